What follows belongs to an exercise in optimizing a design on an open flow for small area; a production flow would make more cautious choices. Where RTL was checked, it was by simulation tests only, not by an equivalence proof against the original. Runs are listed by start time; runs that overlapped did not see each other's results, and the first one shown may already differ from the original design. The series may have gaps, and a smaller design here may also do less where the tests do not look. No functional check of the RTL was part of runs 2, 3, 5 and 7.

==> flow/design.v <==
`timescale 1ns/1ps
package alu_pkg;
    typedef enum logic [3:0] {
        ALU_ADD = 4'b0000,
        ALU_SUB = 4'b0001,
        ALU_AND = 4'b0010,  
        ALU_ORR = 4'b0011,  
        ALU_EOR = 4'b0100,  
        ALU_LSL = 4'b0101,  
        ALU_LSR = 4'b0110,  
        ALU_ASR = 4'b0111   
    } alu_op_t;
    typedef struct packed {
        logic n;   
        logic z;   
        logic c;   
        logic v;   
    } alu_flags_t;
endpackage
`timescale 1ns/1ps
module Alu #()
(
    input  alu_pkg::alu_op_t     alu_opcode ,
    input  logic [31:0] data_in1   ,
    input  logic [31:0] data_in2   ,
    output logic[31:0]  data_out   ,
    output alu_pkg::alu_flags_t flags_out
);
    logic [32:0] result;
    always_comb begin : ALU_Execution
        unique case (alu_opcode)
            alu_pkg::ALU_ADD: begin
                result = {1'b0, data_in1} + {1'b0, data_in2};   
            end
            alu_pkg::ALU_SUB: begin
                result =  {1'b0, data_in1} - {1'b0, data_in2};  
            end
            alu_pkg::ALU_AND: begin
                result = {1'b0, data_in1} & {1'b0, data_in2};
            end
            alu_pkg::ALU_ORR: begin
                result = {1'b0, data_in1} | {1'b0, data_in2};
            end
            alu_pkg::ALU_EOR: begin
                result = {1'b0, data_in1} ^ {1'b0, data_in2};
            end
            alu_pkg::ALU_LSR: begin
                result = {1'b0, data_in1 >> data_in2[4:0]};
            end
            alu_pkg::ALU_LSL: begin
                result = {1'b0, data_in1} << data_in2[4:0];
            end
            alu_pkg::ALU_ASR: begin
                result = {1'b0, $signed(data_in1) >>> data_in2[4:0]};  
            end
            default: begin
                result = 33'b0;
            end
        endcase
    end
    always_comb begin : ALU_Flag_Assignment
        flags_out.n = result[31];  
        flags_out.z = (result[31:0] == 32'h0);  
        unique case (alu_opcode)
            alu_pkg::ALU_ADD: begin
                flags_out.c = result[32];   
                flags_out.v = (data_in1[31] == data_in2[31]) && (result[31] != data_in1[31]);
            end
            alu_pkg::ALU_SUB: begin
                flags_out.c = ~result[32];   
                flags_out.v = (data_in1[31] != data_in2[31]) && (result[31] != data_in1[31]);
            end
            alu_pkg::ALU_LSL: begin
                flags_out.c = result[32];
                flags_out.v = 1'b0;
            end
            alu_pkg::ALU_LSR, alu_pkg::ALU_ASR: begin  
                flags_out.c = (data_in2[4:0] != 0) ? data_in1[data_in2[4:0] - 1] : 1'b0;  
                flags_out.v = 1'b0;
            end
            default: begin
                flags_out.c = 1'b0;
                flags_out.v = 1'b0;
            end
        endcase
    end
    assign data_out = result[31:0];  
endmodule
`timescale 1ns/1ps
module register_file #()
(
    input  logic        clk,
    input  logic        rst_n,
    input  logic [3:0]  read_addr1,
    input  logic [3:0]  read_addr2,
    output logic [31:0] read_data1,
    output logic [31:0] read_data2,
    input  logic [3:0]  write_addr,
    input  logic [31:0] write_data,
    input  logic        write_en
);
logic [31:0] registers [16];  
integer  i;
    always_ff @( posedge clk ) begin : register_file_rst
        if (!rst_n) begin
            for ( i =  0;  i < 12; i++ ) begin
                registers[i] <= 32'b0;
            end
        end
        if(write_en) begin
            registers[write_addr] <= write_data;
        end
    end
    always_comb begin : read_registers
        read_data1 = registers[read_addr1];
        read_data2 = registers[read_addr2];
    end
endmodule
`timescale 1ns/1ps
module xPSR #()
(
    input  logic              clk,
    input  alu_pkg::alu_flags_t    flags_in,
    input  logic          write_en,
    input  logic [1:0]   read_addr,
    output logic [31:0]  read_data
);
logic [31:0] apsr;  
logic [31:0] ipsr;  
logic [31:0] epsr;  
assign ipsr = 32'b0;
assign epsr = 32'b0;
    always_ff @( posedge clk ) begin : APSR_write
        if (write_en) begin
            apsr <= {flags_in, apsr[27:0]};  
        end
    end
    always_comb begin : read_port
        case (read_addr)
            2'd0:    read_data = {apsr[31:28], 28'b0};  
            2'd1:    read_data = ipsr;
            2'd2:    read_data = epsr;
            default: read_data = 32'b0;
        endcase
    end
endmodule
`timescale 1ns/1ps
module exec_core
(
    input  logic        clk,
    input  logic        rst_n,
    input  logic [3:0]  rs1,
    input  logic [3:0]  rs2,
    input  logic [3:0]  rd,
    input  logic [3:0]  alu_op,
    input  logic        use_imm,
    input  logic [31:0] imm,
    input  logic        reg_we,
    input  logic        flags_we,
    input  logic [1:0]  psr_addr,
    output logic [31:0] result,
    output logic [31:0] psr_rdata
);
    logic [31:0] rdata1, rdata2, op2, alu_out;
    alu_pkg::alu_flags_t  alu_flags;
    register_file u_regs (
        .clk        (clk),
        .rst_n      (rst_n),
        .read_addr1 (rs1),
        .read_addr2 (rs2),
        .read_data1 (rdata1),
        .read_data2 (rdata2),
        .write_addr (rd),
        .write_data (alu_out),
        .write_en   (reg_we)
    );
    assign op2 = use_imm ? imm : rdata2;
    Alu u_alu (
        .alu_opcode (alu_pkg::alu_op_t'(alu_op)),
        .data_in1   (rdata1),
        .data_in2   (op2),
        .data_out   (alu_out),
        .flags_out  (alu_flags)
    );
    xPSR u_psr (
        .clk       (clk),
        .flags_in  (alu_flags),
        .write_en  (flags_we),
        .read_addr (psr_addr),
        .read_data (psr_rdata)
    );
    always_ff @(posedge clk) begin : result_reg
        if (!rst_n) result <= 32'b0;
        else        result <= alu_out;
    end
endmodule
==> flow/run.sh <==
#!/bin/bash
# synth_recipe.tcl (not shown) runs the flow's synth.tcl, then flattens the netlist and writes it again
# the make line also repeats each setting of config.mk as NAME=value (left out here)
make -C /OpenROAD-flow-scripts/flow DESIGN_CONFIG=/design/flow/config.mk WORK_HOME=/design/flow/orfs CLKGATE_MAP_FILE= SYNTH_SCRIPT=/design/flow/synth_recipe.tcl finish
==> flow/config.mk <==
export PLATFORM = sky130hd
export DESIGN_NAME = exec_core
export DESIGN_NICKNAME = exec_core
export VERILOG_FILES = /design/flow/design.v
export SDC_FILE = /design/flow/constraint.sdc
export NUM_CORES = 4
export LEC_CHECK = 0
export CAP_MARGIN = 20
export CORE_MARGIN = 2
export CORE_UTILIZATION = 40
export PLACE_DENSITY = 0.6
export SLEW_MARGIN = 20
==> flow/constraint.sdc <==
create_clock -name core_clock -period 7.0 [get_ports {clk}]
set_input_delay 1.4000 -clock core_clock [delete_from_list [all_inputs] [get_ports {clk}]]
set_output_delay 1.4000 -clock core_clock [all_outputs]
set_load 0.01 [all_outputs]
==> results.sh, run 1 <==
export IMPL_outcome="complete, no violations"
export IMPL_synth_most_common_cell="edfxtp_1"
export IMPL_slew_violations=0
export IMPL_dp_hpwl_um=94800
export IMPL_tightest_slew_ps=1040
export IMPL_r2r_cells=25
export IMPL_clock_path_buffers=3
export IMPL_grt_usage=0.299
export IMPL_syn_to_final_growth_pct=19.7
export IMPL_drive_gt1_frac=0.298
export IMPL_setup_ws_ps=159
export IMPL_path_class="in2reg"
export IMPL_synth_top_area_frac=0.442
export IMPL_worstReg2RegStart="u_regs.registers[15][7]"
export IMPL_yosysTopAreaCell="edfxtp_1"
export IMPL_h_tree_depth=2
export IMPL_ys_ff_latch=548
export IMPL_antenna_found_initial=7
export IMPL_synth_edf_count=516
export IMPL_postRouteAntennaNets=0
export IMPL_synth_area_leaders="edfxtp_1, mux4_2, mux2i_1"
export IMPL_finalHoldViolCount=0
export IMPL_ys_top_cells_by_count="edfxtp_1, nor2_1, mux4_2, mux2i_1, nand2_1"
export IMPL_wirelength_um=136000
export IMPL_fin_util=0.484
export IMPL_relSlewSlack=0.284
export IMPL_syn_area_per_cell_um2=12.4
export IMPL_synthXorXnorAreaFrac=0.0142
export IMPL_r2r_end="u_psr.apsr[30]"
export IMPL_core_area_um2=86800
export IMPL_dp_cells=4273
export IMPL_skew_ps=29.4
export IMPL_cts_made_buffers=52
export IMPL_nNetsFinal=3346
export IMPL_num_vias=27500
export IMPL_clk_pin_slew_ps=70
export IMPL_drv_cap=0
export IMPL_critPathLaunchType="primary input"
export IMPL_grt_pass1_vias=28100
export IMPL_startpoint="rs2[0]"
export IMPL_synthFlopType="edfxtp_1"
export IMPL_drc=0
export IMPL_worstPathArrival_ps=7300
export IMPL_first_pass_iters=6
export IMPL_largest_reg_flops=512
export IMPL_gp_congestion=1.03
export IMPL_hold_buffers=0
export IMPL_place_ws_ps=-1130
export IMPL_cp_max_fo=15
export IMPL_synth_simple_gate_area_frac=0.100
export IMPL_synthCells=2828
export IMPL_ios=119
export IMPL_endpoint="u_psr.apsr[30]"
export IMPL_die_y_um=300
export IMPL_fillers=7676
export IMPL_dpl_cell_area_um2=40000
export IMPL_cts_tree="yes"
export IMPL_period_share=0.977
export IMPL_avgRoutedWirePerCell_um=31.0
export IMPL_drtIter0Drc=3642
export IMPL_row_count=108
export IMPL_rsz0062_at_grt="yes"
export IMPL_synth_compound_area_frac=0.0732
export IMPL_critPathRequiredTime_ps=7460
export IMPL_synth_async_reset_ratio=0
export IMPL_final_cell_area_um2=41900
export IMPL_grt_max_degree=65
export IMPL_synth_mux_area_frac=0.265
export IMPL_regToRegSetupSlack_ps=860
export IMPL_grt_pass1_wl_um=195000
export IMPL_cts_root_buf="clkbuf_16"
export IMPL_io_buffers=90
export IMPL_yosys_warnings=4
export IMPL_post_route_min_period_ps=6840
export IMPL_synthesis_area_um2=35100
export IMPL_vias_per_cell=6.28
export IMPL_synth_fa_ha_area_frac=0.0384
export IMPL_holdCritPathClass="reg2reg"
export IMPL_initial_utilization=0.404
export IMPL_synth_top_family_by_area="multiplexers"
export IMPL_grt_ovfl_total=0
export IMPL_clock_sink_count=548
export IMPL_max_freq_mhz=146
export IMPL_crit_path_end_kind="flop"
export IMPL_ys_types=88
export IMPL_setup_viol=0
export IMPL_clkLatencyLatePin_ps=610
export IMPL_die_area_um2=90000
export IMPL_fp_dieW_um=300
export IMPL_fin_cells=4384
export IMPL_seq_area_frac_synth=0.460
==> layer usage <==
metal  vias to the layer above  share of wire  global-route usage
met5                         -        0.00021                   0
met4                         4          0.049               0.136
met3                       301          0.091              0.0434
met2                      1670           0.48               0.490
met1                     14100           0.38               0.394
li1                      11400              -                   -
==> critical path: stages <==
cell and delay, ps:
buf_8 150, buf_12 160, mux4_2 500, mux4_2 570, mux2i_2 200, and2_4 170
nand2_1 100, nor2_4 130, nand2_2 100, o21ai_2 150, xnor2_1 80, ha_1 360
a21o_1 200, a21oi_1 130, o22ai_1 170, or4_4 460, o21ai_4 200, a211oi_2 120
a41o_1 260, o41ai_4 410, buf_4 200, o21a_1 170, mux2i_1 200, and3_1 210
buf_12 160, nand2_1 120, nor3_2 170
==> logic make-up after synthesis <==
logic type / Yosys count
adder cells (fa/ha/maj): 107
AND/OR/NAND/NOR: 829
multiplexers: 533
AO/OA/AOI/OAI: 385
XOR/XNOR: 57
buffers and inverters: 368
flip-flops: 548
other: 1
==> through the flow <==
stage	TNS (ps)	hold slack [ps]
floorplan	-7930	1290
global placement	-125520	1500
finish	0	1540
detailed placement	-127390	1490
global route	-66.7	1590
CTS	0	1520
==> worst min path at each step <==
| stage | endpoint | startpoint | cells after the start |
|---|---|---|---|
| detailed placement | u_psr.apsr[29] | u_regs.registers[11][31] | 7 |
| CTS | u_psr.apsr[29] | u_regs.registers[11][31] | 7 |
| finish | u_psr.apsr[29] | u_regs.registers[11][31] | 7 |
| global placement | u_psr.apsr[29] | u_regs.registers[14][31] | 7 |
| floorplan | u_psr.apsr[29] | u_regs.registers[2][31] | 7 |
| global route | u_psr.apsr[28] | flags_we | 1 |
==> placed cells by master (no fill, tap or decap), types with 14 or more instances in the layout <==
master / synthesis / final
a31oi_1: 28 / 24
dfxtp_1: 32 / 32
edfxtp_1: 516 / 516
clkdlybuf4s50_1: 0 / 82
o22ai_1: 15 / 14
nand3_1: 39 / 36
xnor2_1: 49 / 47
buf_12: 0 / 20
buf_4: 41 / 422
mux4_2: 312 / 312
mux2i_1: 206 / 200
nand2_1: 153 / 130
nand2_2: 0 / 23
conb_1: 1 / 28
a22oi_1: 19 / 19
o21ai_0: 74 / 70
inv_1: 105 / 101
a221oi_1: 25 / 25
ha_1: 106 / 105
a21oi_1: 93 / 91
clkbuf_16: 0 / 53
nor2_1: 513 / 509
==> layout make-up <==
class	instances	area [um^2]	share of cell area
Multi-Input combinational cell	1939	17700	0.423
Sequential cell	548	16100	0.385
Timing Repair Buffer	534	4490	0.107
Tap cell	1155	1450	0.0345
Clock buffer	61	1370	0.0326
Inverter	109	414	0.00987
Clock inverter	36	357	0.00850
Antenna cell	2	5.00	0.000119
==> repair_timing <==
action,4_1_cts,5_1_grt
gates cloned,0,0
setup buffers,1,11
pin swaps,1,10
resized for setup,6,30
endpoints found under the setup margin,123,104
Power of run 1 is not shown: the default activity estimate is doubtful for this run.
==> inputs of run 2 (changes only) <==
==> flow/design.v (replaced) <==
`timescale 1ns/1ps
package alu_pkg;
    typedef enum logic [3:0] {
        ALU_ADD = 4'b0000,
        ALU_SUB = 4'b0001,
        ALU_AND = 4'b0010,  
        ALU_ORR = 4'b0011,  
        ALU_EOR = 4'b0100,  
        ALU_LSL = 4'b0101,  
        ALU_LSR = 4'b0110,  
        ALU_ASR = 4'b0111   
    } alu_op_t;
    typedef struct packed {
        logic n;   
        logic z;   
        logic c;   
        logic v;   
    } alu_flags_t;
endpackage
`timescale 1ns/1ps
module lf_muxi (input logic s, d0, d1, output logic y);
    assign y = ~(s ? d1 : d0);
endmodule
module alu_add32
(
    input  logic [31:0] a,
    input  logic [31:0] b,
    input  logic        cin,
    output logic [31:0] p,
    output logic [31:0] g,
    output logic [32:0] c
);
    assign p = a ^ b;
    assign g = a & b;
    logic [31:0] G [0:5];
    logic [31:0] P [0:5];
    logic [31:0] GG, PP;
    always_comb begin
        G[0] = g;
        P[0] = p;
        G[0][0] = g[0] | (p[0] & cin);
        for (int l = 1; l <= 5; l++) begin
            G[l] = G[l-1];
            P[l] = P[l-1];
            for (int i = 0; i < 32; i++) begin
                if (((i + 1) % (1 << l)) == 0) begin
                    G[l][i] = G[l-1][i] | (P[l-1][i] & G[l-1][i - (1 << (l-1))]);
                    P[l][i] = P[l-1][i] & P[l-1][i - (1 << (l-1))];
                end
            end
        end
        GG = G[5];
        PP = P[5];
        for (int l = 4; l >= 1; l--) begin
            for (int i = 0; i < 32; i++) begin
                if (((i + 1) % (1 << l)) == (1 << (l-1)) && i >= (1 << l)) begin
                    GG[i] = GG[i] | (PP[i] & GG[i - (1 << (l-1))]);
                    PP[i] = PP[i] & PP[i - (1 << (l-1))];
                end
            end
        end
        for (int i = 2; i < 32; i += 2) begin
            GG[i] = GG[i] | (PP[i] & GG[i-1]);
        end
    end
    assign c[0] = cin;
    assign c[32:1] = GG;
endmodule
module alu_rot32n
(
    input  logic [31:0] x,
    input  logic [4:0]  k,
    output logic [31:0] yn
);
    logic [31:0] s0, s1, s2, s3;    
    genvar i;
    generate
        for (i = 0; i < 32; i++) begin : g_rot
            lf_muxi m0 (.s(k[0]), .d0(x[i]),            .d1(x[(i + 1) % 32]),   .y(s0[i]));
            lf_muxi m1 (.s(k[1]), .d0(s0[i]),           .d1(s0[(i + 2) % 32]),  .y(s1[i]));
            lf_muxi m2 (.s(k[2]), .d0(s1[i]),           .d1(s1[(i + 4) % 32]),  .y(s2[i]));
            lf_muxi m3 (.s(k[3]), .d0(s2[i]),           .d1(s2[(i + 8) % 32]),  .y(s3[i]));
            lf_muxi m4 (.s(k[4]), .d0(s3[i]),           .d1(s3[(i + 16) % 32]), .y(yn[i]));
        end
    endgenerate
endmodule
module alu_res_bit
(
    input  logic p, g, c, rotn, keep_r, keep_l,
    input  logic arith, en_g, en_p, lsl, rsh, fill,
    output logic r
);
    logic sh_keep;
    assign sh_keep = (lsl & keep_l) | (rsh & keep_r);
    assign r = (arith & (p ^ c)) | (en_g & g) | (en_p & p)
             | (sh_keep & ~rotn) | (~keep_r & fill);
endmodule
module alu_zero32 (input logic [31:0] x, output logic z);
    assign z = (x == 32'h0);
endmodule
module Alu
(
    input  logic [3:0]          alu_opcode,
    input  logic [31:0]         data_in1,
    input  logic [31:0]         data_in2,
    output logic [31:0]         data_out,
    output alu_pkg::alu_flags_t flags_out
);
    logic op_sub, op_and, op_orr, op_eor, op_lsl, op_lsr, op_asr, arith, rsh, en_g, en_p;
    assign arith  = (alu_opcode[3:1] == 3'b000);
    assign op_sub = (alu_opcode == 4'd1);
    assign op_and = (alu_opcode == 4'd2);
    assign op_orr = (alu_opcode == 4'd3);
    assign op_eor = (alu_opcode == 4'd4);
    assign op_lsl = (alu_opcode == 4'd5);
    assign op_lsr = (alu_opcode == 4'd6);
    assign op_asr = (alu_opcode == 4'd7);
    assign rsh    = op_lsr | op_asr;
    assign en_g   = op_and | op_orr;
    assign en_p   = op_orr | op_eor;
    logic [31:0] bx, p, g;
    logic [32:0] c;
    assign bx = data_in2 ^ {32{op_sub}};
    alu_add32 u_add (.a(data_in1), .b(bx), .cin(op_sub), .p(p), .g(g), .c(c));
    logic [4:0]  sh, k;
    logic [31:0] rotn, keep_t;
    logic        fill;
    assign sh = data_in2[4:0];
    assign k  = op_lsl ? (5'd0 - sh) : sh;
    alu_rot32n u_rot (.x(data_in1), .k(k), .yn(rotn));
    genvar i;
    generate
        for (i = 0; i < 32; i++) begin : g_keep
            assign keep_t[i] = ({1'b0, sh} <= 6'(i));
        end
    endgenerate
    assign fill = op_asr & data_in1[31];
    generate
        for (i = 0; i < 32; i++) begin : g_res
            alu_res_bit u_rb (
                .p(p[i]), .g(g[i]), .c(c[i]), .rotn(rotn[i]),
                .keep_r(keep_t[31 - i]), .keep_l(keep_t[i]),
                .arith(arith), .en_g(en_g), .en_p(en_p), .lsl(op_lsl), .rsh(rsh), .fill(fill),
                .r(data_out[i]));
        end
    endgenerate
    logic z;
    alu_zero32 u_z (.x(data_out), .z(z));
    assign flags_out.n = data_out[31];
    assign flags_out.z = z;
    assign flags_out.c = (arith & c[32]) | ((op_lsl | rsh) & (sh != 5'd0) & ~(op_lsl ? rotn[0] : rotn[31]));
    assign flags_out.v = arith & (c[32] ^ c[31]);
endmodule
`timescale 1ns/1ps
module lf_ao22 (input logic a1, a2, b1, b2, output logic y);
    assign y = (a1 & a2) | (b1 & b2);
endmodule
module lf_aoi222 (input logic a1, a2, b1, b2, c1, c2, output logic y);
    assign y = ~((a1 & a2) | (b1 & b2) | (c1 & c2));
endmodule
module lf_aoi22 (input logic a1, a2, b1, b2, output logic y);
    assign y = ~((a1 & a2) | (b1 & b2));
endmodule
module lf_nand2 (input logic a, b, output logic y);
    assign y = ~(a & b);
endmodule
module lf_and3 (input logic a, b, c, output logic y);
    assign y = a & b & c;
endmodule
module lf_nand4 (input logic a, b, c, d, output logic y);
    assign y = ~(a & b & c & d);
endmodule
module rf_rd16
(
    input  logic [15:0] s,
    input  logic [15:0] d,
    output logic        y
);
    logic t0, t1, t2, t3, t4, t5, u;
    lf_aoi222 m0 (.a1(s[0]),  .a2(d[0]),  .b1(s[1]),  .b2(d[1]),  .c1(s[2]),  .c2(d[2]),  .y(t0));
    lf_aoi222 m1 (.a1(s[3]),  .a2(d[3]),  .b1(s[4]),  .b2(d[4]),  .c1(s[5]),  .c2(d[5]),  .y(t1));
    lf_aoi222 m2 (.a1(s[6]),  .a2(d[6]),  .b1(s[7]),  .b2(d[7]),  .c1(s[8]),  .c2(d[8]),  .y(t2));
    lf_aoi222 m3 (.a1(s[9]),  .a2(d[9]),  .b1(s[10]), .b2(d[10]), .c1(s[11]), .c2(d[11]), .y(t3));
    lf_aoi222 m4 (.a1(s[12]), .a2(d[12]), .b1(s[13]), .b2(d[13]), .c1(s[14]), .c2(d[14]), .y(t4));
    lf_nand2  m5 (.a(s[15]), .b(d[15]), .y(t5));
    lf_and3   m6 (.a(t0), .b(t1), .c(t2), .y(u));
    lf_nand4  m7 (.a(u), .b(t3), .c(t4), .d(t5), .y(y));
endmodule
module rf_rd17
(
    input  logic [15:0] s,
    input  logic [15:0] d,
    input  logic        si,
    input  logic        imm,
    output logic        y
);
    logic t0, t1, t2, t3, t4, t5, u;
    lf_aoi222 m0 (.a1(s[0]),  .a2(d[0]),  .b1(s[1]),  .b2(d[1]),  .c1(s[2]),  .c2(d[2]),  .y(t0));
    lf_aoi222 m1 (.a1(s[3]),  .a2(d[3]),  .b1(s[4]),  .b2(d[4]),  .c1(s[5]),  .c2(d[5]),  .y(t1));
    lf_aoi222 m2 (.a1(s[6]),  .a2(d[6]),  .b1(s[7]),  .b2(d[7]),  .c1(s[8]),  .c2(d[8]),  .y(t2));
    lf_aoi222 m3 (.a1(s[9]),  .a2(d[9]),  .b1(s[10]), .b2(d[10]), .c1(s[11]), .c2(d[11]), .y(t3));
    lf_aoi222 m4 (.a1(s[12]), .a2(d[12]), .b1(s[13]), .b2(d[13]), .c1(s[14]), .c2(d[14]), .y(t4));
    lf_aoi22  m5 (.a1(s[15]), .a2(d[15]), .b1(si), .b2(imm), .y(t5));
    lf_and3   m6 (.a(t0), .b(t1), .c(t2), .y(u));
    lf_nand4  m7 (.a(u), .b(t3), .c(t4), .d(t5), .y(y));
endmodule
`timescale 1ns/1ps
module xPSR
(
    input  logic [3:0]  nzcv,
    input  logic [1:0]  read_addr,
    output logic [31:0] read_data
);
    assign read_data = {nzcv & {4{read_addr == 2'd0}}, 28'b0};
endmodule
`timescale 1ns/1ps
module exec_core
(
    input  logic        clk,
    input  logic        rst_n,
    input  logic [3:0]  rs1,
    input  logic [3:0]  rs2,
    input  logic [3:0]  rd,
    input  logic [3:0]  alu_op,
    input  logic        use_imm,
    input  logic [31:0] imm,
    input  logic        reg_we,
    input  logic        flags_we,
    input  logic [1:0]  psr_addr,
    output logic [31:0] result,
    output logic [31:0] psr_rdata
);
    logic [15:0][31:0] regs;        
    logic [15:0][31:0] regs_d;
    logic [15:0]       sel1, sel2, we, keep;
    logic [31:0]       rdata1, op2, alu_out;
    logic [3:0]        apsr_nzcv, apsr_d;
    alu_pkg::alu_flags_t alu_flags;
    genvar i, j;
    generate
        for (i = 0; i < 16; i++) begin : g_dec
            assign sel1[i] = (rs1 == i);
            assign sel2[i] = !use_imm && (rs2 == i);
            assign we[i]   = reg_we && (rd == i);
            if (i < 12) begin : g_rst
                assign keep[i] = !we[i] && rst_n;
            end else begin : g_norst
                assign keep[i] = !we[i];
            end
        end
        for (i = 0; i < 16; i++) begin : g_wr
            for (j = 0; j < 32; j++) begin : g_bit
                lf_ao22 u_w (.a1(we[i]), .a2(alu_out[j]), .b1(keep[i]), .b2(regs[i][j]), .y(regs_d[i][j]));
            end
        end
        for (j = 0; j < 32; j++) begin : g_rd
            logic [15:0] col;
            for (i = 0; i < 16; i++) begin : g_col
                assign col[i] = regs[i][j];
            end
            rf_rd16 u_r1 (.s(sel1), .d(col), .y(rdata1[j]));
            rf_rd17 u_r2 (.s(sel2), .d(col), .si(use_imm), .imm(imm[j]), .y(op2[j]));
        end
        for (i = 0; i < 4; i++) begin : g_psr
            lf_ao22 u_f (.a1(flags_we), .a2(alu_flags[i]), .b1(!flags_we), .b2(apsr_nzcv[i]), .y(apsr_d[i]));
        end
    endgenerate
    always_ff @(posedge clk) begin : reg_write
        regs      <= regs_d;
        apsr_nzcv <= apsr_d;
    end
    Alu u_alu (
        .alu_opcode (alu_op),
        .data_in1   (rdata1),
        .data_in2   (op2),
        .data_out   (alu_out),
        .flags_out  (alu_flags)
    );
    xPSR u_psr (
        .nzcv      (apsr_nzcv),
        .read_addr (psr_addr),
        .read_data (psr_rdata)
    );
    always_ff @(posedge clk) begin : result_reg
        if (!rst_n) result <= 32'b0;
        else        result <= alu_out;
    end
endmodule
--- a/flow/config.mk
+++ b/flow/config.mk
@@ -10,3 +10,5 @@
 export CORE_UTILIZATION = 40
 export PLACE_DENSITY = 0.6
 export SLEW_MARGIN = 20
+export SYNTH_HIERARCHICAL = 1
+export SYNTH_MINIMUM_KEEP_SIZE = 0
==> results.sh, run 2 <==
export IMPL_place_ws_ps=-382
export IMPL_grt_ovfl_total=0
export IMPL_holdCritPathClass="reg2reg"
export IMPL_seq_area_frac_synth=0.423
export IMPL_ys_ff_latch=548
export IMPL_yosysTopAreaCell="dfxtp_1"
export IMPL_grt_pass1_wl_um=169000
export IMPL_drt_met1_wl_um=47400
export IMPL_clock_path_buffers=3
export IMPL_grt_usage=0.332
export IMPL_post_route_min_period_ps=6660
export IMPL_syn_to_final_growth_pct=24.0
export IMPL_cts_tree="yes"
export IMPL_num_vias=26200
export IMPL_synth_top_area_frac=0.423
export IMPL_wl_met3_um=14100
export IMPL_die_y_um=259
export IMPL_antenna_found_initial=2
export IMPL_worstReg2RegStart="regs[104]"
export IMPL_cp_max_fo=11
export IMPL_cts_root_buf="clkbuf_16"
export IMPL_clk_pin_slew_ps=60
export IMPL_fillers=5849
export IMPL_max_freq_mhz=150
export IMPL_slew_violations=0
export IMPL_setup_viol=0
export IMPL_synth_async_reset_ratio=0
export IMPL_dp_cells=3526
export IMPL_synth_edf_count=0
export IMPL_fp_dieW_um=259
export IMPL_die_area_um2=66900
export IMPL_final_common_cell="dfxtp_1"
export IMPL_drc=0
export IMPL_tightest_slew_ps=1130
export IMPL_synthCells=2349
export IMPL_yosys_warnings=10
export IMPL_synth_most_common_cell="dfxtp_1"
export IMPL_ios=119
export IMPL_clkLatencyLatePin_ps=650
export IMPL_clock_sink_count=548
export IMPL_regToRegSetupSlack_ps=2110
export IMPL_relSlewSlack=0.244
export IMPL_final_cell_mix="dfxtp_1, a22o_1, a222oi_1, buf_4, mux2i_1"
export IMPL_syn_area_per_cell_um2=11.0
export IMPL_setup_ws_ps=340
export IMPL_finalHoldViolCount=0
export IMPL_critPathLaunchType="primary input"
export IMPL_highest_layer="met5"
export IMPL_postRouteAntennaNets=0
export IMPL_fin_cells=3639
export IMPL_synth_area_leaders="dfxtp_1, a22o_1, a222oi_1"
export IMPL_vias_per_cell=7.21
export IMPL_path_class="in2reg"
export IMPL_drive_gt1_frac=0.170
export IMPL_nNetsFinal=2825
export IMPL_synthesis_area_um2=25900
export IMPL_wirelength_um=116000
export IMPL_ys_top_cells_by_count="dfxtp_1, a22o_1, a222oi_1, mux2i_1, nand2_1"
export IMPL_skew_ps=32.0
export IMPL_dp_hpwl_um=77300
export IMPL_avgRoutedWirePerCell_um=32.0
export IMPL_startpoint="rs2[0]"
export IMPL_period_share=0.951
export IMPL_ys_types=59
export IMPL_rsz0062_at_grt="no"
export IMPL_multiInputGateArea_um2=14900
export IMPL_finalSetupTns_ps=0
export IMPL_gp_congestion=0.968
export IMPL_row_count=93
export IMPL_whs_path_depth=1
export IMPL_worstPathArrival_ps=7230
export IMPL_initial_utilization=0.404
export IMPL_io_buffers=90
export IMPL_synthFlopType="dfxtp_1"
export IMPL_first_pass_iters=11
export IMPL_core_area_um2=64200
export IMPL_seq_area_um2=11000
export IMPL_h_tree_depth=2
export IMPL_wl_met2_um=50100
export IMPL_r2r_cells=20
export IMPL_cts_made_buffers=59
export IMPL_outcome="complete, no violations"
export IMPL_crit_path_end_kind="flop"
export IMPL_critPathRequiredTime_ps=7570
export IMPL_drv_cap=0
export IMPL_grt_max_degree=45
export IMPL_drtIter0Drc=5107
export IMPL_min_from="apsr_nzcv[1]"
export IMPL_grt_pass1_vias=25100
export IMPL_largest_reg_flops=512
[run 2: cell count changes in the layout (fill, tap and decap cells not counted), sizes merged, moves of 68 or more]
cell,before,now
ha,106,37
dfxtp,32,548
a21oi,94,19
a22o,4,516
edfxtp,516,0
buf,451,260
a222oi,0,352
inv,111,43
mux4,312,0
nor2,513,39
[run 2: cells by family (layout without fill, tap and decap cells)]
family | count (synthesis) | in the layout | share of synthesized area
other cells | 1 | 29 | 0.000145
compound gates | 1055 | 1055 | 0.367
fa+ha+maj | 37 | 37 | 0.0179
flops | 548 | 548 | 0.423
xor+xnor | 67 | 67 | 0.0273
buf+inv | 96 | 502 | 0.0210
simple gates | 385 | 386 | 0.0816
mux | 160 | 160 | 0.0618
[run 2: final timing paths]
kind / to
setup / recovery: apsr_nzcv[2]
hold / removal: apsr_nzcv[1]
setup reg to reg: apsr_nzcv[2]
hold reg to reg: apsr_nzcv[1]
[run 2: metrics by stage]
| step | area, um^2 | utilization | hold WS (ps) |
|---|---|---|---|
| after CTS | 32100 | 0.500 | 481 |
| after global placement | 30100 | 0.469 | 454 |
| final | 32200 | 0.501 | 473 |
| after floorplan | 26300 | - | 431 |
| after global routing | 32200 | 0.501 | 503 |
| after detailed placement | 30200 | 0.469 | 464 |
[run 2: worst max-delay path, cell delays in order]
cell and delay, ps:
clkdlybuf4s50_1 450, buf_4 160, nor2_1 50, and3b_1 440
buf_4 330, a222oi_1 480, and3_1 320, nand4_1 230
xor2_2 240, ha_1 320, a21oi_1 130, o21a_1 180
o22ai_1 150, a2111o_1 440, a311o_1 350, a31o_1 210
nand2_1 80, nand2b_1 90, xor2_1 170, nand2_1 70
o211ai_1 110, nor4_1 380, nand4_1 120, nor2_1 140
a22o_1 160
[run 2: layout make-up]
class / count / share of cell area
tap: 855 / 0.0333
clock buffer: 82 / 0.0511
multi-input combinational: 1733 / 0.464
timing repair buffer: 348 / 0.0946
clock inverter: 29 / 0.0109
antenna: 1 / 0.0000778
sequential: 548 / 0.341
inverter: 43 / 0.00502
[run 2: metal layers]
metal / vias up / global-route usage
met5: - / 0
met4: 4 / 0.131
met3: 342 / 0.0833
met2: 1922 / 0.497
met1: 12900 / 0.457
li1: 11000 / -
[run 2: timing repair]
item                       4_1_cts  5_1_grt
setup endpoints to repair        0        1
hold buffers                     0        0
resized for setup                0        0
buffers inserted                 0        0
[run 2: modules after synthesis (local to each module, per instance), a selection]
module       flops+latches  cells inside  area [um^2]  copies in the design
lf_ao22                  0             1         8.76                   516
lf_nand4                 0             1         6.26                    64
alu_zero32               0            11         72.6                     1
lf_aoi222                0             1         10.0                   320
xPSR                     0            33          244                     1
lf_and3                  0             1         6.26                    64
exec_core              548           679        11700                     1
lf_aoi22                 0             1         12.5                    32
Alu                      0           128         1020                     1
lf_nand2                 0             1         3.75                    32
lf_muxi                  0             1         10.0                   160
alu_res_bit              0             6         41.3                    32
alu_add32                0           118          926                     1
Power of run 2 is not shown: the default activity estimate is doubtful for this run.
==> inputs of run 3 (changes only) <==
--- a/flow/design.v
+++ b/flow/design.v
@@ -18,8 +18,17 @@
     } alu_flags_t;
 endpackage
 `timescale 1ns/1ps
-module lf_muxi (input logic s, d0, d1, output logic y);
-    assign y = ~(s ? d1 : d0);
+module lf_xor2 (input logic a, b, output logic y);
+    assign y = a ^ b;
+endmodule
+module lf_ao21 (input logic a1, a2, b1, output logic y);
+    assign y = (a1 & a2) | b1;
+endmodule
+module lf_ao221 (input logic a1, a2, b1, b2, c1, output logic y);
+    assign y = (a1 & a2) | (b1 & b2) | c1;
+endmodule
+module lf_res (input logic p, c, en_t, rot, mk, lg, output logic y);
+    assign y = ((p ^ c) & en_t) | (rot & mk) | lg;
 endmodule
 module alu_add32
 (
@@ -66,37 +75,27 @@
     assign c[0] = cin;
     assign c[32:1] = GG;
 endmodule
-module alu_rot32n
+module alu_rot32
 (
     input  logic [31:0] x,
     input  logic [4:0]  k,
-    output logic [31:0] yn
+    input  logic [4:0]  kn,
+    output logic [31:0] y
 );
-    logic [31:0] s0, s1, s2, s3;    
-    genvar i;
+    logic [31:0] s [0:5];
+    assign s[0] = x;
+    genvar i, l;
     generate
-        for (i = 0; i < 32; i++) begin : g_rot
-            lf_muxi m0 (.s(k[0]), .d0(x[i]),            .d1(x[(i + 1) % 32]),   .y(s0[i]));
-            lf_muxi m1 (.s(k[1]), .d0(s0[i]),           .d1(s0[(i + 2) % 32]),  .y(s1[i]));
-            lf_muxi m2 (.s(k[2]), .d0(s1[i]),           .d1(s1[(i + 4) % 32]),  .y(s2[i]));
-            lf_muxi m3 (.s(k[3]), .d0(s2[i]),           .d1(s2[(i + 8) % 32]),  .y(s3[i]));
-            lf_muxi m4 (.s(k[4]), .d0(s3[i]),           .d1(s3[(i + 16) % 32]), .y(yn[i]));
+        for (l = 0; l < 5; l++) begin : g_stage
+            for (i = 0; i < 32; i++) begin : g_bit
+                lf_ao22 m (.a1(kn[l]), .a2(s[l][i]), .b1(k[l]), .b2(s[l][(i + (1 << l)) % 32]), .y(s[l+1][i]));
+            end
         end
     endgenerate
-endmodule
-module alu_res_bit
-(
-    input  logic p, g, c, rotn, keep_r, keep_l,
-    input  logic arith, en_g, en_p, lsl, rsh, fill,
-    output logic r
-);
-    logic sh_keep;
-    assign sh_keep = (lsl & keep_l) | (rsh & keep_r);
-    assign r = (arith & (p ^ c)) | (en_g & g) | (en_p & p)
-             | (sh_keep & ~rotn) | (~keep_r & fill);
+    assign y = s[5];
 endmodule
 module alu_zero32 (input logic [31:0] x, output logic z);
-    assign z = (x == 32'h0);
+    assign z = ~|x;
 endmodule
 module Alu
 (
@@ -118,37 +117,62 @@
     assign rsh    = op_lsr | op_asr;
     assign en_g   = op_and | op_orr;
     assign en_p   = op_orr | op_eor;
+    genvar i;
     logic [31:0] bx, p, g;
     logic [32:0] c;
-    assign bx = data_in2 ^ {32{op_sub}};
+    generate
+        for (i = 0; i < 32; i++) begin : g_bx
+            lf_xor2 u_x (.a(data_in2[i]), .b(op_sub), .y(bx[i]));
+        end
+    endgenerate
     alu_add32 u_add (.a(data_in1), .b(bx), .cin(op_sub), .p(p), .g(g), .c(c));
     logic [4:0]  sh, k;
-    logic [31:0] rotn, keep_t;
-    logic        fill;
+    logic [31:0] rot;
     assign sh = data_in2[4:0];
     assign k  = op_lsl ? (5'd0 - sh) : sh;
-    alu_rot32n u_rot (.x(data_in1), .k(k), .yn(rotn));
-    genvar i;
+    alu_rot32 u_rot (.x(data_in1), .k(k), .kn(~k), .y(rot));
+    logic [1:0] qs;
+    logic [2:0] rs;
+    logic [3:0] lt, eq, gt, eq_l, eq_r, lt_c, gt_f, eq_f;
+    logic [7:0] le, gtr;
+    logic       fill;
+    assign qs   = sh[4:3];
+    assign rs   = sh[2:0];
+    assign fill = op_asr & data_in1[31];
     generate
-        for (i = 0; i < 32; i++) begin : g_keep
-            assign keep_t[i] = ({1'b0, sh} <= 6'(i));
+        for (i = 0; i < 4; i++) begin : g_q
+            assign lt[i]   = (qs < i);
+            assign eq[i]   = (qs == i);
+            assign gt[i]   = (qs > i);
+            assign eq_l[i] = op_lsl & eq[i];
+            assign eq_r[i] = rsh & eq[3 - i];
+            assign gt_f[i] = fill & gt[3 - i];
+            assign eq_f[i] = fill & eq[3 - i];
+        end
+        for (i = 0; i < 4; i++) begin : g_qc
+            assign lt_c[i] = (op_lsl & lt[i]) | (rsh & lt[3 - i]);
+        end
+        for (i = 0; i < 8; i++) begin : g_r
+            assign le[i]  = (rs <= i);
+            assign gtr[i] = (rs > (7 - i));
         end
     endgenerate
-    assign fill = op_asr & data_in1[31];
+    logic [31:0] mk, fk, lg;
     generate
         for (i = 0; i < 32; i++) begin : g_res
-            alu_res_bit u_rb (
-                .p(p[i]), .g(g[i]), .c(c[i]), .rotn(rotn[i]),
-                .keep_r(keep_t[31 - i]), .keep_l(keep_t[i]),
-                .arith(arith), .en_g(en_g), .en_p(en_p), .lsl(op_lsl), .rsh(rsh), .fill(fill),
-                .r(data_out[i]));
+            lf_ao221 u_mk (.a1(eq_l[i / 8]), .a2(le[i % 8]), .b1(eq_r[i / 8]), .b2(le[7 - (i % 8)]),
+                           .c1(lt_c[i / 8]), .y(mk[i]));
+            lf_ao21  u_fk (.a1(eq_f[i / 8]), .a2(gtr[i % 8]), .b1(gt_f[i / 8]), .y(fk[i]));
+            lf_ao221 u_lg (.a1(g[i]), .a2(en_g), .b1(p[i]), .b2(en_p), .c1(fk[i]), .y(lg[i]));
+            lf_res   u_r  (.p(p[i]), .c(c[i]), .en_t(arith), .rot(rot[i]), .mk(mk[i]), .lg(lg[i]),
+                           .y(data_out[i]));
         end
     endgenerate
     logic z;
     alu_zero32 u_z (.x(data_out), .z(z));
     assign flags_out.n = data_out[31];
     assign flags_out.z = z;
-    assign flags_out.c = (arith & c[32]) | ((op_lsl | rsh) & (sh != 5'd0) & ~(op_lsl ? rotn[0] : rotn[31]));
+    assign flags_out.c = (arith & c[32]) | ((op_lsl | rsh) & (sh != 5'd0) & (op_lsl ? rot[0] : rot[31]));
     assign flags_out.v = arith & (c[32] ^ c[31]);
 endmodule
 `timescale 1ns/1ps
@@ -158,9 +182,6 @@
 module lf_aoi222 (input logic a1, a2, b1, b2, c1, c2, output logic y);
     assign y = ~((a1 & a2) | (b1 & b2) | (c1 & c2));
 endmodule
-module lf_aoi22 (input logic a1, a2, b1, b2, output logic y);
-    assign y = ~((a1 & a2) | (b1 & b2));
-endmodule
 module lf_nand2 (input logic a, b, output logic y);
     assign y = ~(a & b);
 endmodule
@@ -170,6 +191,9 @@
 module lf_nand4 (input logic a, b, c, d, output logic y);
     assign y = ~(a & b & c & d);
 endmodule
+module lf_rd_tail (input logic a, b, c, d1, d2, e1, e2, output logic y);
+    assign y = ~(a & b & c & ~((d1 & d2) | (e1 & e2)));
+endmodule
 module rf_rd16
 (
     input  logic [15:0] s,
@@ -194,24 +218,23 @@
     input  logic        imm,
     output logic        y
 );
-    logic t0, t1, t2, t3, t4, t5, u;
-    lf_aoi222 m0 (.a1(s[0]),  .a2(d[0]),  .b1(s[1]),  .b2(d[1]),  .c1(s[2]),  .c2(d[2]),  .y(t0));
-    lf_aoi222 m1 (.a1(s[3]),  .a2(d[3]),  .b1(s[4]),  .b2(d[4]),  .c1(s[5]),  .c2(d[5]),  .y(t1));
-    lf_aoi222 m2 (.a1(s[6]),  .a2(d[6]),  .b1(s[7]),  .b2(d[7]),  .c1(s[8]),  .c2(d[8]),  .y(t2));
-    lf_aoi222 m3 (.a1(s[9]),  .a2(d[9]),  .b1(s[10]), .b2(d[10]), .c1(s[11]), .c2(d[11]), .y(t3));
-    lf_aoi222 m4 (.a1(s[12]), .a2(d[12]), .b1(s[13]), .b2(d[13]), .c1(s[14]), .c2(d[14]), .y(t4));
-    lf_aoi22  m5 (.a1(s[15]), .a2(d[15]), .b1(si), .b2(imm), .y(t5));
-    lf_and3   m6 (.a(t0), .b(t1), .c(t2), .y(u));
-    lf_nand4  m7 (.a(u), .b(t3), .c(t4), .d(t5), .y(y));
+    logic t0, t1, t2, t3, t4, u;
+    lf_aoi222  m0 (.a1(s[0]),  .a2(d[0]),  .b1(s[1]),  .b2(d[1]),  .c1(s[2]),  .c2(d[2]),  .y(t0));
+    lf_aoi222  m1 (.a1(s[3]),  .a2(d[3]),  .b1(s[4]),  .b2(d[4]),  .c1(s[5]),  .c2(d[5]),  .y(t1));
+    lf_aoi222  m2 (.a1(s[6]),  .a2(d[6]),  .b1(s[7]),  .b2(d[7]),  .c1(s[8]),  .c2(d[8]),  .y(t2));
+    lf_aoi222  m3 (.a1(s[9]),  .a2(d[9]),  .b1(s[10]), .b2(d[10]), .c1(s[11]), .c2(d[11]), .y(t3));
+    lf_aoi222  m4 (.a1(s[12]), .a2(d[12]), .b1(s[13]), .b2(d[13]), .c1(s[14]), .c2(d[14]), .y(t4));
+    lf_and3    m6 (.a(t0), .b(t1), .c(t2), .y(u));
+    lf_rd_tail m7 (.a(u), .b(t3), .c(t4), .d1(s[15]), .d2(d[15]), .e1(si), .e2(imm), .y(y));
 endmodule
 `timescale 1ns/1ps
 module xPSR
 (
     input  logic [3:0]  nzcv,
     input  logic [1:0]  read_addr,
-    output logic [31:0] read_data
+    output logic [3:0]  read_nzcv
 );
-    assign read_data = {nzcv & {4{read_addr == 2'd0}}, 28'b0};
+    assign read_nzcv = nzcv & {4{read_addr == 2'd0}};
 endmodule
 `timescale 1ns/1ps
 module exec_core
@@ -279,8 +302,9 @@
     xPSR u_psr (
         .nzcv      (apsr_nzcv),
         .read_addr (psr_addr),
-        .read_data (psr_rdata)
+        .read_nzcv (psr_rdata[31:28])
     );
+    assign psr_rdata[27:0] = 28'b0;
     always_ff @(posedge clk) begin : result_reg
         if (!rst_n) result <= 32'b0;
         else        result <= alu_out;
==> results.sh, run 3 <==
export IMPL_ys_top_cells_by_count="a22o_1, dfxtp_1, a222oi_1, a221o_1, nand4_1"
export IMPL_row_count=92
export IMPL_multiInputGateArea_um2=14800
export IMPL_skew_ps=34.6
export IMPL_critical_path_buf_inv_count=5
export IMPL_dp_cells=3436
export IMPL_drive_gt1_frac=0.150
export IMPL_dp_hpwl_um=76400
export IMPL_clk_pin_slew_ps=70
export IMPL_syn_area_per_cell_um2=11.0
export IMPL_syn_to_final_growth_pct=23.3
export IMPL_worstPathArrival_ps=7290
export IMPL_wirelength_um=118000
export IMPL_cts_tree="yes"
export IMPL_drv_cap=0
export IMPL_setup_viol=0
export IMPL_finalHoldViolCount=0
export IMPL_slowest_delay_ps=780
export IMPL_grt_max_degree=45
export IMPL_max_freq_mhz=149
export IMPL_synth_async_reset_ratio=0
export IMPL_crit_path_end_kind="flop"
export IMPL_postRouteAntennaNets=0
export IMPL_path_class="in2reg"
export IMPL_post_route_min_period_ps=6700
export IMPL_endpoint="apsr_nzcv[2]"
export IMPL_final_cell_mix="a22o_1, dfxtp_1, a222oi_1, buf_4, clkdlybuf4s50_1"
export IMPL_avgRoutedWirePerCell_um=33.2
export IMPL_grt_pass1_vias=25100
export IMPL_hold_ws_ps=471
export IMPL_seq_area_um2=11000
export IMPL_antenna_found_initial=6
export IMPL_cpMostUsedCell="a22o_1"
export IMPL_grt_busiest_layer="met2"
export IMPL_die_area_um2=66000
export IMPL_setup_ws_ps=296
export IMPL_relSlewSlack=0.391
export IMPL_cts_made_buffers=58
export IMPL_num_vias=26500
export IMPL_rsz0062_at_grt="no"
export IMPL_die_y_um=257
export IMPL_cts_root_buf="clkbuf_16"
export IMPL_synth_edf_count=0
export IMPL_ios=119
export IMPL_grt_ovfl_total=0
export IMPL_cts_resized=0
export IMPL_slew_violations=0
export IMPL_worstReg2RegStart="regs[6]"
export IMPL_grt_pass1_wl_um=171000
export IMPL_hold_buffers=0
export IMPL_r2r_cells=20
export IMPL_synth_area_leaders="dfxtp_1, a22o_1, a222oi_1"
export IMPL_holdCritPathClass="reg2reg"
export IMPL_cp_slowest_cell="nor4b_4"
export IMPL_fillers=5744
export IMPL_grt_usage=0.339
export IMPL_ys_ff_latch=548
export IMPL_fp_dieW_um=257
export IMPL_r2r_end="apsr_nzcv[2]"
export IMPL_regToRegSetupSlack_ps=1890
export IMPL_drtIter0Drc=5188
export IMPL_path_cells="clkdlybuf4s50_1 > nand2b_1 > nor4b_4 > a222oi_1 > nand4_1 > buf_4 > clkinvlp_4 > buf_4 > a22o_1 > a22o_1 > a22o_1 > a22o_1 > a22o_1 > a221o_2 > nor4_1 > buf_4 > nand4_1 > nor2_1 > a22o_1"
export IMPL_period_share=0.958
export IMPL_fin_cells=3547
export IMPL_core_area_um2=63100
export IMPL_post_cts_buffers=0
export IMPL_finalSetupTns_ps=0
export IMPL_tightest_slew_ps=909
export IMPL_final_common_cell="a22o_1"
export IMPL_synth_top_area_frac=0.429
export IMPL_io_buffers=90
export IMPL_startpoint="rs2[1]"
export IMPL_gp_congestion=0.980
export IMPL_clock_path_buffers=3
export IMPL_path_delay_family="compound AO/OA/AOI/OAI gates"
export IMPL_synthesis_area_um2=25600
export IMPL_synthCells=2315
export IMPL_yosysTopAreaCell="dfxtp_1"
export IMPL_initial_utilization=0.405
export IMPL_largest_reg_flops=512
export IMPL_grt_use_met3=0.0914
export IMPL_h_tree_depth=2
export IMPL_clock_sink_count=548
export IMPL_yosys_warnings=12
export IMPL_place_ws_ps=-182
export IMPL_min_from="apsr_nzcv[0]"
export IMPL_ys_types=53
export IMPL_grt_use_met2=0.519
export IMPL_worstSetupPathDepth=19
export IMPL_synth_most_common_cell="a22o_1"
export IMPL_cp_max_fo=39
export IMPL_nNetsFinal=2744
export IMPL_synthFlopType="dfxtp_1"
export IMPL_use_met1=0.453
export IMPL_first_pass_iters=15
export IMPL_critPathLaunchType="primary input"
export IMPL_critPathRequiredTime_ps=7580
export IMPL_seq_area_frac_synth=0.429
export IMPL_clkLatencyLatePin_ps=630
export IMPL_drc=0
export IMPL_outcome="complete, no violations"
export IMPL_vias_per_cell=7.48
-- run 3: cell count changes after synthesis, sizes merged, moves of 24 or more --
cell / previous run / this run
a21o: 24 / 57
a221o: 0 / 96
a222oi: 352 / 320
a22o: 516 / 676
a22oi: 64 / 32
inv: 41 / 17
mux2i: 160 / 0
nand2: 91 / 54
o211ai: 32 / 0
-- run 3: logic make-up after synthesis --
logic type | after synthesis | synth area share
AOI/OAI and AO/OA | 1236 | 0.435
xor gates and xnor gates | 67 | 0.0230
adders and majority gates | 38 | 0.0186
buffers and inverters | 68 | 0.0157
DFF | 548 | 0.429
other | 2 | 0.000294
and+or+nand+nor | 356 | 0.0787
-- run 3: layout make-up --
| cell class | instances | share of cell area |
|---|---|---|
| Multi-Input combinational cell | 1733 | 0.469 |
| Tap cell | 846 | 0.0336 |
| Timing Repair Buffer | 293 | 0.0816 |
| Clock buffer | 80 | 0.0535 |
| Antenna cell | 3 | 0.000238 |
| Clock inverter | 27 | 0.0114 |
| Inverter | 17 | 0.00214 |
| Sequential cell | 548 | 0.348 |
-- run 3: Yosys stat by module (local to each module, per instance), excerpt --
module | cells inside | copies in the design | cell area [um^2] | flops+latches
Alu | 94 | 1 | 576 | 0
alu_zero32 | 11 | 1 | 72.6 | 0
xPSR | 4 | 1 | 30.0 | 0
lf_aoi222 | 1 | 320 | 10.0 | 0
lf_ao221 | 1 | 64 | 10.0 | 0
lf_xor2 | 1 | 32 | 8.76 | 0
lf_ao22 | 1 | 676 | 8.76 | 0
lf_and3 | 1 | 64 | 6.26 | 0
lf_nand4 | 1 | 32 | 6.26 | 0
-- run 3: routing by layer --
| layer | share of wire | routed length (um) |
|---|---|---|
| met5 | 0.0015 | 172 |
| met4 | 0.039 | 4610 |
| met3 | 0.13 | 14800 |
| met2 | 0.44 | 51700 |
| met1 | 0.39 | 46600 |
-- run 3: worst min path at each step --
| stage | endpoint | slack (ps) | cells after the start |
|---|---|---|---|
| 6_report | apsr_nzcv[0] | 470 | 1 |
| 5_1_grt | apsr_nzcv[0] | 490 | 1 |
| 4_1_cts | apsr_nzcv[0] | 470 | 1 |
| 3_5_place_dp | apsr_nzcv[0] | 450 | 1 |
| 3_3_place_gp | apsr_nzcv[1] | 450 | 1 |
| 2_1_floorplan | apsr_nzcv[0] | 430 | 1 |
-- run 3: metrics by stage --
stage                util  instance area, um^2
floorplan               -                26000
global placement    0.466                29400
detailed placement  0.466                29400
CTS                 0.499                31500
global route        0.500                31500
finish              0.500                31500
Power of run 3 is not shown: the default activity estimate is doubtful for this run.
==> inputs of run 4 (changes only) <==
--- a/flow/design.v
+++ b/flow/design.v
@@ -21,14 +21,8 @@
 module lf_xor2 (input logic a, b, output logic y);
     assign y = a ^ b;
 endmodule
-module lf_ao21 (input logic a1, a2, b1, output logic y);
-    assign y = (a1 & a2) | b1;
-endmodule
-module lf_ao221 (input logic a1, a2, b1, b2, c1, output logic y);
-    assign y = (a1 & a2) | (b1 & b2) | c1;
-endmodule
-module lf_res (input logic p, c, en_t, rot, mk, lg, output logic y);
-    assign y = ((p ^ c) & en_t) | (rot & mk) | lg;
+module lf_res (input logic t, en_t, g, en_g, p, en_p, sn, output logic y);
+    assign y = (t & en_t) | (g & en_g) | (p & en_p) | ~sn;
 endmodule
 module alu_add32
 (
@@ -75,24 +69,59 @@
     assign c[0] = cin;
     assign c[32:1] = GG;
 endmodule
-module alu_rot32
+module lf_sh (input logic n, xn, r, xr, l, xl, output logic y);
+    assign y = ~((n & xn) | (r & xr) | (l & xl));
+endmodule
+module alu_shift
 (
     input  logic [31:0] x,
-    input  logic [4:0]  k,
-    input  logic [4:0]  kn,
-    output logic [31:0] y
+    input  logic        fill,
+    input  logic [4:0]  n,
+    input  logic [4:0]  r,
+    input  logic [4:0]  l_,
+    output logic [33:0] yn         
 );
-    logic [31:0] s [0:5];
-    assign s[0] = x;
-    genvar i, l;
+    logic [33:0] col [0:5];
+    assign col[0] = {1'b0, x, 1'b0};    
+    genvar i, s;
     generate
-        for (l = 0; l < 5; l++) begin : g_stage
-            for (i = 0; i < 32; i++) begin : g_bit
-                lf_ao22 m (.a1(kn[l]), .a2(s[l][i]), .b1(k[l]), .b2(s[l][(i + (1 << l)) % 32]), .y(s[l+1][i]));
+        for (s = 0; s < 5; s++) begin : g_st
+            localparam int D = 1 << s;
+            localparam bit INV = (s % 2) == 1;    
+            logic fs;
+            assign fs = INV ? ~fill : fill;
+            for (i = -1; i <= 32; i++) begin : g_col
+                if (s == 0 && i == -1) begin : g_m1
+                    lf_nand2 m (.a(r[0]), .b(x[0]), .y(col[1][0]));
+                end else if (s == 0 && i == 32) begin : g_p32
+                    lf_nand2 m (.a(l_[0]), .b(x[31]), .y(col[1][33]));
+                end else if (i == -1) begin : g_m1s
+                    lf_sh m (.n(n[s]), .xn(col[s][0]), .r(r[s]), .xr(col[s][D]),
+                             .l(l_[s]), .xl(n[s]), .y(col[s+1][0]));
+                end else if (i == 32) begin : g_p32s
+                    lf_sh m (.n(n[s]), .xn(col[s][33]), .r(l_[s]), .xr(col[s][33 - D]),
+                             .l(r[s]), .xl(l_[s]), .y(col[s+1][33]));
+                end else begin : g_mid
+                    logic xr_, xl_, ll;
+                    if (i + D <= 31) begin : g_r
+                        assign xr_ = col[s][i + D + 1];
+                    end else begin : g_rf
+                        assign xr_ = fs;
+                    end
+                    if (i - D >= 0) begin : g_l
+                        assign xl_ = col[s][i - D + 1];
+                    end else if (INV) begin : g_l1
+                        assign xl_ = l_[s];
+                    end else begin : g_l0
+                        assign xl_ = n[s];
+                    end
+                    lf_sh m (.n(n[s]), .xn(col[s][i + 1]), .r(r[s]), .xr(xr_),
+                             .l(l_[s]), .xl(xl_), .y(col[s+1][i + 1]));
+                end
             end
         end
     endgenerate
-    assign y = s[5];
+    assign yn = col[5];
 endmodule
 module alu_zero32 (input logic [31:0] x, output logic z);
     assign z = ~|x;
@@ -105,7 +134,7 @@
     output logic [31:0]         data_out,
     output alu_pkg::alu_flags_t flags_out
 );
-    logic op_sub, op_and, op_orr, op_eor, op_lsl, op_lsr, op_asr, arith, rsh, en_g, en_p;
+    logic op_sub, op_and, op_orr, op_eor, op_lsl, op_lsr, op_asr, arith, rsh, shift, en_g, en_p;
     assign arith  = (alu_opcode[3:1] == 3'b000);
     assign op_sub = (alu_opcode == 4'd1);
     assign op_and = (alu_opcode == 4'd2);
@@ -115,10 +144,11 @@
     assign op_lsr = (alu_opcode == 4'd6);
     assign op_asr = (alu_opcode == 4'd7);
     assign rsh    = op_lsr | op_asr;
+    assign shift  = op_lsl | rsh;
     assign en_g   = op_and | op_orr;
     assign en_p   = op_orr | op_eor;
     genvar i;
-    logic [31:0] bx, p, g;
+    logic [31:0] bx, p, g, t;
     logic [32:0] c;
     generate
         for (i = 0; i < 32; i++) begin : g_bx
@@ -126,53 +156,25 @@
         end
     endgenerate
     alu_add32 u_add (.a(data_in1), .b(bx), .cin(op_sub), .p(p), .g(g), .c(c));
-    logic [4:0]  sh, k;
-    logic [31:0] rot;
-    assign sh = data_in2[4:0];
-    assign k  = op_lsl ? (5'd0 - sh) : sh;
-    alu_rot32 u_rot (.x(data_in1), .k(k), .kn(~k), .y(rot));
-    logic [1:0] qs;
-    logic [2:0] rs;
-    logic [3:0] lt, eq, gt, eq_l, eq_r, lt_c, gt_f, eq_f;
-    logic [7:0] le, gtr;
-    logic       fill;
-    assign qs   = sh[4:3];
-    assign rs   = sh[2:0];
-    assign fill = op_asr & data_in1[31];
-    generate
-        for (i = 0; i < 4; i++) begin : g_q
-            assign lt[i]   = (qs < i);
-            assign eq[i]   = (qs == i);
-            assign gt[i]   = (qs > i);
-            assign eq_l[i] = op_lsl & eq[i];
-            assign eq_r[i] = rsh & eq[3 - i];
-            assign gt_f[i] = fill & gt[3 - i];
-            assign eq_f[i] = fill & eq[3 - i];
-        end
-        for (i = 0; i < 4; i++) begin : g_qc
-            assign lt_c[i] = (op_lsl & lt[i]) | (rsh & lt[3 - i]);
-        end
-        for (i = 0; i < 8; i++) begin : g_r
-            assign le[i]  = (rs <= i);
-            assign gtr[i] = (rs > (7 - i));
-        end
-    endgenerate
-    logic [31:0] mk, fk, lg;
+    logic [4:0]  sh, sn_n, sn_r, sn_l;
+    logic [33:0] shn;
+    assign sh   = data_in2[4:0];
+    assign sn_r = {5{rsh}} & sh;
+    assign sn_l = {5{op_lsl}} & sh;
+    assign sn_n = {shift, 4'b1111} & ~sh;
+    alu_shift u_sh (.x(data_in1), .fill(op_asr & data_in1[31]), .n(sn_n), .r(sn_r), .l_(sn_l), .yn(shn));
     generate
         for (i = 0; i < 32; i++) begin : g_res
-            lf_ao221 u_mk (.a1(eq_l[i / 8]), .a2(le[i % 8]), .b1(eq_r[i / 8]), .b2(le[7 - (i % 8)]),
-                           .c1(lt_c[i / 8]), .y(mk[i]));
-            lf_ao21  u_fk (.a1(eq_f[i / 8]), .a2(gtr[i % 8]), .b1(gt_f[i / 8]), .y(fk[i]));
-            lf_ao221 u_lg (.a1(g[i]), .a2(en_g), .b1(p[i]), .b2(en_p), .c1(fk[i]), .y(lg[i]));
-            lf_res   u_r  (.p(p[i]), .c(c[i]), .en_t(arith), .rot(rot[i]), .mk(mk[i]), .lg(lg[i]),
-                           .y(data_out[i]));
+            lf_xor2 u_t (.a(p[i]), .b(c[i]), .y(t[i]));
+            lf_res  u_r (.t(t[i]), .en_t(arith), .g(g[i]), .en_g(en_g), .p(p[i]), .en_p(en_p),
+                         .sn(shn[i + 1]), .y(data_out[i]));
         end
     endgenerate
     logic z;
     alu_zero32 u_z (.x(data_out), .z(z));
     assign flags_out.n = data_out[31];
     assign flags_out.z = z;
-    assign flags_out.c = (arith & c[32]) | ((op_lsl | rsh) & (sh != 5'd0) & (op_lsl ? rot[0] : rot[31]));
+    assign flags_out.c = (arith & c[32]) | (shift & (sh != 5'd0) & ~(op_lsl ? shn[33] : shn[0]));
     assign flags_out.v = arith & (c[32] ^ c[31]);
 endmodule
 `timescale 1ns/1ps
--- a/flow/config.mk
+++ b/flow/config.mk
@@ -5,10 +5,13 @@
 export SDC_FILE = /design/flow/constraint.sdc
 export NUM_CORES = 4
 export LEC_CHECK = 0
-export CAP_MARGIN = 20
+export CAP_MARGIN = 0
 export CORE_MARGIN = 2
 export CORE_UTILIZATION = 40
+export CTS_BUF_LIST = sky130_fd_sc_hd__clkbuf_16
+export CTS_CLUSTER_DIAMETER = 100
+export CTS_CLUSTER_SIZE = 30
 export PLACE_DENSITY = 0.6
-export SLEW_MARGIN = 20
+export SLEW_MARGIN = 0
 export SYNTH_HIERARCHICAL = 1
 export SYNTH_MINIMUM_KEEP_SIZE = 0
==> results.sh, run 4 <==
export IMPL_synth_async_reset_ratio=0
export IMPL_antenna_found_initial=8
export IMPL_yosysTopAreaCell="dfxtp_1"
export IMPL_h_tree_depth=1
export IMPL_setup_viol=0
export IMPL_ys_types=46
export IMPL_io_buffers=90
export IMPL_grt_ovfl_total=0
export IMPL_grt_busiest_layer="met2"
export IMPL_grt_use_met3=0.100
export IMPL_clkLatencyLatePin_ps=610
export IMPL_hold_buffers=0
export IMPL_first_pass_iters=15
export IMPL_row_count=91
export IMPL_wirelength_um=111000
export IMPL_slew_violations=0
export IMPL_cts_root_buf="clkbuf_16"
export IMPL_fp_dieW_um=253
export IMPL_die_area_um2=64100
export IMPL_seq_area_frac_synth=0.442
export IMPL_ios=119
export IMPL_postRouteAntennaNets=0
export IMPL_cp_slowest_cell="a222oi_1"
export IMPL_synthCells=2236
export IMPL_critical_path_buf_inv_count=8
export IMPL_rsz0062_at_grt="no"
export IMPL_grt_pass1_wl_um=163000
export IMPL_drc=0
export IMPL_critPathLaunchType="primary input"
export IMPL_clk_pin_slew_ps=100
export IMPL_ys_ff_latch=548
export IMPL_cts_resized=0
export IMPL_clock_sink_count=548
export IMPL_holdCritPathClass="reg2reg"
export IMPL_nNetsFinal=2766
export IMPL_path_delay_family="compound AO/OA/AOI/OAI gates"
export IMPL_ys_top_cells_by_count="dfxtp_1, a22o_1, a222oi_1, nand2_1, nand4_1"
export IMPL_cpMostUsedCell="buf_4"
export IMPL_synthFlopType="dfxtp_1"
export IMPL_vias_per_cell=7.61
export IMPL_final_cell_mix="dfxtp_1, a22o_1, a222oi_1, buf_4, clkdlybuf4s50_1"
export IMPL_avgRoutedWirePerCell_um=31.9
export IMPL_regToRegSetupSlack_ps=1800
export IMPL_grt_pass1_vias=24700
export IMPL_period_share=0.964
export IMPL_max_freq_mhz=148
export IMPL_initial_utilization=0.404
export IMPL_cts_tree="yes"
export IMPL_skew_ps=21.8
export IMPL_worstPathArrival_ps=7290
export IMPL_final_common_cell="dfxtp_1"
export IMPL_endpoint="apsr_nzcv[2]"
export IMPL_startpoint="rs1[2]"
export IMPL_grt_usage=0.330
export IMPL_cts_made_buffers=23
export IMPL_grt_max_degree=52
export IMPL_largest_reg_flops=512
export IMPL_die_y_um=253
export IMPL_post_route_min_period_ps=6750
export IMPL_drtIter0Drc=5992
export IMPL_post_cts_buffers=0
export IMPL_finalSetupTns_ps=0
export IMPL_cp_max_fo=10
export IMPL_crit_path_end_kind="flop"
export IMPL_synth_edf_count=0
export IMPL_synth_most_common_cell="dfxtp_1"
export IMPL_use_met1=0.454
export IMPL_critPathRequiredTime_ps=7540
export IMPL_clock_path_buffers=3
export IMPL_yosys_warnings=13
export IMPL_r2r_end="apsr_nzcv[2]"
export IMPL_slowest_delay_ps=630
export IMPL_grt_use_met2=0.487
export IMPL_outcome="complete, no violations"
export IMPL_dp_hpwl_um=74600
export IMPL_worstReg2RegStart="regs[288]"
export IMPL_finalHoldViolCount=0
export IMPL_r2r_cells=18
export IMPL_gp_congestion=1.02
export IMPL_synth_area_leaders="dfxtp_1, a222oi_1, a22o_1"
export IMPL_synth_top_area_frac=0.442
export IMPL_path_cells="clkdlybuf4s50_1 > buf_4 > nand2b_1 > nor3_4 > buf_4 > buf_4 > a222oi_1 > and3_1 > nand4_1 > a222oi_1 > buf_4 > buf_4 > a222oi_1 > a222oi_1 > a222oi_1 > a222oi_1 > buf_4 > nand3_1 > nor4_1 > buf_4 > nand4_1 > nor2_1 > a22o_1"
export IMPL_syn_to_final_growth_pct=22.7
export IMPL_tightest_slew_ps=1160
export IMPL_drive_gt1_frac=0.162
export IMPL_path_class="in2reg"
export IMPL_relSlewSlack=0.223
export IMPL_synthesis_area_um2=24800
export IMPL_worstSetupPathDepth=23
export IMPL_syn_area_per_cell_um2=11.1
export IMPL_core_area_um2=61500
export IMPL_num_vias=26500
export IMPL_drv_cap=0
==> run 4: area by class of cell <==
cell class | instances | area (um^2)
Fill cell | 5579 | 31000
Multi-Input combinational cell | 1661 | 14000
Sequential cell | 548 | 11000
Timing Repair Buffer | 435 | 3820
Tap cell | 790 | 988
Clock buffer | 23 | 576
Clock inverter | 8 | 71.3
Inverter | 10 | 37.5
Antenna cell | 2 | 5.00
==> run 4: logic make-up after synthesis <==
family	synth area share
buffers and inverters	0.0130
adders and majority gates	0.0161
xor gates and xnor gates	0.0229
other	0.000151
AOI/OAI and AO/OA	0.417
and+or+nand+nor	0.0891
DFF	0.442
==> run 4: how the worst min path moves through the flow <==
stage / cells past startpoint / end / from / slack (ps)
after floorplan: 1 / apsr_nzcv[0] / apsr_nzcv[0] / 430
after global placement: 1 / apsr_nzcv[0] / apsr_nzcv[0] / 460
after detailed placement: 1 / apsr_nzcv[3] / apsr_nzcv[3] / 460
after CTS: 1 / apsr_nzcv[3] / apsr_nzcv[3] / 490
after global routing: 1 / apsr_nzcv[3] / apsr_nzcv[3] / 510
final: 1 / apsr_nzcv[3] / apsr_nzcv[3] / 480
==> run 4: per-module statistics from Yosys (local to each module, per instance), a selection <==
module | area, um^2 | copies in the design | flops+latches
Alu | 226 | 1 | 0
alu_add32 | 926 | 1 | 0
alu_shift | 3.75 | 1 | 0
alu_zero32 | 72.6 | 1 | 0
lf_and3 | 6.26 | 64 | 0
lf_ao22 | 8.76 | 516 | 0
lf_aoi222 | 10.0 | 320 | 0
lf_nand4 | 6.26 | 32 | 0
lf_rd_tail | 13.8 | 32 | 0
lf_sh | 10.0 | 168 | 0
lf_xor2 | 8.76 | 64 | 0
xPSR | 30.0 | 1 | 0
==> run 4: metal layers <==
metal,up-vias,share of wire
met5,-,0.00052
met3,268,0.14
met4,10,0.037
li1,11100,-
met2,2040,0.42
met1,13000,0.40
==> run 4: through the flow <==
stage	worst slack (ps)	util	hold WS, ps	cells	area [um^2]
floorplan	53.0	-	431	2263	25100
global placement	-470	0.484	456	3439	29800
detailed placement	-399	0.484	462	3439	29800
CTS	172	0.495	488	3470	30400
global route	25.4	0.495	509	3475	30500
finish	254	0.496	481	3477	30500
Power of run 4 is not shown: the default activity estimate is doubtful for this run.
==> inputs of run 5 (changes only) <==
==> flow/design.v: back to that of run 3 <==
--- a/flow/config.mk
+++ b/flow/config.mk
@@ -7,11 +7,11 @@
 export LEC_CHECK = 0
 export CAP_MARGIN = 0
 export CORE_MARGIN = 2
-export CORE_UTILIZATION = 40
+export CORE_UTILIZATION = 50
 export CTS_BUF_LIST = sky130_fd_sc_hd__clkbuf_16
 export CTS_CLUSTER_DIAMETER = 100
-export CTS_CLUSTER_SIZE = 30
-export PLACE_DENSITY = 0.6
+export CTS_CLUSTER_SIZE = 24
+export PLACE_DENSITY = 0.75
 export SLEW_MARGIN = 0
 export SYNTH_HIERARCHICAL = 1
 export SYNTH_MINIMUM_KEEP_SIZE = 0
==> results.sh, run 5 <==
export IMPL_outcome="complete, no violations"
export IMPL_path_cells="clkdlybuf4s50_1 > nand2b_1 > nor3_2 > buf_4 > a222oi_1 > and3_1 > nand4_1 > ha_1 > and2_1 > a211o_1 > buf_4 > a31oi_1 > inv_1 > a21o_1 > a21o_1 > a21o_1 > xor2_1 > a221o_2 > nor4_1 > nand4_1 > nor2_1 > a22o_1"
export IMPL_ys_top_cells_by_count="a22o_1, dfxtp_1, a222oi_1, a221o_1, nand4_1"
export IMPL_regToRegSetupSlack_ps=1790
export IMPL_ys_ff_latch=548
export IMPL_yosys_warnings=12
export IMPL_max_freq_mhz=146
export IMPL_num_vias=26700
export IMPL_tightest_slew_ps=1100
export IMPL_critPathRequiredTime_ps=7570
export IMPL_endpoint="apsr_nzcv[2]"
export IMPL_rsz0062_at_grt="no"
export IMPL_crit_path_end_kind="flop"
export IMPL_die_y_um=230
export IMPL_relSlewSlack=0.267
export IMPL_worstReg2RegStart="regs[96]"
export IMPL_startpoint="rs1[2]"
export IMPL_dpl_cell_area_um2=29300
export IMPL_final_common_cell="a22o_1"
export IMPL_cts_made_buffers=27
export IMPL_post_route_min_period_ps=6840
export IMPL_grt_max_degree=41
export IMPL_critPathLaunchType="primary input"
export IMPL_largest_reg_flops=512
export IMPL_synth_async_reset_ratio=0
export IMPL_postRouteAntennaNets=0
export IMPL_ios=119
export IMPL_clk_pin_slew_ps=100
export IMPL_final_cell_mix="a22o_1, dfxtp_1, a222oi_1, buf_4, clkdlybuf4s50_1"
export IMPL_slew_violations=0
export IMPL_synth_most_common_cell="a22o_1"
export IMPL_synth_top_area_frac=0.429
export IMPL_synthCells=2315
export IMPL_clkLatencyLatePin_ps=640
export IMPL_drv_cap=0
export IMPL_critical_path_buf_inv_count=4
export IMPL_cts_root_buf="clkbuf_16"
export IMPL_slowest_delay_ps=690
export IMPL_grt_ovfl_total=0
export IMPL_synth_edf_count=0
export IMPL_gp_congestion=1.01
export IMPL_skew_ps=20.0
export IMPL_synthFlopType="dfxtp_1"
export IMPL_clock_sink_count=548
export IMPL_synthesis_area_um2=25600
export IMPL_cts_tree="yes"
export IMPL_drc=0
export IMPL_grt_pass1_vias=25400
export IMPL_holdCritPathClass="reg2reg"
export IMPL_drive_gt1_frac=0.137
export IMPL_cp_slowest_cell="nor3_2"
export IMPL_dp_hpwl_um=75300
export IMPL_clock_path_buffers=3
export IMPL_cp_max_fo=18
export IMPL_synth_area_leaders="dfxtp_1, a22o_1, a222oi_1"
export IMPL_setup_viol=0
export IMPL_worstSetupPathDepth=22
export IMPL_wirelength_um=111000
export IMPL_finalHoldViolCount=0
export IMPL_seq_area_frac_synth=0.429
export IMPL_antenna_found_initial=3
export IMPL_period_share=0.977
export IMPL_die_area_um2=53000
export IMPL_ys_types=53
export IMPL_nNetsFinal=2741
export IMPL_avgRoutedWirePerCell_um=33.3
export IMPL_grt_pass1_wl_um=163000
export IMPL_yosysTopAreaCell="dfxtp_1"
export IMPL_h_tree_depth=1
export IMPL_first_pass_iters=13
export IMPL_path_class="in2reg"
export IMPL_core_area_um2=50300
export IMPL_row_count=82
export IMPL_syn_area_per_cell_um2=11.0
export IMPL_worstPathArrival_ps=7410
export IMPL_final_cell_area_um2=30100
export IMPL_path_delay_family="simple AND/OR/NAND/NOR gates"
export IMPL_drtIter0Drc=5472
export IMPL_io_buffers=90
export IMPL_hold_buffers=0
export IMPL_fillers=4253
export IMPL_initial_utilization=0.509
export IMPL_r2r_end="apsr_nzcv[2]"
export IMPL_cpMostUsedCell="a21o_1"
export IMPL_syn_to_final_growth_pct=17.6
export IMPL_fp_dieW_um=230
export IMPL_grt_usage=0.399
export IMPL_r2r_cells=20
export IMPL_vias_per_cell=8.02
run 5: area by class of cell:
| type | count | area [um^2] | share of cell area |
|---|---|---|---|
| clock inverters | 4 | 53.8 | 0.00179 |
| multi-input cells | 1733 | 14800 | 0.492 |
| diodes | 3 | 7.51 | 0.000250 |
| well taps | 672 | 841 | 0.0280 |
| inverters | 17 | 67.6 | 0.00225 |
| clock buffers | 27 | 676 | 0.0225 |
| flip-flops and latches | 548 | 11000 | 0.365 |
| repair buffers | 321 | 2670 | 0.0887 |
run 5: through the flow:
step,hold WS (ps),TNS (ps),instances,utilization,setup WS (ps)
final,479,0,3325,0.598,160
after global routing,509,0,3323,0.598,34.1
after CTS,477,0,3318,0.597,241
after detailed placement,451,-2550,3287,0.583,-374
after global placement,447,-180,3287,0.583,-180
after floorplan,431,-13890,2349,-,-463
run 5: worst min path at each step:
| stage | start | slack, ps | endpoint | depth (start not counted) |
|---|---|---|---|---|
| 5_1_grt | apsr_nzcv[0] | 510 | apsr_nzcv[0] | 1 |
| 3_3_place_gp | apsr_nzcv[0] | 450 | apsr_nzcv[0] | 1 |
| 2_1_floorplan | apsr_nzcv[0] | 430 | apsr_nzcv[0] | 1 |
| 6_report | apsr_nzcv[0] | 480 | apsr_nzcv[0] | 1 |
| 3_5_place_dp | apsr_nzcv[0] | 450 | apsr_nzcv[0] | 1 |
| 4_1_cts | apsr_nzcv[0] | 480 | apsr_nzcv[0] | 1 |
run 5: routing by layer:
metal | vias up | share of wire | wire, um | track usage
li1 | 11000 | - | - | -
met1 | 12900 | 0.38 | 41600 | 0.526
met2 | 2226 | 0.42 | 46900 | 0.601
met3 | 494 | 0.15 | 16100 | 0.126
met4 | 0 | 0.054 | 5980 | 0.171
met5 | - | 0 | 0 | 0
run 5: logic make-up (layout without fill, tap and decap cells):
logic type      count (synthesis)  after routing  share of synthesized area
compound gates               1236           1236                      0.435
flops                         548            548                      0.429
simple gates                  356            356                     0.0787
buf+inv                        68            369                     0.0157
xor+xnor                       67             67                     0.0230
fa+ha+maj                      38             38                     0.0186
other cells                     2             39                   0.000294
run 5: timing repair:
action	4_1_cts	5_1_grt
endpoints found under the setup margin	0	1
resized for setup	0	0
setup buffers	0	4
run 5: Yosys stat by module (local to each module, per instance), a selection:
| module | cells | flops+latches | area [um^2] |
|---|---|---|---|
| exec_core | 708 | 548 | 11900 |
| xPSR | 4 | 0 | 30.0 |
| lf_res | 2 | 0 | 18.8 |
| lf_rd_tail | 2 | 0 | 13.8 |
| lf_ao221 | 1 | 0 | 10.0 |
| lf_ao22 | 1 | 0 | 8.76 |
| lf_xor2 | 1 | 0 | 8.76 |
| lf_ao21 | 1 | 0 | 7.51 |
| lf_and3 | 1 | 0 | 6.26 |
| lf_nand4 | 1 | 0 | 6.26 |
| lf_nand2 | 1 | 0 | 3.75 |
Power of run 5 is not shown: the default activity estimate is doubtful for this run.
==> inputs of run 6 (changes only) <==
==> flow/design.v: back to that of run 4 <==
==> flow/flow/run.sh (new file) <==
#!/bin/bash
# Layout flow: the standard ORFS flow (standard.sh) with two changes:
#  - the input and output ports are buffered with sky130_fd_sc_hd__buf_1
#    instead of the default port buffer cell;
#  - after global routing, repair_timing -recover_power downsizes cells on
#    paths that have slack to spare.
# standard.sh's full output goes to standard.log in the work folder; ORFS's
# per-step logs stay under orfs/logs/.
set -euo pipefail
export BUFFER_PORTS_ARGS="-buffer_cell sky130_fd_sc_hd__buf_1"
export RECOVER_POWER=100
bash standard.sh > standard.log 2>&1
==> flow/standard.sh (new file) <==
#!/bin/bash
# synth_recipe.tcl (not shown) runs the flow's synth.tcl, then flattens the netlist and writes it again
# the make line also repeats each setting of config.mk as NAME=value (left out here)
make -C /OpenROAD-flow-scripts/flow DESIGN_CONFIG=/design/flow/config.mk WORK_HOME=/design/flow/orfs CLKGATE_MAP_FILE= SYNTH_SCRIPT=/design/flow/synth_recipe.tcl "${@:-finish}"
--- a/flow/config.mk
+++ b/flow/config.mk
@@ -7,11 +7,11 @@
 export LEC_CHECK = 0
 export CAP_MARGIN = 0
 export CORE_MARGIN = 2
-export CORE_UTILIZATION = 50
+export CORE_UTILIZATION = 40
 export CTS_BUF_LIST = sky130_fd_sc_hd__clkbuf_16
 export CTS_CLUSTER_DIAMETER = 100
-export CTS_CLUSTER_SIZE = 24
-export PLACE_DENSITY = 0.75
+export CTS_CLUSTER_SIZE = 30
+export PLACE_DENSITY = 0.6
 export SLEW_MARGIN = 0
 export SYNTH_HIERARCHICAL = 1
 export SYNTH_MINIMUM_KEEP_SIZE = 0
removed: flow/run.sh
==> results.sh, run 6 <==
export IMPL_fp_dieW_um=253
export IMPL_dp_hpwl_um=69400
export IMPL_regToRegSetupSlack_ps=1390
export IMPL_gp_congestion=0.964
export IMPL_worstReg2RegStart="regs[192]"
export IMPL_syn_area_per_cell_um2=11.1
export IMPL_clkLatencyLatePin_ps=600
export IMPL_cp_max_fo=23
export IMPL_synthesis_area_um2=24800
export IMPL_setup_viol=0
export IMPL_relSlewSlack=0.125
export IMPL_multiInputGateArea_um2=14000
export IMPL_outcome="complete, no violations"
export IMPL_place_ws_ps=-228
export IMPL_period_share=0.967
export IMPL_clk_pin_slew_ps=110
export IMPL_critPathLaunchType="primary input"
export IMPL_synth_area_leaders="dfxtp_1, a222oi_1, a22o_1"
export IMPL_rsz0062_at_grt="no"
export IMPL_ys_top_cells_by_count="dfxtp_1, a22o_1, a222oi_1, nand2_1, nand4_1"
export IMPL_io_buffers=90
export IMPL_cpMostUsedCell="a222oi_1"
export IMPL_synth_edf_count=0
export IMPL_final_cell_mix="dfxtp_1, a22o_1, a222oi_1, buf_4, buf_1"
export IMPL_slew_violations=0
export IMPL_yosys_warnings=13
export IMPL_fillers=5737
export IMPL_slowest_delay_ps=780
export IMPL_drv_cap=0
export IMPL_seq_area_frac_synth=0.442
export IMPL_whs_path_depth=1
export IMPL_cts_tree="yes"
export IMPL_r2r_cells=15
export IMPL_min_to="apsr_nzcv[0]"
export IMPL_vias_per_cell=7.80
export IMPL_drc=0
export IMPL_die_area_um2=64100
export IMPL_r2r_end="apsr_nzcv[2]"
export IMPL_synth_top_area_frac=0.442
export IMPL_min_from="apsr_nzcv[0]"
export IMPL_post_route_min_period_ps=6770
export IMPL_path_class="in2reg"
export IMPL_dpl_cell_area_um2=27500
export IMPL_avgRoutedWirePerCell_um=32.3
export IMPL_ys_ff_latch=548
export IMPL_wirelength_um=106000
export IMPL_drtIter0Drc=5477
export IMPL_synth_async_reset_ratio=0
export IMPL_synthCells=2236
export IMPL_grt_usage=0.316
export IMPL_clock_path_buffers=3
export IMPL_num_vias=25700
export IMPL_yosysTopAreaCell="dfxtp_1"
export IMPL_synthFlopType="dfxtp_1"
export IMPL_skew_ps=18.9
export IMPL_finalHoldViolCount=0
export IMPL_cts_made_buffers=23
export IMPL_critPathRequiredTime_ps=7530
export IMPL_first_pass_iters=19
export IMPL_cp_slowest_cell="a222oi_1"
export IMPL_cts_root_buf="clkbuf_16"
export IMPL_crit_path_end_kind="flop"
export IMPL_postRouteAntennaNets=0
export IMPL_grt_ovfl_total=0
export IMPL_setup_ws_ps=233
export IMPL_synth_most_common_cell="dfxtp_1"
export IMPL_final_common_cell="dfxtp_1"
export IMPL_grt_max_degree=52
export IMPL_final_cell_area_um2=28100
export IMPL_max_freq_mhz=148
export IMPL_seq_area_um2=11000
export IMPL_h_tree_depth=1
export IMPL_hold_buffers=0
export IMPL_holdCritPathClass="reg2reg"
export IMPL_largest_reg_flops=512
export IMPL_syn_to_final_growth_pct=13.1
export IMPL_antenna_found_initial=2
export IMPL_initial_utilization=0.404
export IMPL_path_cells="clkbuf_1 > nand2b_1 > nor2_2 > buf_4 > a222oi_1 > and3_1 > nand4_1 > a222oi_1 > a222oi_1 > a222oi_1 > a222oi_1 > a222oi_1 > nand3_1 > nor4_2 > nand4_1 > nor2_1 > a22o_1"
export IMPL_fin_util=0.457
export IMPL_finalSetupTns_ps=0
export IMPL_grt_pass1_vias=24000
export IMPL_row_count=91
export IMPL_die_y_um=253
export IMPL_clock_sink_count=548
export IMPL_nNetsFinal=2582
export IMPL_core_area_um2=61500
export IMPL_drive_gt1_frac=0.0921
export IMPL_ys_types=46
export IMPL_ios=119
export IMPL_tightest_slew_ps=1310
export IMPL_worstPathArrival_ps=7300
export IMPL_grt_pass1_wl_um=156000
==> run 6: layer usage <==
metal / up-vias / track usage / routed length, um / share of wire
li1: 10800 / - / - / -
met1: 12700 / 0.430 / 42200 / 0.40
met2: 1941 / 0.476 / 45700 / 0.43
met3: 269 / 0.0791 / 14100 / 0.13
met4: 0 / 0.128 / 4170 / 0.039
met5: - / 0 / 0 / 0
==> run 6: metrics by stage <==
stage	instances	hold slack, ps
6_report	3289	482
5_1_grt	3289	490
4_1_cts	3280	483
3_5_place_dp	3252	456
3_3_place_gp	3252	456
2_1_floorplan	2263	431
==> run 6: cell type report <==
cell class	count	share of cell area
clock buffers	23	0.0205
well taps	790	0.0352
clock inverters	5	0.00232
inverters	10	0.00134
multi-input cells	1661	0.498
flip-flops and latches	548	0.391
diodes	1	0.0000891
repair buffers	251	0.0525
==> run 6: cell families (layout without fill, tap and decap cells) <==
group	after synthesis	in the layout	synth area share
buffers and inverters	54	289	0.0130
xor gates and xnor gates	65	65	0.0229
adders and majority gates	32	32	0.0161
and+or+nand+nor	401	401	0.0891
DFF	548	548	0.442
AOI/OAI and AO/OA	1135	1135	0.417
other	1	29	0.000151
==> run 6: modules after synthesis, one instance, submodules excluded, excerpt <==
module	area [um^2]	flops+latches
exec_core	11900	548
lf_and3	6.26	0
alu_add32	926	0
lf_aoi222	10.0	0
lf_nand4	6.26	0
lf_ao22	8.76	0
lf_rd_tail	13.8	0
lf_xor2	8.76	0
alu_zero32	72.6	0
lf_res	16.3	0
xPSR	30.0	0
lf_nand2	3.75	0
lf_sh	10.0	0
alu_shift	3.75	0
Alu	226	0
==> run 6: timing repair <==
| item | CTS | global route |
|---|---|---|
| endpoints found under the hold margin | 0 | 0 |
| buffers inserted | 0 | 8 |
| resized for setup | 0 | 1 |
| setup endpoints to repair | 0 | 1 |
==> run 6: worst max-delay path by stage <==
stage / start / end / cells past startpoint
2_1_floorplan: use_imm / apsr_nzcv[2] / 22
3_3_place_gp: rs1[1] / apsr_nzcv[2] / 18
3_5_place_dp: rs2[1] / apsr_nzcv[2] / 19
4_1_cts: rs2[1] / apsr_nzcv[2] / 19
5_1_grt: use_imm / apsr_nzcv[2] / 18
6_report: rs1[0] / apsr_nzcv[2] / 17
==> run 6: critical path, delay by kind of cell <==
family,cells,cell delay [ps]
simple gates,8,2200
compound gates,7,3060
buf+inv,2,570
Power of run 6 is not shown: the default activity estimate is doubtful for this run.
==> inputs of run 7 (changes only) <==
==> flow/design.v: back to that of run 3 <==
--- a/flow/config.mk
+++ b/flow/config.mk
@@ -10,7 +10,7 @@
 export CORE_UTILIZATION = 40
 export CTS_BUF_LIST = sky130_fd_sc_hd__clkbuf_16
 export CTS_CLUSTER_DIAMETER = 100
-export CTS_CLUSTER_SIZE = 30
+export CTS_CLUSTER_SIZE = 24
 export PLACE_DENSITY = 0.6
 export SLEW_MARGIN = 0
 export SYNTH_HIERARCHICAL = 1
==> results.sh, run 7 <==
export IMPL_crit_path_end_kind="flop"
export IMPL_path_class="in2reg"
export IMPL_avgRoutedWirePerCell_um=34.0
export IMPL_critPathRequiredTime_ps=7570
export IMPL_seq_area_um2=11000
export IMPL_skew_ps=47.3
export IMPL_cp_max_fo=17
export IMPL_post_cts_buffers=0
export IMPL_postRouteAntennaNets=0
export IMPL_place_ws_ps=-268
export IMPL_holdCritPathClass="reg2reg"
export IMPL_synthFlopType="dfxtp_1"
export IMPL_synthCells=2315
export IMPL_grt_max_degree=45
export IMPL_synth_most_common_cell="a22o_1"
export IMPL_finalSetupTns_ps=0
export IMPL_die_area_um2=66000
export IMPL_yosys_warnings=12
export IMPL_outcome="complete, no violations"
export IMPL_largest_reg_flops=512
export IMPL_worstPathArrival_ps=7390
export IMPL_cts_made_buffers=28
export IMPL_antenna_found_initial=1
export IMPL_seq_area_frac_synth=0.429
export IMPL_fp_dieW_um=257
export IMPL_cts_root_buf="clkbuf_16"
export IMPL_initial_utilization=0.405
export IMPL_wirelength_um=117000
export IMPL_setup_viol=0
export IMPL_final_common_cell="a22o_1"
export IMPL_yosysTopAreaCell="dfxtp_1"
export IMPL_synth_area_leaders="dfxtp_1, a22o_1, a222oi_1"
export IMPL_finalHoldViolCount=0
export IMPL_relSlewSlack=0.140
export IMPL_ys_top_cells_by_count="a22o_1, dfxtp_1, a222oi_1, a221o_1, nand4_1"
export IMPL_die_y_um=257
export IMPL_grt_pass1_wl_um=168000
export IMPL_drtIter0Drc=5693
export IMPL_core_area_um2=63100
export IMPL_critPathLaunchType="primary input"
export IMPL_syn_to_final_growth_pct=14.4
export IMPL_dp_hpwl_um=77700
export IMPL_ys_types=53
export IMPL_tightest_slew_ps=1280
export IMPL_dpl_cell_area_um2=28500
export IMPL_antenna_cells=0
export IMPL_grt_usage=0.335
export IMPL_final_cell_area_um2=29300
export IMPL_nNetsFinal=2677
export IMPL_syn_area_per_cell_um2=11.0
export IMPL_hold_ws_ps=474
export IMPL_h_tree_depth=1
export IMPL_first_pass_iters=11
export IMPL_vias_per_cell=7.63
export IMPL_clkLatencyLatePin_ps=640
export IMPL_synth_top_area_frac=0.429
export IMPL_num_vias=26200
export IMPL_fillers=5959
export IMPL_final_cell_mix="a22o_1, dfxtp_1, a222oi_1, buf_4, buf_1"
export IMPL_clk_pin_slew_ps=100
export IMPL_row_count=92
export IMPL_clock_path_buffers=3
export IMPL_post_route_min_period_ps=6820
export IMPL_io_buffers=90
export IMPL_drc=0
export IMPL_ios=119
export IMPL_hold_buffers=0
export IMPL_setup_ws_ps=182
export IMPL_drv_cap=0
export IMPL_max_freq_mhz=147
export IMPL_slew_violations=0
export IMPL_period_share=0.974
export IMPL_clock_sink_count=548
export IMPL_gp_congestion=0.975
export IMPL_cts_resized=0
export IMPL_synth_async_reset_ratio=0
export IMPL_synth_edf_count=0
export IMPL_drive_gt1_frac=0.114
export IMPL_cts_tree="yes"
export IMPL_ys_ff_latch=548
export IMPL_rsz0062_at_grt="no"
export IMPL_synthesis_area_um2=25600
export IMPL_grt_ovfl_total=0
export IMPL_multiInputGateArea_um2=14800
export IMPL_grt_pass1_vias=24500
## run 7: cell count changes after synthesis, sizes merged, moves of 7 or more
cell,delta
nand2,-31
a221o,+96
inv,+7
a21oi,+7
nor2,+20
a21o,+34
a22o,+160
a222oi,-168
and2,-10
buf,+7
nand3,-31
a22oi,-32
## run 7: layout make-up
cell class / count / share of cell area
multi-input combinational: 1734 / 0.506
inverter: 17 / 0.00231
tap: 846 / 0.0362
sequential: 548 / 0.375
clock buffer: 29 / 0.0248
timing repair buffer: 255 / 0.0533
clock inverter: 5 / 0.00227
## run 7: worst paths after layout
kind / startpoint / to / slack [ps] / cells after the start
min: apsr_nzcv[0] / apsr_nzcv[0] / 470 / 1
max reg2reg: regs[4] / apsr_nzcv[2] / 1810 / 20
min reg2reg: apsr_nzcv[0] / apsr_nzcv[0] / 470 / 1
max: use_imm / apsr_nzcv[2] / 180 / 23
## run 7: per-stage QoR
step	instances	util
3_3_place_gp	3397	0.452
2_1_floorplan	2349	-
5_1_grt	3434	0.464
4_1_cts	3431	0.465
3_5_place_dp	3397	0.452
6_report	3434	0.464
## run 7: critical path, stage by stage
cell	delay, ps
clkbuf_2	110
buf_12	160
nor4_4	1080
a222oi_1	300
and3_1	350
nand4_1	180
xor2_1	170
ha_1	300
a21o_1	170
a31o_1	220
a211o_1	370
clkbuf_1	170
a31oi_1	250
inv_1	100
a21o_1	190
a21o_1	200
a21o_1	190
xor2_1	150
a221o_2	380
nor4_1	480
nand4_1	150
nor2_1	170
a22o_1	150
## run 7: per-module statistics from Yosys (local to each module, per instance), a selection
module | copies in the design | cells | flip-flops and latches
xPSR | 1 | 4 | 0
lf_rd_tail | 32 | 2 | 0
Alu | 1 | 94 | 0
lf_res | 32 | 2 | 0
lf_ao221 | 64 | 1 | 0
alu_zero32 | 1 | 11 | 0
lf_ao22 | 676 | 1 | 0
exec_core | 1 | 708 | 548
## run 7: per-layer routing
layer,global-route usage,vias up,wire [um]
met3,0.0636,314,14400
met1,0.457,13000,45400
met5,0,-,14
met2,0.521,2003,51400
met4,0.130,2,5690
li1,-,10900,-
## run 7: cells by family (layout without fill, tap and decap cells)
logic type                 Yosys count  in the layout  share of synthesized area
other                                2             36                   0.000294
and+or+nand+nor                    356            357                     0.0787
DFF                                548            548                      0.429
AOI/OAI and AO/OA                 1236           1236                      0.435
xor gates and xnor gates            67             67                     0.0230
adders and majority gates           38             38                     0.0186
buffers and inverters               68            306                     0.0157
Power of run 7 is not shown: the default activity estimate is doubtful for this run.
==> inputs of run 8 (changes only) <==
--- a/flow/design.v
+++ b/flow/design.v
@@ -21,14 +21,8 @@
 module lf_xor2 (input logic a, b, output logic y);
     assign y = a ^ b;
 endmodule
-module lf_ao21 (input logic a1, a2, b1, output logic y);
-    assign y = (a1 & a2) | b1;
-endmodule
-module lf_ao221 (input logic a1, a2, b1, b2, c1, output logic y);
-    assign y = (a1 & a2) | (b1 & b2) | c1;
-endmodule
-module lf_res (input logic p, c, en_t, rot, mk, lg, output logic y);
-    assign y = ((p ^ c) & en_t) | (rot & mk) | lg;
+module lf_res (input logic t, en_t, g, en_g, p, en_p, sn, output logic y);
+    assign y = (t & en_t) | (g & en_g) | (p & en_p) | ~sn;
 endmodule
 module alu_add32
 (
@@ -75,24 +69,59 @@
     assign c[0] = cin;
     assign c[32:1] = GG;
 endmodule
-module alu_rot32
+module lf_sh (input logic n, xn, r, xr, l, xl, output logic y);
+    assign y = ~((n & xn) | (r & xr) | (l & xl));
+endmodule
+module alu_shift
 (
     input  logic [31:0] x,
-    input  logic [4:0]  k,
-    input  logic [4:0]  kn,
-    output logic [31:0] y
-);
-    logic [31:0] s [0:5];
-    assign s[0] = x;
-    genvar i, l;
+    input  logic        fill,
+    input  logic [4:0]  n,
+    input  logic [4:0]  r,
+    input  logic [4:0]  l_,
+    output logic [33:0] yn         
+);
+    logic [33:0] col [0:5];
+    assign col[0] = {1'b0, x, 1'b0};    
+    genvar i, s;
     generate
-        for (l = 0; l < 5; l++) begin : g_stage
-            for (i = 0; i < 32; i++) begin : g_bit
-                lf_ao22 m (.a1(kn[l]), .a2(s[l][i]), .b1(k[l]), .b2(s[l][(i + (1 << l)) % 32]), .y(s[l+1][i]));
+        for (s = 0; s < 5; s++) begin : g_st
+            localparam int D = 1 << s;
+            localparam bit INV = (s % 2) == 1;    
+            logic fs;
+            assign fs = INV ? ~fill : fill;
+            for (i = -1; i <= 32; i++) begin : g_col
+                if (s == 0 && i == -1) begin : g_m1
+                    lf_nand2 m (.a(r[0]), .b(x[0]), .y(col[1][0]));
+                end else if (s == 0 && i == 32) begin : g_p32
+                    lf_nand2 m (.a(l_[0]), .b(x[31]), .y(col[1][33]));
+                end else if (i == -1) begin : g_m1s
+                    lf_sh m (.n(n[s]), .xn(col[s][0]), .r(r[s]), .xr(col[s][D]),
+                             .l(l_[s]), .xl(n[s]), .y(col[s+1][0]));
+                end else if (i == 32) begin : g_p32s
+                    lf_sh m (.n(n[s]), .xn(col[s][33]), .r(l_[s]), .xr(col[s][33 - D]),
+                             .l(r[s]), .xl(l_[s]), .y(col[s+1][33]));
+                end else begin : g_mid
+                    logic xr_, xl_, ll;
+                    if (i + D <= 31) begin : g_r
+                        assign xr_ = col[s][i + D + 1];
+                    end else begin : g_rf
+                        assign xr_ = fs;
+                    end
+                    if (i - D >= 0) begin : g_l
+                        assign xl_ = col[s][i - D + 1];
+                    end else if (INV) begin : g_l1
+                        assign xl_ = l_[s];
+                    end else begin : g_l0
+                        assign xl_ = n[s];
+                    end
+                    lf_sh m (.n(n[s]), .xn(col[s][i + 1]), .r(r[s]), .xr(xr_),
+                             .l(l_[s]), .xl(xl_), .y(col[s+1][i + 1]));
+                end
             end
         end
     endgenerate
-    assign y = s[5];
+    assign yn = col[5];
 endmodule
 module alu_zero32 (input logic [31:0] x, output logic z);
     assign z = ~|x;
@@ -105,7 +134,7 @@
     output logic [31:0]         data_out,
     output alu_pkg::alu_flags_t flags_out
 );
-    logic op_sub, op_and, op_orr, op_eor, op_lsl, op_lsr, op_asr, arith, rsh, en_g, en_p;
+    logic op_sub, op_and, op_orr, op_eor, op_lsl, op_lsr, op_asr, arith, rsh, shift, en_g, en_p;
     assign arith  = (alu_opcode[3:1] == 3'b000);
     assign op_sub = (alu_opcode == 4'd1);
     assign op_and = (alu_opcode == 4'd2);
@@ -115,10 +144,11 @@
     assign op_lsr = (alu_opcode == 4'd6);
     assign op_asr = (alu_opcode == 4'd7);
     assign rsh    = op_lsr | op_asr;
+    assign shift  = op_lsl | rsh;
     assign en_g   = op_and | op_orr;
     assign en_p   = op_orr | op_eor;
     genvar i;
-    logic [31:0] bx, p, g;
+    logic [31:0] bx, p, g, t;
     logic [32:0] c;
     generate
         for (i = 0; i < 32; i++) begin : g_bx
@@ -126,53 +156,25 @@
         end
     endgenerate
     alu_add32 u_add (.a(data_in1), .b(bx), .cin(op_sub), .p(p), .g(g), .c(c));
-    logic [4:0]  sh, k;
-    logic [31:0] rot;
-    assign sh = data_in2[4:0];
-    assign k  = op_lsl ? (5'd0 - sh) : sh;
-    alu_rot32 u_rot (.x(data_in1), .k(k), .kn(~k), .y(rot));
-    logic [1:0] qs;
-    logic [2:0] rs;
-    logic [3:0] lt, eq, gt, eq_l, eq_r, lt_c, gt_f, eq_f;
-    logic [7:0] le, gtr;
-    logic       fill;
-    assign qs   = sh[4:3];
-    assign rs   = sh[2:0];
-    assign fill = op_asr & data_in1[31];
-    generate
-        for (i = 0; i < 4; i++) begin : g_q
-            assign lt[i]   = (qs < i);
-            assign eq[i]   = (qs == i);
-            assign gt[i]   = (qs > i);
-            assign eq_l[i] = op_lsl & eq[i];
-            assign eq_r[i] = rsh & eq[3 - i];
-            assign gt_f[i] = fill & gt[3 - i];
-            assign eq_f[i] = fill & eq[3 - i];
-        end
-        for (i = 0; i < 4; i++) begin : g_qc
-            assign lt_c[i] = (op_lsl & lt[i]) | (rsh & lt[3 - i]);
-        end
-        for (i = 0; i < 8; i++) begin : g_r
-            assign le[i]  = (rs <= i);
-            assign gtr[i] = (rs > (7 - i));
-        end
-    endgenerate
-    logic [31:0] mk, fk, lg;
+    logic [4:0]  sh, sn_n, sn_r, sn_l;
+    logic [33:0] shn;
+    assign sh   = data_in2[4:0];
+    assign sn_r = {5{rsh}} & sh;
+    assign sn_l = {5{op_lsl}} & sh;
+    assign sn_n = {shift, 4'b1111} & ~sh;
+    alu_shift u_sh (.x(data_in1), .fill(op_asr & data_in1[31]), .n(sn_n), .r(sn_r), .l_(sn_l), .yn(shn));
     generate
         for (i = 0; i < 32; i++) begin : g_res
-            lf_ao221 u_mk (.a1(eq_l[i / 8]), .a2(le[i % 8]), .b1(eq_r[i / 8]), .b2(le[7 - (i % 8)]),
-                           .c1(lt_c[i / 8]), .y(mk[i]));
-            lf_ao21  u_fk (.a1(eq_f[i / 8]), .a2(gtr[i % 8]), .b1(gt_f[i / 8]), .y(fk[i]));
-            lf_ao221 u_lg (.a1(g[i]), .a2(en_g), .b1(p[i]), .b2(en_p), .c1(fk[i]), .y(lg[i]));
-            lf_res   u_r  (.p(p[i]), .c(c[i]), .en_t(arith), .rot(rot[i]), .mk(mk[i]), .lg(lg[i]),
-                           .y(data_out[i]));
+            lf_xor2 u_t (.a(p[i]), .b(c[i]), .y(t[i]));
+            lf_res  u_r (.t(t[i]), .en_t(arith), .g(g[i]), .en_g(en_g), .p(p[i]), .en_p(en_p),
+                         .sn(shn[i + 1]), .y(data_out[i]));
         end
     endgenerate
     logic z;
     alu_zero32 u_z (.x(data_out), .z(z));
     assign flags_out.n = data_out[31];
     assign flags_out.z = z;
-    assign flags_out.c = (arith & c[32]) | ((op_lsl | rsh) & (sh != 5'd0) & (op_lsl ? rot[0] : rot[31]));
+    assign flags_out.c = (arith & c[32]) | (shift & (sh != 5'd0) & ~(op_lsl ? shn[33] : shn[0]));
     assign flags_out.v = arith & (c[32] ^ c[31]);
 endmodule
 `timescale 1ns/1ps
@@ -185,6 +187,12 @@
 module lf_nand2 (input logic a, b, output logic y);
     assign y = ~(a & b);
 endmodule
+module lf_nor2 (input logic a, b, output logic y);
+    assign y = ~(a | b);
+endmodule
+module lf_inv (input logic a, output logic y);
+    assign y = ~a;
+endmodule
 module lf_and3 (input logic a, b, c, output logic y);
     assign y = a & b & c;
 endmodule
@@ -256,19 +264,30 @@
     logic [15:0][31:0] regs;        
     logic [15:0][31:0] regs_d;
     logic [15:0]       sel1, sel2, we, keep;
+    logic [3:0]        lo1_n, hi1_n, lo2_n, hi2_n, low_n, hiw_n;
+    logic              rst;
     logic [31:0]       rdata1, op2, alu_out;
     logic [3:0]        apsr_nzcv, apsr_d;
     alu_pkg::alu_flags_t alu_flags;
+    assign rst = !rst_n;
     genvar i, j;
     generate
+        for (i = 0; i < 4; i++) begin : g_pre
+            assign lo1_n[i] = (rs1[1:0] != i);
+            assign hi1_n[i] = (rs1[3:2] != i);
+            assign lo2_n[i] = (rs2[1:0] != i);
+            assign hi2_n[i] = use_imm || (rs2[3:2] != i);
+            assign low_n[i] = (rd[1:0] != i);
+            assign hiw_n[i] = !reg_we || (rd[3:2] != i);
+        end
         for (i = 0; i < 16; i++) begin : g_dec
-            assign sel1[i] = (rs1 == i);
-            assign sel2[i] = !use_imm && (rs2 == i);
-            assign we[i]   = reg_we && (rd == i);
+            lf_nor2 u_s1 (.a(lo1_n[i % 4]), .b(hi1_n[i / 4]), .y(sel1[i]));
+            lf_nor2 u_s2 (.a(lo2_n[i % 4]), .b(hi2_n[i / 4]), .y(sel2[i]));
+            lf_nor2 u_we (.a(low_n[i % 4]), .b(hiw_n[i / 4]), .y(we[i]));
             if (i < 12) begin : g_rst
-                assign keep[i] = !we[i] && rst_n;
+                lf_nor2 u_k (.a(we[i]), .b(rst), .y(keep[i]));
             end else begin : g_norst
-                assign keep[i] = !we[i];
+                lf_inv  u_k (.a(we[i]), .y(keep[i]));
             end
         end
         for (i = 0; i < 16; i++) begin : g_wr
==> flow/flow/run.sh (replaced) <==
#!/bin/bash
# Layout flow: the standard ORFS flow (standard.sh) with these changes:
#  - the input and output ports are buffered with sky130_fd_sc_hd__buf_1
#    instead of the default port buffer cell;
#  - the synthesised netlist is not resized before placement (its
#    synthesis buffers are removed instead, REMOVE_ABC_BUFFERS);
#  - after global routing, repair_timing -recover_power downsizes cells on
#    paths that have slack to spare.
# standard.sh's full output goes to standard.log in the work folder; ORFS's
# per-step logs stay under orfs/logs/.
set -euo pipefail
export BUFFER_PORTS_ARGS="-buffer_cell sky130_fd_sc_hd__buf_1"
export RECOVER_POWER=100
export REMOVE_ABC_BUFFERS=1
bash standard.sh > standard.log 2>&1
==> results.sh, run 8 <==
export IMPL_core_area_um2=61400
export IMPL_skew_ps=20.4
export IMPL_grt_pass1_wl_um=164000
export IMPL_drive_gt1_frac=0.101
export IMPL_final_common_cell="dfxtp_1"
export IMPL_drc=0
export IMPL_first_pass_iters=14
export IMPL_slowest_delay_ps=1060
export IMPL_path_cells="buf_1 > nand2b_1 > nor2_2 > buf_4 > a222oi_1 > and3_1 > nand4_1 > a222oi_1 > clkbuf_1 > a222oi_1 > a222oi_1 > a222oi_1 > a222oi_1 > nand3_1 > clkbuf_1 > nor4_1 > nand4_1 > nor2_1 > a22o_1"
export IMPL_dp_hpwl_um=73000
export IMPL_whs_path_depth=1
export IMPL_critPathLaunchType="primary input"
export IMPL_final_cell_mix="dfxtp_1, a22o_1, a222oi_1, buf_4, buf_1"
export IMPL_syn_to_final_growth_pct=13.8
export IMPL_outcome="complete, no violations"
export IMPL_clock_path_buffers=3
export IMPL_die_y_um=253
export IMPL_clk_pin_slew_ps=90
export IMPL_row_count=91
export IMPL_post_route_min_period_ps=6850
export IMPL_clock_sink_count=548
export IMPL_ys_ff_latch=548
export IMPL_period_share=0.978
export IMPL_rsz0062_at_grt="no"
export IMPL_critPathRequiredTime_ps=7500
export IMPL_avgRoutedWirePerCell_um=34.2
export IMPL_setup_viol=0
export IMPL_synthFlopType="dfxtp_1"
export IMPL_antenna_found_initial=6
export IMPL_setup_ws_ps=154
export IMPL_place_ws_ps=-425
export IMPL_drtIter0Drc=5923
export IMPL_dpl_cell_area_um2=27500
export IMPL_clkLatencyLatePin_ps=610
export IMPL_largest_reg_flops=512
export IMPL_ios=119
export IMPL_wirelength_um=113000
export IMPL_h_tree_depth=1
export IMPL_holdCritPathClass="reg2reg"
export IMPL_min_from="apsr_nzcv[1]"
export IMPL_drv_cap=0
export IMPL_seq_area_frac_synth=0.444
export IMPL_yosys_warnings=13
export IMPL_initial_utilization=0.403
export IMPL_worstPathArrival_ps=7350
export IMPL_synth_most_common_cell="dfxtp_1"
export IMPL_startpoint="rs1[3]"
export IMPL_synthCells=2230
export IMPL_grt_pass1_vias=24600
export IMPL_synth_async_reset_ratio=0
export IMPL_relSlewSlack=0.0967
export IMPL_ys_types=44
export IMPL_cts_root_buf="clkbuf_16"
export IMPL_slew_violations=0
export IMPL_num_vias=26100
export IMPL_worstReg2RegStart="regs[96]"
export IMPL_cpMostUsedCell="a222oi_1"
export IMPL_tightest_slew_ps=1350
export IMPL_r2r_cells=17
export IMPL_yosysTopAreaCell="dfxtp_1"
export IMPL_nNetsFinal=2600
export IMPL_io_buffers=90
export IMPL_crit_path_end_kind="flop"
export IMPL_vias_per_cell=7.88
export IMPL_syn_area_per_cell_um2=11.1
export IMPL_synth_top_area_frac=0.444
export IMPL_cts_tree="yes"
export IMPL_ys_top_cells_by_count="dfxtp_1, a22o_1, a222oi_1, nand2_1, nand4_1"
export IMPL_fp_dieW_um=253
export IMPL_grt_usage=0.337
export IMPL_synth_edf_count=0
export IMPL_die_area_um2=63800
export IMPL_finalHoldViolCount=0
export IMPL_grt_max_degree=52
export IMPL_cp_slowest_cell="nor2_2"
export IMPL_gp_congestion=0.963
export IMPL_max_freq_mhz=146
export IMPL_cts_made_buffers=27
export IMPL_path_class="in2reg"
export IMPL_postRouteAntennaNets=0
export IMPL_final_cell_area_um2=28100
export IMPL_synthesis_area_um2=24700
export IMPL_grt_ovfl_total=0
export IMPL_finalSetupTns_ps=0
export IMPL_hold_ws_ps=485
export IMPL_synth_area_leaders="dfxtp_1, a222oi_1, a22o_1"
export IMPL_cp_max_fo=21
==> run 8: changes by cell type in the layout (fill, tap and decap cells not counted), sizes merged, moves of 14 or more <==
cell | before | now
a22o | 676 | 516
a221o | 96 | 0
nand3 | 3 | 34
nor3 | 22 | 3
a222oi | 320 | 488
nor2 | 49 | 63
a22oi | 32 | 64
nand2 | 54 | 85
a21o | 57 | 23
==> run 8: worst paths after layout <==
kind | to | slack, ps
worst max-delay path | apsr_nzcv[2] | 150
worst max register to register | apsr_nzcv[2] | 1610
worst min register to register | apsr_nzcv[1] | 480
worst min-delay path | apsr_nzcv[1] | 480
==> run 8: critical path: cells and delay by family <==
family                 cells  cell delay [ps]
buffers and inverters      4             1330
AOI/OAI and AO/OA          7             2280
and+or+nand+nor            8             2310
==> run 8: timing repair <==
item                                    in CTS  in global routing
setup buffers                                0                  2
endpoints found under the setup margin       0                  1
hold buffers                                 0                  0
resized for setup                            0                 10
==> run 8: cell type report <==
cell class,count,area (um^2)
clock buffer,27,676
inverter,15,56.3
tap,790,988
clock inverter,3,41.3
sequential,548,11000
antenna,2,5.00
timing repair buffer,261,1550
multi-input combinational,1660,13800
fill,5755,33300
==> run 8: kinds of logic (layout without fill, tap and decap cells) <==
family	after synthesis	in the layout	share of synthesized area
AOI/OAI and AO/OA	1123	1123	0.415
DFF	548	548	0.444
and+or+nand+nor	412	412	0.0893
xor gates and xnor gates	65	65	0.0230
buffers and inverters	49	306	0.0123
adders and majority gates	32	32	0.0162
other	1	30	0.000152
==> run 8: stage by stage <==
stage                     instances   util
after floorplan                2223      -
after global placement         3272  0.448
after detailed placement       3272  0.448
after CTS                      3302  0.460
after global routing           3304  0.458
final                          3306  0.458
==> run 8: routing by layer <==
layer,vias to the layer above,global-route usage,routed length [um]
li1,10700,-,-
met1,12800,0.439,43200
met2,2118,0.522,49100
met3,397,0.0940,14900
met4,6,0.146,5720
met5,-,0,39
==> run 8: per-module statistics from Yosys (local to each module, per instance), a selection <==
module | cells | flops+latches | times used | cell area [um^2]
alu_add32 | 118 | 0 | 1 | 926
alu_shift | 1 | 0 | 1 | 3.75
exec_core | 638 | 548 | 1 | 11600
lf_and3 | 1 | 0 | 64 | 6.26
lf_ao22 | 1 | 0 | 516 | 8.76
lf_inv | 1 | 0 | 4 | 3.75
lf_nand4 | 1 | 0 | 32 | 6.26
lf_nor2 | 1 | 0 | 60 | 3.75
lf_rd_tail | 2 | 0 | 32 | 13.8
lf_res | 3 | 0 | 32 | 16.3
lf_sh | 1 | 0 | 168 | 10.0
lf_xor2 | 1 | 0 | 64 | 8.76
Power of run 8 is not shown: the default activity estimate is doubtful for this run.
==> inputs of run 9 (changes only) <==
--- a/flow/flow/run.sh
+++ b/flow/flow/run.sh
@@ -5,11 +5,13 @@
 #  - the synthesised netlist is not resized before placement (its
 #    synthesis buffers are removed instead, REMOVE_ABC_BUFFERS);
 #  - after global routing, repair_timing -recover_power downsizes cells on
-#    paths that have slack to spare.
+#    paths that have slack to spare, and setup timing is then repaired to a
+#    0.1 ns margin (flow/grt_hook.tcl).
 # standard.sh's full output goes to standard.log in the work folder; ORFS's
 # per-step logs stay under orfs/logs/.
 set -euo pipefail
 export BUFFER_PORTS_ARGS="-buffer_cell sky130_fd_sc_hd__buf_1"
 export RECOVER_POWER=100
 export REMOVE_ABC_BUFFERS=1
+export PRE_GLOBAL_ROUTE_TCL="$PWD/flow/grt_hook.tcl"
 bash standard.sh > standard.log 2>&1
==> flow/flow/grt_hook.tcl (new file) <==
proc ::recover_power_helper { } {
  puts "Power recovery, then setup repair to a 0.1 ns margin"
  report_tns
  report_wns
  log_cmd repair_timing -verbose -recover_power 100
  report_tns
  report_wns
  log_cmd repair_timing -verbose -setup -setup_margin 0.1
  report_tns
  report_wns
}
--- a/flow/config.mk
+++ b/flow/config.mk
@@ -8,9 +8,9 @@
 export CAP_MARGIN = 0
 export CORE_MARGIN = 2
 export CORE_UTILIZATION = 40
-export CTS_BUF_LIST = sky130_fd_sc_hd__clkbuf_16
-export CTS_CLUSTER_DIAMETER = 100
-export CTS_CLUSTER_SIZE = 24
+export CTS_BUF_LIST = sky130_fd_sc_hd__clkbuf_8
+export CTS_CLUSTER_DIAMETER = 60
+export CTS_CLUSTER_SIZE = 16
 export PLACE_DENSITY = 0.6
 export SLEW_MARGIN = 0
 export SYNTH_HIERARCHICAL = 1
==> results.sh, run 9 <==
export IMPL_outcome="complete, no violations"
export IMPL_setup_ws_ps=207
export IMPL_slew_violations=0
export IMPL_hold_ws_ps=481
export IMPL_place_ws_ps=-425
export IMPL_clkLatencyLatePin_ps=700
export IMPL_cp_max_fo=21
export IMPL_synth_area_leaders="dfxtp_1, a222oi_1, a22o_1"
export IMPL_synthCells=2230
export IMPL_endpoint="apsr_nzcv[2]"
export IMPL_seq_area_frac_synth=0.444
export IMPL_grt_pass1_wl_um=164000
export IMPL_drtIter0Drc=6141
export IMPL_drc=0
export IMPL_tightest_slew_ps=1380
export IMPL_fillers=5726
export IMPL_critPathRequiredTime_ps=7620
export IMPL_nNetsFinal=2618
export IMPL_final_common_cell="dfxtp_1"
export IMPL_synthesis_area_um2=24700
export IMPL_path_class="in2reg"
export IMPL_io_buffers=90
export IMPL_ys_top_cells_by_count="dfxtp_1, a22o_1, a222oi_1, nand2_1, nand4_1"
export IMPL_multiInputGateArea_um2=13800
export IMPL_relSlewSlack=0.0804
export IMPL_syn_area_per_cell_um2=11.1
export IMPL_ys_ff_latch=548
export IMPL_synth_top_area_frac=0.444
export IMPL_grt_ovfl_total=0
export IMPL_synth_mux_area_frac=0
export IMPL_vias_per_cell=7.83
export IMPL_r2r_cells=20
export IMPL_die_y_um=253
export IMPL_postRouteAntennaNets=0
export IMPL_worstReg2RegStart="regs[96]"
export IMPL_synth_top_family_by_area="compound AO/OA/AOI/OAI gates"
export IMPL_final_cell_mix="dfxtp_1, a22o_1, a222oi_1, buf_4, buf_1"
export IMPL_max_freq_mhz=147
export IMPL_h_tree_depth=2
export IMPL_num_vias=26200
export IMPL_drv_cap=0
export IMPL_synth_fa_ha_area_frac=0.0162
export IMPL_synthFlopType="dfxtp_1"
export IMPL_skew_ps=54.1
export IMPL_die_area_um2=63800
export IMPL_synth_edf_count=0
export IMPL_synth_simple_gate_area_frac=0.0893
export IMPL_ys_types=44
export IMPL_cts_made_buffers=46
export IMPL_critPathLaunchType="primary input"
export IMPL_period_share=0.970
export IMPL_finalHoldViolCount=0
export IMPL_clock_sink_count=548
export IMPL_path_cells="buf_1 > nand2b_1 > nor2_2 > buf_4 > a222oi_1 > and3_1 > nand4_1 > ha_1 > and2_1 > a211o_1 > a2111o_1 > a311o_1 > a31o_1 > nand2_1 > nand2b_1 > xor2_1 > nand2_1 > nand3_1 > nor4_1 > nand4_1 > nor2_1 > a22o_1"
export IMPL_drive_gt1_frac=0.123
export IMPL_synthXorXnorAreaFrac=0.0230
export IMPL_syn_to_final_growth_pct=15.1
export IMPL_finalSetupTns_ps=0
export IMPL_ios=119
export IMPL_slowest_delay_ps=1060
export IMPL_regToRegSetupSlack_ps=1650
export IMPL_setup_viol=0
export IMPL_cts_root_buf="clkbuf_8"
export IMPL_r2r_end="apsr_nzcv[2]"
export IMPL_antenna_found_initial=7
export IMPL_synth_most_common_cell="dfxtp_1"
export IMPL_gp_congestion=0.963
export IMPL_row_count=91
export IMPL_rsz0062_at_grt="no"
export IMPL_grt_pass1_vias=24800
export IMPL_first_pass_iters=15
export IMPL_grt_max_degree=52
export IMPL_grt_usage=0.339
export IMPL_holdCritPathClass="reg2reg"
export IMPL_largest_reg_flops=512
export IMPL_initial_utilization=0.403
export IMPL_yosysTopAreaCell="dfxtp_1"
export IMPL_wirelength_um=114000
export IMPL_post_route_min_period_ps=6790
export IMPL_synth_compound_area_frac=0.415
export IMPL_clock_path_buffers=3
export IMPL_cts_tree="yes"
export IMPL_avgRoutedWirePerCell_um=33.9
export IMPL_crit_path_end_kind="flop"
export IMPL_fp_dieW_um=253
export IMPL_synth_async_reset_ratio=0
export IMPL_yosys_warnings=13
export IMPL_seq_area_um2=11000
export IMPL_min_from="apsr_nzcv[1]"
export IMPL_fin_util=0.464
export IMPL_startpoint="rs1[3]"
export IMPL_worstPathArrival_ps=7410
export IMPL_clk_pin_slew_ps=80
export IMPL_dp_hpwl_um=73000
export IMPL_cp_slowest_cell="nor2_2"
export IMPL_core_area_um2=61400
run 9: changes by cell type in the layout (fill, tap and decap cells not counted), moves of 7 or more:
cell       before  now
clkbuf_8        0   49
clkbuf_2       22    4
and2_0          7    0
and2_1         39   46
clkbuf_16      27    0
clkinv_2        0    7
clkbuf_1       25    0
buf_4         123  162
run 9: critical path, delay by kind of cell:
| kind | cells | cell delay (ps) |
|---|---|---|
| and+or+nand+nor | 12 | 3120 |
| AOI/OAI and AO/OA | 6 | 1810 |
| buffers and inverters | 2 | 530 |
| adders and majority gates | 1 | 330 |
| xor gates and xnor gates | 1 | 170 |
run 9: layout make-up:
class	count	share of cell area
Antenna cell	6	0.000528
Clock buffer	49	0.0237
Clock inverter	22	0.00814
Inverter	15	0.00198
Multi-Input combinational cell	1660	0.486
Sequential cell	548	0.386
Tap cell	790	0.0347
Timing Repair Buffer	260	0.0593
run 9: per-layer routing:
metal / wire (um) / vias up / track usage
met3: 14400 / 387 / 0.0919
li1: - / 10800 / -
met2: 49200 / 2143 / 0.519
met4: 5640 / 8 / 0.155
met5: 104 / - / 0.00849
met1: 44300 / 12900 / 0.444
run 9: per-module statistics from Yosys, one instance, submodules excluded, a selection:
module,copies in the design,flops+latches,cells inside
Alu,1,0,36
alu_add32,1,0,118
alu_shift,1,0,1
alu_zero32,1,0,11
exec_core,1,548,638
lf_and3,64,0,1
lf_aoi222,320,0,1
lf_inv,4,0,1
lf_sh,168,0,1
lf_xor2,64,0,1
xPSR,1,0,4
run 9: cell families after synthesis:
group	count (synthesis)
AOI/OAI and AO/OA	1123
xor gates and xnor gates	65
adders and majority gates	32
buffers and inverters	49
DFF	548
other	1
and+or+nand+nor	412
run 9: through the flow:
step                area, um^2  std cells
finish                   28500       3350
global route             28400       3347
CTS                      28400       3343
detailed placement       27500       3272
global placement         27500       3272
floorplan                24600       2223
run 9: how the worst min path moves through the flow:
| stage | slack, ps | endpoint | cells after the start |
|---|---|---|---|
| final | 480 | apsr_nzcv[1] | 1 |
| after global routing | 520 | apsr_nzcv[1] | 1 |
| after CTS | 480 | apsr_nzcv[1] | 1 |
| after detailed placement | 460 | apsr_nzcv[1] | 1 |
| after global placement | 470 | regs[16] | 1 |
| after floorplan | 430 | apsr_nzcv[0] | 1 |
run 9: repair_timing:
item                                   CTS  global route
endpoints found under the hold margin    0             0
buffers inserted                         0             1
gates resized for setup                  0             9
setup endpoints to repair                0             1
hold buffers                             0             0
Power of run 9 is not shown: the default activity estimate is doubtful for this run.
==> inputs of run 10 (changes only) <==
--- a/flow/config.mk
+++ b/flow/config.mk
@@ -8,9 +8,9 @@
 export CAP_MARGIN = 0
 export CORE_MARGIN = 2
 export CORE_UTILIZATION = 40
-export CTS_BUF_LIST = sky130_fd_sc_hd__clkbuf_8
-export CTS_CLUSTER_DIAMETER = 60
-export CTS_CLUSTER_SIZE = 16
+export CTS_BUF_LIST = sky130_fd_sc_hd__clkbuf_16
+export CTS_CLUSTER_DIAMETER = 100
+export CTS_CLUSTER_SIZE = 30
 export PLACE_DENSITY = 0.6
 export SLEW_MARGIN = 0
 export SYNTH_HIERARCHICAL = 1
==> results.sh, run 10 <==
export IMPL_outcome="complete, no violations"
export IMPL_yosysTopAreaCell="dfxtp_1"
export IMPL_drive_gt1_frac=0.105
export IMPL_wirelength_um=113000
export IMPL_ios=119
export IMPL_min_to="apsr_nzcv[1]"
export IMPL_finalHoldViolCount=0
export IMPL_dp_hpwl_um=73000
export IMPL_max_freq_mhz=150
export IMPL_worstReg2RegStart="regs[96]"
export IMPL_syn_area_per_cell_um2=11.1
export IMPL_path_delay_family="compound AO/OA/AOI/OAI gates"
export IMPL_h_tree_depth=1
export IMPL_ys_ff_latch=548
export IMPL_startpoint="rs2[1]"
export IMPL_seq_area_frac_synth=0.444
export IMPL_slew_violations=0
export IMPL_synthCells=2230
export IMPL_cp_max_fo=31
export IMPL_fin_util=0.459
export IMPL_cp_slowest_cell="a222oi_1"
export IMPL_synth_area_leaders="dfxtp_1, a222oi_1, a22o_1"
export IMPL_setup_viol=0
export IMPL_drc=0
export IMPL_clock_sink_count=548
export IMPL_avgRoutedWirePerCell_um=34.0
export IMPL_place_ws_ps=-425
export IMPL_setup_ws_ps=320
export IMPL_critical_path_buf_inv_count=3
export IMPL_grt_usage=0.336
export IMPL_path_class="in2reg"
export IMPL_synthesis_area_um2=24700
export IMPL_grt_pass1_wl_um=163000
export IMPL_synth_edf_count=0
export IMPL_crit_path_end_kind="flop"
export IMPL_hold_ws_ps=484
export IMPL_period_share=0.954
export IMPL_fp_dieW_um=253
export IMPL_fillers=5740
export IMPL_final_common_cell="dfxtp_1"
export IMPL_r2r_end="apsr_nzcv[2]"
export IMPL_die_y_um=253
export IMPL_clkLatencyLatePin_ps=620
export IMPL_ys_top_cells_by_count="dfxtp_1, a22o_1, a222oi_1, nand2_1, nand4_1"
export IMPL_skew_ps=30.5
export IMPL_post_route_min_period_ps=6680
export IMPL_synth_most_common_cell="dfxtp_1"
export IMPL_cts_tree="yes"
export IMPL_slowest_delay_ps=490
export IMPL_nNetsFinal=2602
export IMPL_whs_path_depth=1
export IMPL_cts_made_buffers=24
export IMPL_vias_per_cell=7.80
export IMPL_drtIter0Drc=5858
export IMPL_drv_cap=0
export IMPL_worstPathArrival_ps=7230
export IMPL_grt_pass1_vias=24500
export IMPL_synthFlopType="dfxtp_1"
export IMPL_syn_to_final_growth_pct=14.1
export IMPL_first_pass_iters=17
export IMPL_synth_async_reset_ratio=0
export IMPL_clk_pin_slew_ps=90
export IMPL_critPathLaunchType="primary input"
export IMPL_gp_congestion=0.963
export IMPL_regToRegSetupSlack_ps=1520
export IMPL_yosys_warnings=13
export IMPL_relSlewSlack=0.0780
export IMPL_hold_buffers=0
export IMPL_worstSetupPathDepth=24
export IMPL_antenna_found_initial=5
export IMPL_holdCritPathClass="reg2reg"
export IMPL_core_area_um2=61400
export IMPL_rsz0062_at_grt="no"
export IMPL_cts_root_buf="clkbuf_16"
export IMPL_die_area_um2=63800
export IMPL_r2r_cells=20
export IMPL_io_buffers=90
export IMPL_initial_utilization=0.403
export IMPL_path_cells="buf_1 > nand2b_1 > buf_4 > nor2_2 > buf_4 > a222oi_1 > nand4_1 > xor2_1 > ha_1 > and4_1 > and2_1 > a211o_1 > a2111o_1 > a311o_1 > a31o_1 > nand2_1 > nand2b_1 > xor2_1 > nand2_1 > nand3_1 > nor4_1 > nand4_1 > nor2_1 > a22o_1"
export IMPL_tightest_slew_ps=1380
export IMPL_ys_types=44
export IMPL_largest_reg_flops=512
export IMPL_postRouteAntennaNets=0
export IMPL_grt_max_degree=52
export IMPL_grt_ovfl_total=0
export IMPL_critPathRequiredTime_ps=7550
export IMPL_clock_path_buffers=3
export IMPL_synth_top_area_frac=0.444
export IMPL_row_count=91
export IMPL_min_from="apsr_nzcv[1]"
export IMPL_finalSetupTns_ps=0
export IMPL_num_vias=25800
export IMPL_final_cell_mix="dfxtp_1, a22o_1, a222oi_1, buf_4, buf_1"
## run 10: how the worst max path moves through the flow
| stage | slack (ps) | end |
|---|---|---|
| finish | 320 | apsr_nzcv[2] |
| global route | 100 | apsr_nzcv[2] |
| CTS | 130 | apsr_nzcv[2] |
| detailed placement | -430 | apsr_nzcv[2] |
| global placement | -280 | apsr_nzcv[2] |
| floorplan | -310 | apsr_nzcv[2] |
## run 10: what timing repair did
item	CTS	global route
setup endpoints to repair	0	1
endpoints found under the hold margin	0	0
setup buffers	0	7
gates resized for setup	0	13
## run 10: cells by family (layout without fill, tap and decap cells)
kind of cell             after synthesis  after routing  share of synthesized area
AO/OA/AOI/OAI                       1123           1123                      0.415
other                                  1             30                   0.000152
XOR/XNOR                              65             65                     0.0230
adder cells (fa/ha/maj)               32             32                     0.0162
flip-flops                           548            548                      0.444
buffers and inverters                 49            313                     0.0123
AND/OR/NAND/NOR                      412            412                     0.0893
## run 10: stage by stage
stage | cell area, um^2 | cells
floorplan | 24600 | 2223
global placement | 27500 | 3272
detailed placement | 27500 | 3272
CTS | 28200 | 3304
global route | 28200 | 3313
finish | 28200 | 3313
## run 10: final cells by class
cell class | instances | area, um^2 | share of cell area
clock buffer | 25 | 626 | 0.0222
tap | 790 | 988 | 0.0351
multi-input combinational | 1660 | 13800 | 0.491
clock inverter | 7 | 109 | 0.00386
sequential | 548 | 11000 | 0.389
antenna | 2 | 5.00 | 0.000178
timing repair buffer | 266 | 1590 | 0.0565
inverter | 15 | 56.3 | 0.00200
## run 10: layer usage
layer,up-vias,GRT usage,wire (um)
met5,-,0,26
met4,4,0.147,5250
met3,349,0.0836,14000
met2,2001,0.521,49500
met1,12700,0.443,43900
li1,10800,-,-
## run 10: per-module statistics from Yosys (local to each module, per instance), excerpt
module      cells  cell area [um^2]
exec_core     638             11600
alu_add32     118               926
Alu            36               226
alu_zero32     11              72.6
xPSR            4              30.0
lf_res          3              16.3
lf_rd_tail      2              13.8
lf_aoi222       1              10.0
lf_ao22         1              8.76
lf_xor2         1              8.76
lf_and3         1              6.26
lf_nand4        1              6.26
lf_nor2         1              3.75
alu_shift       1              3.75
lf_nand2        1              3.75
Power of run 10 is not shown: the default activity estimate is doubtful for this run.
==> inputs of run 11 (changes only) <==
--- a/flow/config.mk
+++ b/flow/config.mk
@@ -11,6 +11,7 @@
 export CTS_BUF_LIST = sky130_fd_sc_hd__clkbuf_16
 export CTS_CLUSTER_DIAMETER = 100
 export CTS_CLUSTER_SIZE = 30
+export GPL_TIMING_DRIVEN = 0
 export PLACE_DENSITY = 0.6
 export SLEW_MARGIN = 0
 export SYNTH_HIERARCHICAL = 1
==> results.sh, run 11 <==
export IMPL_syn_area_per_cell_um2=11.1
export IMPL_synthFlopType="dfxtp_1"
export IMPL_synth_fa_ha_area_frac=0.0162
export IMPL_synth_area_leaders="dfxtp_1, a222oi_1, a22o_1"
export IMPL_endpoint_type="register data pin"
export IMPL_lastStage="5_1_grt"
export IMPL_ys_ff_latch=548
export IMPL_die_y_um=253
export IMPL_cts_root_buf="clkbuf_16"
export IMPL_synthesis_area_um2=24700
export IMPL_synthCells=2230
export IMPL_ios=119
export IMPL_ys_top_cells_by_count="dfxtp_1, a22o_1, a222oi_1, nand2_1, nand4_1"
export IMPL_io_buffers=90
export IMPL_antenna_found_initial=3
export IMPL_h_tree_depth=1
export IMPL_yosys_warnings=13
export IMPL_yosysTopAreaCell="dfxtp_1"
export IMPL_clock_sink_count=548
export IMPL_cts_made_buffers=24
export IMPL_synth_simple_gate_area_frac=0.0893
export IMPL_synth_top_family_by_area="compound AO/OA/AOI/OAI gates"
export IMPL_synth_most_common_cell="dfxtp_1"
export IMPL_synth_top_area_frac=0.444
export IMPL_outcome="did not finish"
export IMPL_synth_compound_area_frac=0.415
export IMPL_ys_types=44
export IMPL_seq_area_frac_synth=0.444
export IMPL_fp_dieW_um=253
export IMPL_synthXorXnorAreaFrac=0.0230
export IMPL_synth_async_reset_ratio=0
export IMPL_grt_max_degree=44
export IMPL_synth_mux_area_frac=0
export IMPL_dp_hpwl_um=72900
export IMPL_clock_path_buffers=3
export IMPL_error_line="[ERROR DPL-0033] detailed placement checks failed during check placement."
export IMPL_crit_endpoint="apsr_nzcv[2]$_DFF_P_/D"
export IMPL_initial_utilization=0.403
export IMPL_synth_edf_count=0
export IMPL_gp_congestion=0.937
export IMPL_row_count=91
[run 11: cell counts after synthesis]
No cell type changed its count.
[run 11: cells by family after synthesis]
family | Yosys count
adder cells (fa/ha/maj) | 32
AND/OR/NAND/NOR | 412
other | 1
AO/OA/AOI/OAI | 1123
flip-flops | 548
buffers and inverters | 49
XOR/XNOR | 65
[run 11: stage by stage]
step	setup slack (ps)	instance area [um^2]	TNS [ps]	std cells
4_1_cts	8.03	29400	0	3253
2_1_floorplan	-306	24600	-1350	2223
3_5_place_dp	-2590	27900	-742210	3173
3_3_place_gp	-5340	25900	-2479400	3103
[run 11: what timing repair did]
action / 4_1_cts
hold buffers: 0
pin swaps: 63
cloned: 1
gates resized for setup: 76
endpoints found under the setup margin: 547
setup buffers: 46
[run 11: worst max-delay path by stage]
stage / from / end / slack [ps] / depth (start not counted)
after global placement: use_imm / apsr_nzcv[2] / -5340 / 13
after floorplan: alu_op[1] / apsr_nzcv[2] / -310 / 19
after detailed placement: use_imm / apsr_nzcv[2] / -2590 / 19
after CTS: use_imm / apsr_nzcv[2] / 8 / 21
[run 11: per-module statistics from Yosys, one instance, submodules excluded, excerpt]
module      cell area, um^2  cells inside  copies in the design
alu_add32               926           118                     1
alu_zero32             72.6            11                     1
xPSR                   30.0             4                     1
lf_res                 16.3             3                    32
lf_rd_tail             13.8             2                    32
lf_aoi222              10.0             1                   320
lf_ao22                8.76             1                   516
lf_nand4               6.26             1                    32
lf_and3                6.26             1                    64
lf_nor2                3.75             1                    60
lf_nand2               3.75             1                    34
lf_inv                 3.75             1                     4
alu_shift              3.75             1                     1
==> inputs of run 12 (changes only) <==
--- a/flow/design.v
+++ b/flow/design.v
@@ -72,6 +72,9 @@
 module lf_sh (input logic n, xn, r, xr, l, xl, output logic y);
     assign y = ~((n & xn) | (r & xr) | (l & xl));
 endmodule
+module lf_sh2 (input logic n, xn, r, xr, output logic y);
+    assign y = ~((n & xn) | (r & xr));
+endmodule
 module alu_shift
 (
     input  logic [31:0] x,
@@ -96,27 +99,28 @@
                 end else if (s == 0 && i == 32) begin : g_p32
                     lf_nand2 m (.a(l_[0]), .b(x[31]), .y(col[1][33]));
                 end else if (i == -1) begin : g_m1s
-                    lf_sh m (.n(n[s]), .xn(col[s][0]), .r(r[s]), .xr(col[s][D]),
-                             .l(l_[s]), .xl(n[s]), .y(col[s+1][0]));
+                    lf_sh2 m (.n(n[s]), .xn(col[s][0]), .r(r[s]), .xr(col[s][D]),
+                              .y(col[s+1][0]));
                 end else if (i == 32) begin : g_p32s
-                    lf_sh m (.n(n[s]), .xn(col[s][33]), .r(l_[s]), .xr(col[s][33 - D]),
-                             .l(r[s]), .xl(l_[s]), .y(col[s+1][33]));
+                    lf_sh2 m (.n(n[s]), .xn(col[s][33]), .r(l_[s]), .xr(col[s][33 - D]),
+                              .y(col[s+1][33]));
                 end else begin : g_mid
-                    logic xr_, xl_, ll;
+                    logic xr_;
                     if (i + D <= 31) begin : g_r
                         assign xr_ = col[s][i + D + 1];
                     end else begin : g_rf
                         assign xr_ = fs;
                     end
                     if (i - D >= 0) begin : g_l
-                        assign xl_ = col[s][i - D + 1];
+                        lf_sh m (.n(n[s]), .xn(col[s][i + 1]), .r(r[s]), .xr(xr_),
+                                 .l(l_[s]), .xl(col[s][i - D + 1]), .y(col[s+1][i + 1]));
                     end else if (INV) begin : g_l1
-                        assign xl_ = l_[s];
+                        lf_sh m (.n(n[s]), .xn(col[s][i + 1]), .r(r[s]), .xr(xr_),
+                                 .l(l_[s]), .xl(l_[s]), .y(col[s+1][i + 1]));
                     end else begin : g_l0
-                        assign xl_ = n[s];
+                        lf_sh2 m (.n(n[s]), .xn(col[s][i + 1]), .r(r[s]), .xr(xr_),
+                                  .y(col[s+1][i + 1]));
                     end
-                    lf_sh m (.n(n[s]), .xn(col[s][i + 1]), .r(r[s]), .xr(xr_),
-                             .l(l_[s]), .xl(xl_), .y(col[s+1][i + 1]));
                 end
             end
         end
--- a/flow/config.mk
+++ b/flow/config.mk
@@ -11,7 +11,6 @@
 export CTS_BUF_LIST = sky130_fd_sc_hd__clkbuf_16
 export CTS_CLUSTER_DIAMETER = 100
 export CTS_CLUSTER_SIZE = 30
-export GPL_TIMING_DRIVEN = 0
 export PLACE_DENSITY = 0.6
 export SLEW_MARGIN = 0
 export SYNTH_HIERARCHICAL = 1
==> results.sh, run 12 <==
export IMPL_syn_to_final_growth_pct=14.4
export IMPL_seq_area_um2=11000
export IMPL_fillers=5769
export IMPL_cp_slowest_cell="clkbuf_1"
export IMPL_place_ws_ps=188
export IMPL_grt_pass1_vias=23600
export IMPL_crit_path_end_kind="flop"
export IMPL_clock_path_buffers=3
export IMPL_ys_types=45
export IMPL_wirelength_um=106000
export IMPL_worstPathArrival_ps=7310
export IMPL_synth_top_area_frac=0.443
export IMPL_clock_sink_count=548
export IMPL_relSlewSlack=0.170
export IMPL_final_cell_mix="dfxtp_1, a22o_1, a222oi_1, buf_4, buf_1"
export IMPL_gp_congestion=1.00
export IMPL_vias_per_cell=7.68
export IMPL_outcome="complete, no violations"
export IMPL_dp_hpwl_um=72000
export IMPL_endpoint="regs[152]"
export IMPL_multiInputGateArea_um2=13800
export IMPL_synth_area_leaders="dfxtp_1, a222oi_1, a22o_1"
export IMPL_io_buffers=90
export IMPL_cpMostUsedCell="a222oi_1"
export IMPL_clk_pin_slew_ps=110
export IMPL_holdCritPathClass="reg2reg"
export IMPL_fp_dieW_um=253
export IMPL_dp_cells=3301
export IMPL_path_class="in2reg"
export IMPL_critical_path_buf_inv_count=6
export IMPL_row_count=91
export IMPL_max_freq_mhz=148
export IMPL_rsz0062_at_grt="no"
export IMPL_r2r_cells=15
export IMPL_largest_reg_flops=512
export IMPL_synth_edf_count=0
export IMPL_skew_ps=29.5
export IMPL_dpl_cell_area_um2=27900
export IMPL_finalHoldViolCount=0
export IMPL_hold_buffers=0
export IMPL_antenna_found_initial=2
export IMPL_drive_gt1_frac=0.110
export IMPL_syn_area_per_cell_um2=11.1
export IMPL_cts_tree="yes"
export IMPL_period_share=0.966
export IMPL_die_y_um=253
export IMPL_avgRoutedWirePerCell_um=31.9
export IMPL_ios=119
export IMPL_tightest_slew_ps=1250
export IMPL_die_area_um2=64000
export IMPL_post_route_min_period_ps=6760
export IMPL_ys_ff_latch=548
export IMPL_slowest_delay_ps=790
export IMPL_nNetsFinal=2623
export IMPL_critPathRequiredTime_ps=7550
export IMPL_regToRegSetupSlack_ps=1600
export IMPL_drtIter0Drc=5854
export IMPL_yosys_warnings=13
export IMPL_grt_max_degree=36
export IMPL_worstSetupPathDepth=19
export IMPL_cts_made_buffers=23
export IMPL_clkLatencyLatePin_ps=610
export IMPL_final_common_cell="dfxtp_1"
export IMPL_path_delay_family="compound AO/OA/AOI/OAI gates"
export IMPL_synth_async_reset_ratio=0
export IMPL_synth_most_common_cell="dfxtp_1"
export IMPL_grt_ovfl_total=0
export IMPL_ys_top_cells_by_count="dfxtp_1, a22o_1, a222oi_1, nand2_1, nand4_1"
export IMPL_synthCells=2230
export IMPL_grt_pass1_wl_um=156000
export IMPL_path_cells="clkbuf_1 > or3b_1 > nor2_2 > a222oi_1 > and3_1 > nand4_1 > buf_4 > and2_0 > buf_12 > a222oi_1 > clkbuf_1 > a222oi_1 > a222oi_1 > clkbuf_1 > a222oi_1 > a222oi_1 > nand3_1 > clkbuf_1 > a22o_1"
export IMPL_setup_viol=0
export IMPL_initial_utilization=0.403
export IMPL_final_cell_area_um2=28300
export IMPL_synthFlopType="dfxtp_1"
export IMPL_cts_resized=0
export IMPL_drv_cap=0
export IMPL_slew_violations=0
export IMPL_synthesis_area_um2=24800
export IMPL_finalSetupTns_ps=0
export IMPL_cts_root_buf="clkbuf_16"
export IMPL_post_cts_buffers=0
export IMPL_num_vias=25600
export IMPL_cp_max_fo=32
export IMPL_postRouteAntennaNets=0
export IMPL_r2r_end="regs[133]"
export IMPL_core_area_um2=61500
export IMPL_first_pass_iters=14
export IMPL_drc=0
export IMPL_setup_ws_ps=236
export IMPL_min_from="apsr_nzcv[1]"
export IMPL_worstReg2RegStart="regs[1]"
export IMPL_yosysTopAreaCell="dfxtp_1"
export IMPL_startpoint="use_imm"
export IMPL_h_tree_depth=1
export IMPL_critPathLaunchType="primary input"
export IMPL_fin_cells=3336
export IMPL_grt_usage=0.317
export IMPL_seq_area_frac_synth=0.443
==> run 12: cell count changes after synthesis, sizes merged <==
cell    before  now
a222oi     488  459
a22oi       64   93
==> run 12: per-stage QoR <==
stage / utilization / hold slack, ps
after global placement: 0.453 / 447
after CTS: 0.464 / 478
after global routing: 0.461 / 512
final: 0.461 / 474
after floorplan: - / 431
after detailed placement: 0.453 / 446
==> run 12: worst min path at each step <==
| stage | endpoint | slack (ps) | depth (start not counted) |
|---|---|---|---|
| CTS | apsr_nzcv[1] | 480 | 1 |
| finish | apsr_nzcv[1] | 470 | 1 |
| global placement | apsr_nzcv[1] | 450 | 1 |
| floorplan | apsr_nzcv[0] | 430 | 1 |
| detailed placement | apsr_nzcv[1] | 450 | 1 |
| global route | apsr_nzcv[0] | 510 | 1 |
==> run 12: final cells by class <==
type                            count  area share
Clock inverter                     10     0.00455
Multi-Input combinational cell   1660       0.487
Inverter                           15     0.00199
Timing Repair Buffer              288      0.0638
Tap cell                          790      0.0349
Clock buffer                       23      0.0203
Sequential cell                   548       0.387
Antenna cell                        2    0.000177
==> run 12: routing by layer <==
layer | share of wire | GRT usage | vias up
met5 | 0.000075 | 0 | -
met4 | 0.042 | 0.116 | 2
met3 | 0.13 | 0.0716 | 242
met2 | 0.42 | 0.474 | 1956
met1 | 0.41 | 0.443 | 12700
li1 | - | - | 10700
==> run 12: cells by family after synthesis <==
group	synth area share
AOI/OAI and AO/OA	0.417
xor gates and xnor gates	0.0230
buffers and inverters	0.0123
and+or+nand+nor	0.0891
other	0.000151
DFF	0.443
adders and majority gates	0.0162
==> run 12: worst register-to-register path: stages, from the launching register on <==
cell and delay (ps):
dfxtp_1 340, a222oi_1 460, and3_1 430, nand4_1 260
clkbuf_1 190, and2_1 140, buf_4 210, clkbuf_1 210
a222oi_1 590, a222oi_1 210, buf_4 210, a222oi_1 590
a22oi_1 320, nand3_1 220, clkbuf_1 710, a22o_1 270
==> run 12: per-module statistics from Yosys, one instance, submodules excluded, a selection <==
module / cells / flip-flops and latches / area [um^2] / copies in the design
lf_sh: 1 / 0 / 10.0 / 139
lf_nor2: 1 / 0 / 3.75 / 60
alu_add32: 118 / 0 / 926 / 1
lf_and3: 1 / 0 / 6.26 / 64
lf_inv: 1 / 0 / 3.75 / 4
lf_xor2: 1 / 0 / 8.76 / 64
lf_aoi222: 1 / 0 / 10.0 / 320
xPSR: 4 / 0 / 30.0 / 1
lf_rd_tail: 2 / 0 / 13.8 / 32
alu_zero32: 11 / 0 / 72.6 / 1
lf_ao22: 1 / 0 / 8.76 / 516
exec_core: 638 / 548 / 11600 / 1
Power of run 12 is not shown: the default activity estimate is doubtful for this run.

-- static timing again, ports no longer ideal --
How much do the figures lean on ideal ports? The routed layouts below were timed once more, with nothing changed but the port constraints.
Step 1 assumes that a clkbuf_16 drives the clock port and a buf_2 every other input.
Step 2 also shifts input and output timing later by t, the mid clock arrival at the registers, as if the neighbouring blocks saw the same clock.
Slacks: no drivers / after step 1 / after step 2; pairs: no drivers / after step 1.
| run | shift t [ns] | setup WS [ns] | slew at the worst register clock pin (ns) | cell pins on the clock port's net |
|---|---|---|---|---|
| run 1 | 0.661 | 0.159 / 0.104 / -0.556 | 0.07 / 0.07 | 1 |
| run 2 | 0.695 | 0.340 / 0.377 / -0.318 | 0.07 / 0.07 | 1 |
| run 3 | 0.684 | 0.296 / 0.340 / -0.345 | 0.07 / 0.07 | 1 |
| run 4 | 0.665 | 0.254 / 0.298 / -0.367 | 0.12 / 0.12 | 1 |
| run 5 | 0.686 | 0.160 / 0.187 / -0.499 | 0.10 / 0.10 | 1 |
| run 6 | 0.653 | 0.233 / 0.079 / -0.573 | 0.12 / 0.12 | 1 |
| run 7 | 0.682 | 0.182 / 0.188 / -0.494 | 0.11 / 0.11 | 1 |
| run 8 | 0.671 | 0.154 / 0.194 / -0.477 | 0.11 / 0.11 | 1 |
| run 9 | 0.733 | 0.207 / 0.242 / -0.491 | 0.11 / 0.11 | 1 |
| run 10 | 0.669 | 0.320 / 0.360 / -0.310 | 0.12 / 0.12 | 1 |
| run 12 | 0.657 | 0.236 / 0.270 / -0.387 | 0.12 / 0.12 | 1 |
With both steps, setup timing fails in every run listed, where it was met with ideal ports. The setup slack of run 6, which loses most, moves by -0.154 ns with the drivers and by -0.806 ns with both steps.
